Source: an optimization exercise on an open RTL-to-GDS flow (aim: small area and a short achievable clock period). Production flows keep margins and buffers that such runs may drop. In this exercise RTL edits were held to simulation tests only and were not proved equivalent to the original. The runs stand in the order in which they began. Some may have run side by side, so a run need not build on the results above it, and the first need not be the original design. The series may have gaps, and a smaller design here may also do less where the tests do not look.

**flow/design.v**
```verilog
module axis_cordic #
(
  parameter FREQ_WIDTH = 32, 
  parameter IN_WIDTH   = 18,  
  parameter EXTRA_BITS = 5   
)
(
  input wire aresetn,
  input wire aclk,
  input signed [FREQ_WIDTH-1:0] frequency,
  input signed [IN_WIDTH-1:0] in_data,
  output wire [47:0] m_axis_tdata,
  output wire m_axis_tvalid 
);
localparam WR =  IN_WIDTH + EXTRA_BITS + 1;  
localparam OUT_WIDTH = WR;                   
localparam WZ =  IN_WIDTH + EXTRA_BITS - 1;  
localparam STG = IN_WIDTH + EXTRA_BITS - 2;  
localparam WO = OUT_WIDTH;
localparam WF = 32;  
localparam WP = WF;  
localparam WT = 32;
wire signed [WT-1:0] atan_table [1:WT-1];
assign atan_table[01] = 32'b00100101110010000000101000111011;  
assign atan_table[02] = 32'b00010011111101100111000010110111;  
assign atan_table[03] = 32'b00001010001000100010001110101000;  
assign atan_table[04] = 32'b00000101000101100001101010000110;  
assign atan_table[05] = 32'b00000010100010111010111111000011;  
assign atan_table[06] = 32'b00000001010001011110110000111101;  
assign atan_table[07] = 32'b00000000101000101111100010101010;  
assign atan_table[08] = 32'b00000000010100010111110010100111;  
assign atan_table[09] = 32'b00000000001010001011111001011101;  
assign atan_table[10] = 32'b00000000000101000101111100110000;  
assign atan_table[11] = 32'b00000000000010100010111110011000;  
assign atan_table[12] = 32'b00000000000001010001011111001100;  
assign atan_table[13] = 32'b00000000000000101000101111100110;  
assign atan_table[14] = 32'b00000000000000010100010111110011;  
assign atan_table[15] = 32'b00000000000000001010001011111010;  
assign atan_table[16] = 32'b00000000000000000101000101111101;  
assign atan_table[17] = 32'b00000000000000000010100010111110;  
assign atan_table[18] = 32'b00000000000000000001010001011111;  
assign atan_table[19] = 32'b00000000000000000000101000110000;  
assign atan_table[20] = 32'b00000000000000000000010100011000;  
assign atan_table[21] = 32'b00000000000000000000001010001100;  
assign atan_table[22] = 32'b00000000000000000000000101000110;  
assign atan_table[23] = 32'b00000000000000000000000010100011;  
assign atan_table[24] = 32'b00000000000000000000000001010001;  
assign atan_table[25] = 32'b00000000000000000000000000101001;  
assign atan_table[26] = 32'b00000000000000000000000000010100;  
assign atan_table[27] = 32'b00000000000000000000000000001010;  
assign atan_table[28] = 32'b00000000000000000000000000000101;  
assign atan_table[29] = 32'b00000000000000000000000000000011;  
assign atan_table[30] = 32'b00000000000000000000000000000001;  
assign atan_table[31] = 32'b00000000000000000000000000000001;  
reg [WP-1:0] phase;
reg signed [WR-1:0] X [0:STG-1];
reg signed [WR-1:0] Y [0:STG-1];
reg signed [WZ-1:0] Z [0:STG-1];
wire signed [WR-1:0] in_data_ext = {in_data[IN_WIDTH-1], in_data, {EXTRA_BITS{1'b0}}};
wire [1:0] quadrant = phase[WP-1:WP-2];
always @(posedge aclk)
begin
  if (!aresetn) begin 
		X[0] <= 0;
		Y[0] <= 0; 
		Z[0] <= 0;
		end 
  else 
  begin
	  case (quadrant)
		 0: begin X[0] <=  in_data_ext;   Y[0] <=  in_data_ext; end
		 1: begin X[0] <= -in_data_ext;   Y[0] <=  in_data_ext; end
		 2: begin X[0] <= -in_data_ext;   Y[0] <= -in_data_ext; end
		 3: begin X[0] <=  in_data_ext;   Y[0] <= -in_data_ext; end
	  endcase
	  Z[0] <= {~phase[WP-3], ~phase[WP-3], phase[WP-4:WP-WZ-1]};
  end 
  if 
	(!aresetn) phase <= 0;
  else
	phase <= phase + frequency;
end
genvar n;
generate
  for (n=0; n<=(STG-2); n=n+1)
    begin : stages
    wire signed [WR-1:0] X_shr = {{(n+1){X[n][WR-1]}}, X[n][WR-1:n+1]};
    wire signed [WR-1:0] Y_shr = {{(n+1){Y[n][WR-1]}}, Y[n][WR-1:n+1]};
    wire [WZ-2-n:0] atan = atan_table[n+1][WT-2-n:WT-WZ] + atan_table[n+1][WT-WZ-1];
    wire Z_sign = Z[n][WZ-1-n];
	 always @(posedge aclk)
	 begin
      X[n+1] <= !aresetn ? 0 : (Z_sign ? X[n] + Y_shr + Y[n][n] : X[n] - Y_shr - Y[n][n]);
      Y[n+1] <= !aresetn ? 0 : (Z_sign ? Y[n] - X_shr - X[n][n] : Y[n] + X_shr + X[n][n]);
      if (n < STG-2)
        begin : angles
        Z[n+1][WZ-2-n:0] <= !aresetn ? 0 : (Z_sign ? Z[n][WZ-2-n:0] + atan : Z[n][WZ-2-n:0] - atan);
        end
      end
    end
endgenerate
generate
  if (OUT_WIDTH == WR)
    begin
    assign m_axis_tdata[23:0] = X[STG-1];
    assign m_axis_tdata[47:24] = Y[STG-1];
    end
  else
    begin
    reg signed [WO-1:0] rounded_I;
    reg signed [WO-1:0] rounded_Q;
    always @(posedge aclk)
	 if (!aresetn)
		 begin 
			rounded_I <= 0;
			rounded_Q <= 0;
		 end 
	 else 
      begin
      rounded_I <= X[STG-1][WR-1 : WR-WO] + X[STG-1][WR-1-WO];
      rounded_Q <= Y[STG-1][WR-1 : WR-WO] + Y[STG-1][WR-1-WO];
      end
    assign m_axis_tdata[23:0] = rounded_I;
    assign m_axis_tdata[47:24] = rounded_Q;
    end
endgenerate
assign m_axis_tvalid = 1;                        
endmodule
```
**flow/run.sh**
```bash
#!/bin/bash
# synth_recipe.tcl (not shown) runs the flow's synth.tcl, then flattens the netlist and writes it again
# the make line also repeats each setting of config.mk as NAME=value (left out here)
make -C /OpenROAD-flow-scripts/flow DESIGN_CONFIG=/design/flow/config.mk WORK_HOME=/design/flow/orfs CLKGATE_MAP_FILE= SYNTH_SCRIPT=/design/flow/synth_recipe.tcl finish
```
**flow/config.mk**
```make
export PLATFORM = sky130hd
export DESIGN_NAME = axis_cordic
export DESIGN_NICKNAME = axis_cordic
export VERILOG_FILES = /design/flow/design.v
export SDC_FILE = /design/flow/constraint.sdc
export NUM_CORES = 4
export LEC_CHECK = 0
export CAP_MARGIN = 20
export CORE_MARGIN = 2
export CORE_UTILIZATION = 40
export SLEW_MARGIN = 20
```
**flow/constraint.sdc**
```tcl
create_clock -name core_clock -period 5.0 [get_ports {aclk}]
set_input_delay 1.0000 -clock core_clock [delete_from_list [all_inputs] [get_ports {aclk}]]
set_output_delay 1.0000 -clock core_clock [all_outputs]
set_load 0.01 [all_outputs]
```
==> flow_metrics.tcl, run 1 <==
set metrics [dict create \
    crit_start "X[13][23]$_SDFF_PN0_" \
    cts_tree "yes" \
    maxSlewViolCount 0 \
    remaining_drc_errors 0 \
    gp_congestion 0.910 \
    fin_crit_sh_pct 84.4 \
    post-route-min-period_ns 4.22 \
    drt_iter0_drc 7740 \
    startpoint_type "register" \
    worst_pin_slew_ns 1.11 \
    arrival_ns 5.10 \
    ff2ff_path_depth 12 \
    crit_chain "ha_1 -> inv_1 -> ha_1 -> and2_1 -> nand3_1 -> a2111oi_0 -> nor4bb_1 -> nor3_1 -> nor3_1 -> o211a_1 -> a211oi_1 -> mux2i_1" \
    outcome "no timing/DRC/antenna violations" \
    finalHoldViolCount 0 \
    nNetsFinal 22200 \
    fp.dieW_um 611 \
    rsz0062_at_grt "no" \
    ys_top_cells_by_area "ha_1 24%, dfxtp_1 17%, inv_1 7.5%" \
    first_pass_iters 8 \
    crit_fanout 13 \
    synth_cells 19100 \
    antenna_found_initial 17 \
    path_delay_family "compound AO/OA/AOI/OAI gates" \
    post_cts_resized 0 \
    syn2layout_area_growth_pct 8.47 \
    setup_violations 0 \
    grt_usage_pct 21.1 \
    async_flop_share_pct 0 \
    yosys.cell_types.count 109 \
    clock_path_buffers 4 \
    slew_headroom_pct 25.3 \
    critPathKind "reg2reg" \
    cap_violations 0 \
    cts_sinks 1262 \
    first_global_vias 122000 \
    routed_wl_um 409000 \
    initial_core_util_pct 40.3 \
    yosysTopAreaCellShare_pct 23.6 \
    die_h_um 611 \
    routed-via-count 129000 \
    clk_latency_ns 0.95 \
    wire_per_inst_um 17.0 \
    vias_per_cell 5.34 \
    grt_pass1_wl_um 649000 \
    path_buf_inv 1 \
    crit_slowest_cell "a2111oi_0" \
    io_pins 101 \
    cts_buffers 168 \
    cts.clk_slew.worst_paths_ns 0.06 \
    cts_setup_buffers 0 \
    synth_area_per_cell_um2 7.70 \
    yosysTopAreaCell "ha_1" \
    overflow 0 \
    timing.rr.start "X[13][23]$_SDFF_PN0_" \
    end_kind "register" \
    row_count 222 \
    worst_slack_ns 0.778 \
    hp-class "reg2reg" \
    dp_worst_setup_slack_ns 0.773 \
    postCtsHoldBufs 0 \
    postRouteAntennaNets 0 \
    max_freq_ghz 0.237 \
    max_stage_delay_ns 0.88 \
    yosysSeqAreaShare_pct 17.1 \
    dieArea_um2 374000 \
    htree_levels 4 \
    hpwl_um 329000 \
    synth_warnings 4 \
    finalClockSkew_ns 0.0976 \
    cts_root_buf "clkbuf_16" \
    ys_ff_latch 1262 \
    synth_nets 22100 \
    synth_edf_count 0 \
    port-buffer-count 99 \
    hp-start "phase[29]$_SDFF_PN0_" \
    fin_tns_setup_ns 0 \
    worstPathRequired_ns 5.88 \
    synth_area_um2 147000 \
    hold_depth 1 \
    grt_max_degree 106 \
    synthFlopType "dfxtp_1" \
    path_depth 12 \
    core_area_um2 366000 \
    drive_gt1_share_pct 3.26 \
]
-- through the flow --
stage | hold WS, ns | instances | utilization (%) | cell area [µm²]
global placement | 0.413 | 23800 | 42.1 | 154000
detailed placement | 0.414 | 23800 | 42.1 | 154000
finish | 0.429 | 24100 | 43.7 | 160000
global route | 0.430 | 24100 | 43.7 | 160000
floorplan | 0.397 | 19100 | - | 147000
CTS | 0.426 | 24100 | 43.7 | 160000
-- final timing paths --
check,endpoint,slack [ns]
worst max-delay path,Y[14][23]$_SDFF_PN0_,0.78
worst min-delay path,Z[0][20]$_SDFF_PN0_,0.43
worst max register to register,Y[14][23]$_SDFF_PN0_,0.78
worst min register to register,Z[0][20]$_SDFF_PN0_,0.43
-- layout make-up --
class / instances / area [µm²]
clock buffer: 202 / 4550
multi-input combinational: 14600 / 110000
tap: 4816 / 6030
inverter: 2966 / 11100
fill: 37100 / 206000
clock inverter: 99 / 1280
sequential: 1262 / 25300
timing repair buffer: 210 / 1970
antenna: 2 / 5.00
-- layer usage --
metal | GRT usage [%] | routed length (µm)
met2 | 37.0 | 193000
met5 | 0 | 0
met3 | 1.74 | 15100
met4 | 5.43 | 10400
met1 | 27.7 | 190000
-- cells by family (layout without fill, tap and decap cells) --
logic type,after synthesis,in the layout,synth area share (%)
AO/OA/AOI/OAI,5040,5040,22.3
XOR/XNOR,1606,1606,9.54
adder cells (fa/ha/maj),2958,2958,25.9
buffers and inverters,3333,3477,8.49
flip-flops,1262,1262,17.1
multiplexers,156,156,1.07
other,1,3,0.00254
AND/OR/NAND/NOR,4792,4792,15.6
-- layout by cell type, fill, tap and decap left out, drive strengths merged, types with 216 or more instances in the layout --
cell    instances
xnor2        1223
dfxtp        1262
nand2         745
or3           216
o21bai        293
a21o          359
o21ai         839
inv          2978
nand3         297
xor2          383
nor2         1856
ha           2781
a21oi        1576
nand2b        295
a211oi        494
nor3          455
-- worst register-to-register path: stages, from the launching register on --
cell and delay (ns):
dfxtp_1 0.76, ha_1 0.33, inv_1 0.10, ha_1 0.36, and2_1 0.24, nand3_1 0.16, a2111oi_0 0.88, nor4bb_1 0.20
nor3_1 0.32, nor3_1 0.12, o211a_1 0.23, a211oi_1 0.27, mux2i_1 0.21
-- synthesized netlist by cell type, types with 46 or more instances --
cell type	number
inv_1	2956
ha_1	2781
nor2_1	1855
a21oi_1	1576
dfxtp_1	1262
xnor2_1	1223
o21ai_0	822
nand2_1	745
a211oi_1	490
nor3_1	454
xor2_1	383
a21o_1	359
clkbuf_1	299
nand3_1	297
nand2b_1	295
o21bai_1	292
or3_1	216
o21a_1	204
nor2b_1	203
a31oi_1	159
fa_1	159
mux2i_1	137
o31ai_1	128
and3_1	123
and2_1	119
o211ai_1	106
nand4_1	87
or2_2	86
nor4_1	80
o22ai_1	75
nor3b_1	65
buf_1	64
a311oi_1	63
a21boi_0	62
a211o_1	54
o211a_1	50
o2111ai_1	48
a221oi_1	46
-- flip-flops by register name, indices dropped and copies added (netlist names) --
name and flops:
X 491, Y 492, Z 247, phase 32
Power of run 1 is left out: the tool's default activity adds up to more than one toggle a clock period on the data nets, which glitch-free logic cannot reach.
==> run 2: changes to the inputs <==
==> flow/design.v (replaced) <==
module axis_cordic #
(
  parameter FREQ_WIDTH = 32,
  parameter IN_WIDTH   = 18,  
  parameter EXTRA_BITS = 5   
)
(
  input wire aresetn,
  input wire aclk,
  input signed [FREQ_WIDTH-1:0] frequency,
  input signed [IN_WIDTH-1:0] in_data,
  output wire [47:0] m_axis_tdata,
  output wire m_axis_tvalid
);
localparam WR =  IN_WIDTH + EXTRA_BITS + 1;  
localparam WZ =  IN_WIDTH + EXTRA_BITS - 1;  
localparam STG = IN_WIDTH + EXTRA_BITS - 2;  
localparam WP = 32;                          
localparam WT = 32;
wire signed [WT-1:0] atan_table [1:WT-1];
assign atan_table[01] = 32'b00100101110010000000101000111011;  
assign atan_table[02] = 32'b00010011111101100111000010110111;  
assign atan_table[03] = 32'b00001010001000100010001110101000;  
assign atan_table[04] = 32'b00000101000101100001101010000110;  
assign atan_table[05] = 32'b00000010100010111010111111000011;  
assign atan_table[06] = 32'b00000001010001011110110000111101;  
assign atan_table[07] = 32'b00000000101000101111100010101010;  
assign atan_table[08] = 32'b00000000010100010111110010100111;  
assign atan_table[09] = 32'b00000000001010001011111001011101;  
assign atan_table[10] = 32'b00000000000101000101111100110000;  
assign atan_table[11] = 32'b00000000000010100010111110011000;  
assign atan_table[12] = 32'b00000000000001010001011111001100;  
assign atan_table[13] = 32'b00000000000000101000101111100110;  
assign atan_table[14] = 32'b00000000000000010100010111110011;  
assign atan_table[15] = 32'b00000000000000001010001011111010;  
assign atan_table[16] = 32'b00000000000000000101000101111101;  
assign atan_table[17] = 32'b00000000000000000010100010111110;  
assign atan_table[18] = 32'b00000000000000000001010001011111;  
assign atan_table[19] = 32'b00000000000000000000101000110000;  
assign atan_table[20] = 32'b00000000000000000000010100011000;  
assign atan_table[21] = 32'b00000000000000000000001010001100;  
assign atan_table[22] = 32'b00000000000000000000000101000110;  
assign atan_table[23] = 32'b00000000000000000000000010100011;  
assign atan_table[24] = 32'b00000000000000000000000001010001;  
assign atan_table[25] = 32'b00000000000000000000000000101001;  
assign atan_table[26] = 32'b00000000000000000000000000010100;  
assign atan_table[27] = 32'b00000000000000000000000000001010;  
assign atan_table[28] = 32'b00000000000000000000000000000101;  
assign atan_table[29] = 32'b00000000000000000000000000000011;  
assign atan_table[30] = 32'b00000000000000000000000000000001;  
assign atan_table[31] = 32'b00000000000000000000000000000001;  
reg [WP-1:0] freq_r;         
reg [WP-1:0] phase;          
reg          rst_d;          
reg [IN_WIDTH-1:0] d_r;      
reg [4:0]    cnt;            
wire         live = (cnt == STG);
always @(posedge aclk)
begin
  freq_r <= frequency;
  rst_d  <= !aresetn;
  d_r    <= in_data;
  phase  <= rst_d ? {WP{1'b0}} : phase + freq_r;
  cnt    <= !aresetn ? 5'd0 : (live ? cnt : cnt + 5'd1);
end
reg signed [WR-1:0] X [1:STG-1];
reg signed [WR-1:0] Y [1:STG-1];
reg        [WZ-1:0] Z [1:STG-2];
wire ax_neg = phase[WP-1] ^ phase[WP-2];
wire ay_neg = phase[WP-1];
wire sg_neg = phase[WP-3];            
wire big_x  = ~(ax_neg ^ ay_neg ^ sg_neg);
wire big_y  = ~big_x;
wire [19:0] d_ext = {{2{d_r[IN_WIDTH-1]}}, d_r};
wire [19:0] d4    = {d_r, 2'b00};
wire [19:0] x1a = big_x ? (d4 ^ {20{ax_neg}}) : 20'd0;
wire [19:0] x1b = d_ext ^ {20{big_x ^ ax_neg}};
wire        x1c = big_x | ax_neg;
wire [19:0] y1a = big_y ? (d4 ^ {20{ay_neg}}) : 20'd0;
wire [19:0] y1b = d_ext ^ {20{big_y ^ ay_neg}};
wire        y1c = big_y | ay_neg;
wire [20:0] x1s = {x1a, 1'b1} + {x1b, x1c};
wire [20:0] y1s = {y1a, 1'b1} + {y1b, y1c};
wire        zs0  = ~phase[WP-3];
wire [WZ-2:0] z0 = {~phase[WP-3], phase[WP-4:WP-WZ-1]};
wire [WZ-2:0] at0 = atan_table[1][WT-2:WT-WZ] + atan_table[1][WT-WZ-1];
wire [WZ-1:0] z1s = {z0, 1'b1} + {at0 ^ {(WZ-1){~zs0}}, ~zs0};
always @(posedge aclk)
begin
  X[1] <= {x1s[20:1], 4'b0000};
  Y[1] <= {y1s[20:1], 4'b0000};
  Z[1][WZ-2:0] <= z1s[WZ-1:1];
end
genvar n;
generate
  for (n=1; n<=(STG-2); n=n+1)
    begin : stages
    wire signed [WR-1:0] X_shr = {{(n+1){X[n][WR-1]}}, X[n][WR-1:n+1]};
    wire signed [WR-1:0] Y_shr = {{(n+1){Y[n][WR-1]}}, Y[n][WR-1:n+1]};
    wire Z_sign = Z[n][WZ-1-n];
    wire m = ~Z_sign;
    wire [WR:0] xs = {X[n], 1'b1} + {Y_shr ^ {WR{m}}, Y[n][n] ^ m};
    wire [WR:0] ys = {Y[n], 1'b1} + {X_shr ^ {WR{Z_sign}}, X[n][n] ^ Z_sign};
    always @(posedge aclk)
    begin
      X[n+1] <= xs[WR:1];
      Y[n+1] <= ys[WR:1];
    end
    if (n < STG-2)
      begin : angles
      wire [WZ-2-n:0] atan = atan_table[n+1][WT-2-n:WT-WZ] + atan_table[n+1][WT-WZ-1];
      wire [WZ-1-n:0] zs = {Z[n][WZ-2-n:0], 1'b1} + {atan ^ {(WZ-1-n){m}}, m};
      always @(posedge aclk)
        Z[n+1][WZ-2-n:0] <= zs[WZ-1-n:1];
      end
    end
endgenerate
assign m_axis_tdata[23:0]  = X[STG-1] & {WR{live}};
assign m_axis_tdata[47:24] = Y[STG-1] & {WR{live}};
assign m_axis_tvalid = 1;                        
endmodule
==> run 2 against run 1 <==
Against the previous run:
- die area is 41% lower
- sequential cell count did not move
- critical path depth unchanged
- hold slack better by 0.083 ns
- utilization rose by 1.0 points
- first-iteration DRC count shrank 47%
- non-clock buffer count decreased by 48
- cell count shrank 47%
- global-route usage fell by 2.6 points
- worst setup slack gained 0.23 ns
- design area is 40% lower
- still clean
==> flow_metrics.tcl, run 2 <==
set metrics [dict create \
    outcome "no timing/DRC/antenna violations" \
    routed-via-count 69200 \
    arrival_ns 4.66 \
    synth_cells 9764 \
    die_h_um 469 \
    startpoint_type "register" \
    io_pins 101 \
    fin_tns_setup_ns 0 \
    gp_congestion 0.882 \
    postRouteAntennaNets 0 \
    yosys.cell_types.count 104 \
    synth_compound_area_share_pct 20.8 \
    drt_iter0_drc 4105 \
    routed_wl_um 209000 \
    synth_area_um2 86500 \
    row_count 170 \
    ys_ff_latch 1262 \
    hp-class "reg2reg" \
    final_common_cell "dfxtp_1" \
    cts_root_buf "clkbuf_16" \
    finalClockSkew_ns 0.0246 \
    setup_violations 0 \
    synth_area_per_cell_um2 8.86 \
    grt_usage_pct 18.5 \
    htree_levels 4 \
    cts_tree "yes" \
    first_pass_iters 8 \
    grt_pass1_wl_um 337000 \
    synth_nets 11000 \
    critPathKind "reg2reg" \
    hpwl_um 167000 \
    post_cts_resized 0 \
    synth-simple-area-share_pct 13.2 \
    cts_buffers 145 \
    worstPathRequired_ns 5.66 \
    synth_edf_count 0 \
    synth.top_cells.by_count "1,262 x dfxtp_1, 1,167 x ha_1, 1,018 x xnor2_1" \
    yosysTopAreaCell "dfxtp_1" \
    nNetsFinal 11200 \
    cts_sinks 1262 \
    fp.dieW_um 469 \
    grtUsageMet3_pct 2.25 \
    worst_pin_slew_ns 0.944 \
    rsz0062_at_grt "no" \
    reg_top3 "X x474, Y x474, Z x226" \
    postCtsHoldBufs 0 \
    fin_crit_sh_pct 79.9 \
    cap_violations 0 \
    core_area_um2 215000 \
    synth_xor_area_share_pct 16.1 \
    overflow 0 \
    use_met2_pct 29.9 \
    top_usage_layer "met2" \
    async_flop_share_pct 0 \
    synthFlopType "dfxtp_1" \
    cts.clk_slew.worst_paths_ns 0.06 \
    yosysTopAreaCellShare_pct 29.2 \
    r2r_slack_ns 1.00 \
    dieArea_um2 220000 \
    first_global_vias 66000 \
    clk_latency_ns 0.79 \
    port-buffer-count 99 \
    synth_fa_ha_area_share_pct 17.9 \
    wire_per_inst_um 16.2 \
    post-route-min-period_ns 4.00 \
    ys_top_cells_by_area "dfxtp_1 29%, ha_1 17%, xnor2_1 10%" \
    remaining_drc_errors 0 \
    grt_max_degree 58 \
    vias_per_cell 5.37 \
    grt.met1_usage_pct 26.1 \
    slew_headroom_pct 36.6 \
    yosysSeqAreaShare_pct 29.2 \
    clock_path_buffers 3 \
    end_kind "register" \
    antenna_cells 0 \
    antenna_found_initial 3 \
    finalHoldViolCount 0 \
    drive_gt1_share_pct 4.30 \
    synth_warnings 4 \
    synth.most_common_cell "dfxtp_1" \
    yosys-mux-area-fraction_pct 0.165 \
    layout_common_cells "1,249 x dfxtp_1, 1,167 x ha_1, 1,016 x xnor2_1, 902 x a21oi_1, 681 x nor2_1" \
    syn2layout_area_growth_pct 11.0 \
    synth_top_family_by_area "compound AO/OA/AOI/OAI gates" \
    initial_core_util_pct 40.3 \
    maxSlewViolCount 0 \
    crit_fanout 17 \
    max_freq_ghz 0.250 \
    cts_setup_buffers 0 \
]
[run 2: path summary, 6_finish.rpt]
check                       from                  end  cells past startpoint
max             Z[13][8]$_DFF_P_    X[14][22]$_DFF_P_                     12
min          cnt[4]$_SDFFE_PN0P_  cnt[4]$_SDFFE_PN0P_                      2
max reg2reg     Z[13][8]$_DFF_P_    X[14][22]$_DFF_P_                     12
min reg2reg  cnt[4]$_SDFFE_PN0P_  cnt[4]$_SDFFE_PN0P_                      2
[run 2: final cells by class]
cell class | count | area (µm²)
fillers | 20800 | 119000
repair buffers | 162 | 1490
clock buffers | 199 | 4140
clock inverters | 67 | 871
multi-input cells | 7937 | 59100
inverters | 422 | 1580
flip-flops and latches | 1262 | 25300
well taps | 2838 | 3550
[run 2: kinds of logic after synthesis]
group / Yosys count
other: 1
multiplexers: 14
AO/OA/AOI/OAI: 2780
XOR/XNOR: 1583
buffers and inverters: 565
adder cells (fa/ha/maj): 1213
AND/OR/NAND/NOR: 2346
flip-flops: 1262
[run 2: per-layer routing]
metal,share of wire [%],vias up
met2,44,1212
met4,1.9,0
met5,0,-
li1,-,35400
met3,3.9,262
met1,50,32400
[run 2: stage by stage]
stage                     util (%)  std cells  hold WS (ns)  instance area (µm²)  worst slack [ns]
after CTS                     44.7      12900         0.518                96000              1.00
after global placement        42.3      12600         0.490                90900              1.05
after global routing          44.7      12900         0.551                96000             0.600
after floorplan                  -       9764         0.414                86500             0.818
final                         44.7      12900         0.512                96000              1.00
after detailed placement      42.3      12600         0.503                90900              1.01
[run 2: critical path, stage by stage (launching register included)]
cell	delay, ns
dfxtp_1	0.86
buf_4	0.39
xnor2_1	0.16
ha_1	0.30
and2_1	0.21
and3_1	0.20
a32oi_1	0.17
a31oi_1	0.17
a21oi_1	0.40
a21oi_1	0.16
a21boi_0	0.49
o31ai_1	0.17
xor2_1	0.17
Power of run 2 is left out for the same reason.
==> run 3: changes to the inputs <==
==> flow/design.v (replaced) <==
module axis_cordic #
(
  parameter FREQ_WIDTH = 32,
  parameter IN_WIDTH   = 18,  
  parameter EXTRA_BITS = 5   
)
(
  input wire aresetn,
  input wire aclk,
  input signed [FREQ_WIDTH-1:0] frequency,
  input signed [IN_WIDTH-1:0] in_data,
  output wire [47:0] m_axis_tdata,
  output wire m_axis_tvalid
);
reg [31:0] freq_r;           
reg [31:0] phase;            
reg        rst_d;            
reg [17:0] d_r;              
reg [4:0]  cnt;              
wire       live = (cnt == 5'd21);
wire [31:0] phase_sum;
cordic_add #(.W(32), .ARCH(0)) acc (.a(phase), .b(freq_r), .ci(1'b0), .s(phase_sum), .co());
always @(posedge aclk)
begin
  freq_r <= frequency;
  rst_d  <= !aresetn;
  d_r    <= in_data;
  phase  <= rst_d ? 32'd0 : phase_sum;
  cnt    <= !aresetn ? 5'd0 : (live ? cnt : cnt + 5'd1);
end
wire [2:0] q_nx = rst_d ? 3'd0 : phase_sum[31:29];
reg ax_neg, ay_neg, big_x;
always @(posedge aclk)
begin
  ax_neg <= q_nx[2] ^ q_nx[1];        
  ay_neg <= q_nx[2];                  
  big_x  <= ~(q_nx[1] ^ q_nx[0]);     
end
wire big_y = ~big_x;
wire [19:0] d_ext = {{2{d_r[17]}}, d_r};
wire [19:0] d4    = {d_r, 2'b00};
wire [19:0] x1s, y1s;
cordic_add #(.W(20), .ARCH(0)) x1add (.a(big_x ? (d4 ^ {20{ax_neg}}) : 20'd0),
  .b(d_ext ^ {20{big_x ^ ax_neg}}), .ci(big_x | ax_neg), .s(x1s), .co());
cordic_add #(.W(20), .ARCH(0)) y1add (.a(big_y ? (d4 ^ {20{ay_neg}}) : 20'd0),
  .b(d_ext ^ {20{big_y ^ ay_neg}}), .ci(big_y | ay_neg), .s(y1s), .co());
reg [19:0] X1, Y1;           
always @(posedge aclk)
begin
  X1 <= x1s;
  Y1 <= y1s;
end
wire [0:0] zs0 = ~phase[29];    
wire [20:0] zn1;
cordic_sxadd #(.W(21), .LO(20), .ARCH(0)) zadd1 (.a({~phase[29], phase[28:9]}), .b(20'd619011 ^ {20{~zs0}}), .bs(~zs0), .ci(~zs0), .s(zn1));
reg [20:0] Z1;
always @(posedge aclk) Z1 <= zn1;
wire [0:0] zs1 = Z1[20];    
wire [19:0] zn2;
cordic_sxadd #(.W(20), .LO(19), .ARCH(0)) zadd2 (.a(Z1[19:0]), .b(19'd327068 ^ {19{~zs1}}), .bs(~zs1), .ci(~zs1), .s(zn2));
reg [19:0] Z2;
always @(posedge aclk) Z2 <= zn2;
wire [0:0] zs2 = Z2[19];    
wire [18:0] zn3;
cordic_sxadd #(.W(19), .LO(18), .ARCH(0)) zadd3 (.a(Z2[18:0]), .b(18'd166025 ^ {18{~zs2}}), .bs(~zs2), .ci(~zs2), .s(zn3));
reg [18:0] Z3;
always @(posedge aclk) Z3 <= zn3;
wire [0:0] zs3 = Z3[18];    
wire [17:0] zn4;
cordic_sxadd #(.W(18), .LO(17), .ARCH(0)) zadd4 (.a(Z3[17:0]), .b(17'd83335 ^ {17{~zs3}}), .bs(~zs3), .ci(~zs3), .s(zn4));
reg [17:0] Z4;
always @(posedge aclk) Z4 <= zn4;
wire [0:0] zs4 = Z4[17];    
wire [16:0] zn5;
cordic_sxadd #(.W(17), .LO(16), .ARCH(0)) zadd5 (.a(Z4[16:0]), .b(16'd41708 ^ {16{~zs4}}), .bs(~zs4), .ci(~zs4), .s(zn5));
reg [16:0] Z5;
always @(posedge aclk) Z5 <= zn5;
wire [0:0] zs5 = Z5[16];    
wire [15:0] zn6;
cordic_sxadd #(.W(16), .LO(15), .ARCH(0)) zadd6 (.a(Z5[15:0]), .b(15'd20859 ^ {15{~zs5}}), .bs(~zs5), .ci(~zs5), .s(zn6));
reg [15:0] Z6;
always @(posedge aclk) Z6 <= zn6;
wire [0:0] zs6 = Z6[15];    
wire [14:0] zn7;
cordic_sxadd #(.W(15), .LO(14), .ARCH(0)) zadd7 (.a(Z6[14:0]), .b(14'd10430 ^ {14{~zs6}}), .bs(~zs6), .ci(~zs6), .s(zn7));
reg [14:0] Z7;
always @(posedge aclk) Z7 <= zn7;
wire [0:0] zs7 = Z7[14];    
wire [13:0] zn8;
cordic_sxadd #(.W(14), .LO(13), .ARCH(0)) zadd8 (.a(Z7[13:0]), .b(13'd5215 ^ {13{~zs7}}), .bs(~zs7), .ci(~zs7), .s(zn8));
reg [13:0] Z8;
always @(posedge aclk) Z8 <= zn8;
wire [0:0] zs8 = Z8[13];    
wire [12:0] zn9;
cordic_sxadd #(.W(13), .LO(12), .ARCH(0)) zadd9 (.a(Z8[12:0]), .b(12'd2608 ^ {12{~zs8}}), .bs(~zs8), .ci(~zs8), .s(zn9));
reg [12:0] Z9;
always @(posedge aclk) Z9 <= zn9;
wire [0:0] zs9 = Z9[12];    
wire [11:0] zn10;
cordic_sxadd #(.W(12), .LO(11), .ARCH(0)) zadd10 (.a(Z9[11:0]), .b(11'd1304 ^ {11{~zs9}}), .bs(~zs9), .ci(~zs9), .s(zn10));
reg [11:0] Z10;
always @(posedge aclk) Z10 <= zn10;
wire [0:0] zs10 = Z10[11];    
wire [10:0] zn11;
cordic_sxadd #(.W(11), .LO(10), .ARCH(0)) zadd11 (.a(Z10[10:0]), .b(10'd652 ^ {10{~zs10}}), .bs(~zs10), .ci(~zs10), .s(zn11));
reg [10:0] Z11;
always @(posedge aclk) Z11 <= zn11;
wire [0:0] zs11 = Z11[10];    
wire [9:0] zn12;
cordic_sxadd #(.W(10), .LO(9), .ARCH(0)) zadd12 (.a(Z11[9:0]), .b(9'd326 ^ {9{~zs11}}), .bs(~zs11), .ci(~zs11), .s(zn12));
reg [9:0] Z12;
always @(posedge aclk) Z12 <= zn12;
wire [0:0] zs12 = Z12[9];    
wire [8:0] zn13;
cordic_sxadd #(.W(9), .LO(8), .ARCH(0)) zadd13 (.a(Z12[8:0]), .b(8'd163 ^ {8{~zs12}}), .bs(~zs12), .ci(~zs12), .s(zn13));
reg [8:0] Z13;
always @(posedge aclk) Z13 <= zn13;
wire [0:0] zs13 = Z13[8];    
wire [7:0] zn14;
cordic_sxadd #(.W(8), .LO(7), .ARCH(0)) zadd14 (.a(Z13[7:0]), .b(7'd81 ^ {7{~zs13}}), .bs(~zs13), .ci(~zs13), .s(zn14));
reg [7:0] Z14;
always @(posedge aclk) Z14 <= zn14;
wire [0:0] zs14 = Z14[7];    
wire [6:0] zn15;
cordic_sxadd #(.W(7), .LO(6), .ARCH(0)) zadd15 (.a(Z14[6:0]), .b(6'd41 ^ {6{~zs14}}), .bs(~zs14), .ci(~zs14), .s(zn15));
reg [6:0] Z15;
always @(posedge aclk) Z15 <= zn15;
wire [0:0] zs15 = Z15[6];    
wire [5:0] zn16;
cordic_sxadd #(.W(6), .LO(5), .ARCH(0)) zadd16 (.a(Z15[5:0]), .b(5'd20 ^ {5{~zs15}}), .bs(~zs15), .ci(~zs15), .s(zn16));
reg [5:0] Z16;
always @(posedge aclk) Z16 <= zn16;
wire [0:0] zs16 = Z16[5];    
wire [4:0] zn17;
cordic_sxadd #(.W(5), .LO(4), .ARCH(0)) zadd17 (.a(Z16[4:0]), .b(4'd10 ^ {4{~zs16}}), .bs(~zs16), .ci(~zs16), .s(zn17));
reg [4:0] Z17;
always @(posedge aclk) Z17 <= zn17;
wire [0:0] zs17 = Z17[4];    
wire [3:0] zn18;
cordic_sxadd #(.W(4), .LO(3), .ARCH(0)) zadd18 (.a(Z17[3:0]), .b(3'd5 ^ {3{~zs17}}), .bs(~zs17), .ci(~zs17), .s(zn18));
reg [3:0] Z18;
always @(posedge aclk) Z18 <= zn18;
wire [0:0] zs18 = Z18[3];    
wire [2:0] zn19;
cordic_sxadd #(.W(3), .LO(2), .ARCH(0)) zadd19 (.a(Z18[2:0]), .b(2'd3 ^ {2{~zs18}}), .bs(~zs18), .ci(~zs18), .s(zn19));
reg [2:0] Z19;
always @(posedge aclk) Z19 <= zn19;
wire [23:0] Xf1 = {X1, 4'b0000};
wire [23:0] Yf1 = {Y1, 4'b0000};
wire m1 = ~Z1[20];
wire [21:0] xs2, ys2;
cordic_sxadd #(.W(22), .LO(20), .ARCH(0)) xadd2 (.a({X1, 2'b00}), .b(Y1 ^ {20{m1}}), .bs(Y1[19] ^ m1), .ci(m1), .s(xs2));
cordic_sxadd #(.W(22), .LO(20), .ARCH(0)) yadd2 (.a({Y1, 2'b00}), .b(X1 ^ {20{~m1}}), .bs(X1[19] ^ ~m1), .ci(~m1), .s(ys2));
reg [21:0] X2, Y2;
always @(posedge aclk) begin X2 <= xs2; Y2 <= ys2; end
wire [23:0] Xf2 = {X2, 2'b00};
wire [23:0] Yf2 = {Y2, 2'b00};
wire m2 = ~Z2[19];
wire [23:0] xs3, ys3;
cordic_sxadd #(.W(24), .LO(20), .ARCH(0)) xadd3 (.a(Xf2), .b(Yf2[22:3] ^ {20{m2}}), .bs(Yf2[23] ^ m2), .ci(Yf2[2] ^ m2), .s(xs3));
cordic_sxadd #(.W(24), .LO(20), .ARCH(0)) yadd3 (.a(Yf2), .b(Xf2[22:3] ^ {20{~m2}}), .bs(Xf2[23] ^ ~m2), .ci(Xf2[2] ^ ~m2), .s(ys3));
reg [23:0] X3, Y3;
always @(posedge aclk) begin X3 <= xs3; Y3 <= ys3; end
wire [23:0] Xf3 = X3;
wire [23:0] Yf3 = Y3;
wire m3 = ~Z3[18];
wire [23:0] xs4, ys4;
cordic_sxadd #(.W(24), .LO(19), .ARCH(0)) xadd4 (.a(Xf3), .b(Yf3[22:4] ^ {19{m3}}), .bs(Yf3[23] ^ m3), .ci(Yf3[3] ^ m3), .s(xs4));
cordic_sxadd #(.W(24), .LO(19), .ARCH(0)) yadd4 (.a(Yf3), .b(Xf3[22:4] ^ {19{~m3}}), .bs(Xf3[23] ^ ~m3), .ci(Xf3[3] ^ ~m3), .s(ys4));
reg [23:0] X4, Y4;
always @(posedge aclk) begin X4 <= xs4; Y4 <= ys4; end
wire [23:0] Xf4 = X4;
wire [23:0] Yf4 = Y4;
wire m4 = ~Z4[17];
wire [23:0] xs5, ys5;
cordic_sxadd #(.W(24), .LO(18), .ARCH(0)) xadd5 (.a(Xf4), .b(Yf4[22:5] ^ {18{m4}}), .bs(Yf4[23] ^ m4), .ci(Yf4[4] ^ m4), .s(xs5));
cordic_sxadd #(.W(24), .LO(18), .ARCH(0)) yadd5 (.a(Yf4), .b(Xf4[22:5] ^ {18{~m4}}), .bs(Xf4[23] ^ ~m4), .ci(Xf4[4] ^ ~m4), .s(ys5));
reg [23:0] X5, Y5;
always @(posedge aclk) begin X5 <= xs5; Y5 <= ys5; end
wire [23:0] Xf5 = X5;
wire [23:0] Yf5 = Y5;
wire m5 = ~Z5[16];
wire [23:0] xs6, ys6;
cordic_sxadd #(.W(24), .LO(17), .ARCH(0)) xadd6 (.a(Xf5), .b(Yf5[22:6] ^ {17{m5}}), .bs(Yf5[23] ^ m5), .ci(Yf5[5] ^ m5), .s(xs6));
cordic_sxadd #(.W(24), .LO(17), .ARCH(0)) yadd6 (.a(Yf5), .b(Xf5[22:6] ^ {17{~m5}}), .bs(Xf5[23] ^ ~m5), .ci(Xf5[5] ^ ~m5), .s(ys6));
reg [23:0] X6, Y6;
always @(posedge aclk) begin X6 <= xs6; Y6 <= ys6; end
wire [23:0] Xf6 = X6;
wire [23:0] Yf6 = Y6;
wire m6 = ~Z6[15];
wire [23:0] xs7, ys7;
cordic_sxadd #(.W(24), .LO(16), .ARCH(0)) xadd7 (.a(Xf6), .b(Yf6[22:7] ^ {16{m6}}), .bs(Yf6[23] ^ m6), .ci(Yf6[6] ^ m6), .s(xs7));
cordic_sxadd #(.W(24), .LO(16), .ARCH(0)) yadd7 (.a(Yf6), .b(Xf6[22:7] ^ {16{~m6}}), .bs(Xf6[23] ^ ~m6), .ci(Xf6[6] ^ ~m6), .s(ys7));
reg [23:0] X7, Y7;
always @(posedge aclk) begin X7 <= xs7; Y7 <= ys7; end
wire [23:0] Xf7 = X7;
wire [23:0] Yf7 = Y7;
wire m7 = ~Z7[14];
wire [23:0] xs8, ys8;
cordic_sxadd #(.W(24), .LO(15), .ARCH(0)) xadd8 (.a(Xf7), .b(Yf7[22:8] ^ {15{m7}}), .bs(Yf7[23] ^ m7), .ci(Yf7[7] ^ m7), .s(xs8));
cordic_sxadd #(.W(24), .LO(15), .ARCH(0)) yadd8 (.a(Yf7), .b(Xf7[22:8] ^ {15{~m7}}), .bs(Xf7[23] ^ ~m7), .ci(Xf7[7] ^ ~m7), .s(ys8));
reg [23:0] X8, Y8;
always @(posedge aclk) begin X8 <= xs8; Y8 <= ys8; end
wire [23:0] Xf8 = X8;
wire [23:0] Yf8 = Y8;
wire m8 = ~Z8[13];
wire [23:0] xs9, ys9;
cordic_sxadd #(.W(24), .LO(14), .ARCH(0)) xadd9 (.a(Xf8), .b(Yf8[22:9] ^ {14{m8}}), .bs(Yf8[23] ^ m8), .ci(Yf8[8] ^ m8), .s(xs9));
cordic_sxadd #(.W(24), .LO(14), .ARCH(0)) yadd9 (.a(Yf8), .b(Xf8[22:9] ^ {14{~m8}}), .bs(Xf8[23] ^ ~m8), .ci(Xf8[8] ^ ~m8), .s(ys9));
reg [23:0] X9, Y9;
always @(posedge aclk) begin X9 <= xs9; Y9 <= ys9; end
wire [23:0] Xf9 = X9;
wire [23:0] Yf9 = Y9;
wire m9 = ~Z9[12];
wire [23:0] xs10, ys10;
cordic_sxadd #(.W(24), .LO(13), .ARCH(0)) xadd10 (.a(Xf9), .b(Yf9[22:10] ^ {13{m9}}), .bs(Yf9[23] ^ m9), .ci(Yf9[9] ^ m9), .s(xs10));
cordic_sxadd #(.W(24), .LO(13), .ARCH(0)) yadd10 (.a(Yf9), .b(Xf9[22:10] ^ {13{~m9}}), .bs(Xf9[23] ^ ~m9), .ci(Xf9[9] ^ ~m9), .s(ys10));
reg [23:0] X10, Y10;
always @(posedge aclk) begin X10 <= xs10; Y10 <= ys10; end
wire [23:0] Xf10 = X10;
wire [23:0] Yf10 = Y10;
wire m10 = ~Z10[11];
wire [23:0] xs11, ys11;
cordic_sxadd #(.W(24), .LO(12), .ARCH(0)) xadd11 (.a(Xf10), .b(Yf10[22:11] ^ {12{m10}}), .bs(Yf10[23] ^ m10), .ci(Yf10[10] ^ m10), .s(xs11));
cordic_sxadd #(.W(24), .LO(12), .ARCH(0)) yadd11 (.a(Yf10), .b(Xf10[22:11] ^ {12{~m10}}), .bs(Xf10[23] ^ ~m10), .ci(Xf10[10] ^ ~m10), .s(ys11));
reg [23:0] X11, Y11;
always @(posedge aclk) begin X11 <= xs11; Y11 <= ys11; end
wire [23:0] Xf11 = X11;
wire [23:0] Yf11 = Y11;
wire m11 = ~Z11[10];
wire [23:0] xs12, ys12;
cordic_sxadd #(.W(24), .LO(11), .ARCH(0)) xadd12 (.a(Xf11), .b(Yf11[22:12] ^ {11{m11}}), .bs(Yf11[23] ^ m11), .ci(Yf11[11] ^ m11), .s(xs12));
cordic_sxadd #(.W(24), .LO(11), .ARCH(0)) yadd12 (.a(Yf11), .b(Xf11[22:12] ^ {11{~m11}}), .bs(Xf11[23] ^ ~m11), .ci(Xf11[11] ^ ~m11), .s(ys12));
reg [23:0] X12, Y12;
always @(posedge aclk) begin X12 <= xs12; Y12 <= ys12; end
wire [23:0] Xf12 = X12;
wire [23:0] Yf12 = Y12;
wire m12 = ~Z12[9];
wire [23:0] xs13, ys13;
cordic_sxadd #(.W(24), .LO(10), .ARCH(0)) xadd13 (.a(Xf12), .b(Yf12[22:13] ^ {10{m12}}), .bs(Yf12[23] ^ m12), .ci(Yf12[12] ^ m12), .s(xs13));
cordic_sxadd #(.W(24), .LO(10), .ARCH(0)) yadd13 (.a(Yf12), .b(Xf12[22:13] ^ {10{~m12}}), .bs(Xf12[23] ^ ~m12), .ci(Xf12[12] ^ ~m12), .s(ys13));
reg [23:0] X13, Y13;
always @(posedge aclk) begin X13 <= xs13; Y13 <= ys13; end
wire [23:0] Xf13 = X13;
wire [23:0] Yf13 = Y13;
wire m13 = ~Z13[8];
wire [23:0] xs14, ys14;
cordic_sxadd #(.W(24), .LO(9), .ARCH(0)) xadd14 (.a(Xf13), .b(Yf13[22:14] ^ {9{m13}}), .bs(Yf13[23] ^ m13), .ci(Yf13[13] ^ m13), .s(xs14));
cordic_sxadd #(.W(24), .LO(9), .ARCH(0)) yadd14 (.a(Yf13), .b(Xf13[22:14] ^ {9{~m13}}), .bs(Xf13[23] ^ ~m13), .ci(Xf13[13] ^ ~m13), .s(ys14));
reg [23:0] X14, Y14;
always @(posedge aclk) begin X14 <= xs14; Y14 <= ys14; end
wire [23:0] Xf14 = X14;
wire [23:0] Yf14 = Y14;
wire m14 = ~Z14[7];
wire [23:0] xs15, ys15;
cordic_sxadd #(.W(24), .LO(8), .ARCH(0)) xadd15 (.a(Xf14), .b(Yf14[22:15] ^ {8{m14}}), .bs(Yf14[23] ^ m14), .ci(Yf14[14] ^ m14), .s(xs15));
cordic_sxadd #(.W(24), .LO(8), .ARCH(0)) yadd15 (.a(Yf14), .b(Xf14[22:15] ^ {8{~m14}}), .bs(Xf14[23] ^ ~m14), .ci(Xf14[14] ^ ~m14), .s(ys15));
reg [23:0] X15, Y15;
always @(posedge aclk) begin X15 <= xs15; Y15 <= ys15; end
wire [23:0] Xf15 = X15;
wire [23:0] Yf15 = Y15;
wire m15 = ~Z15[6];
wire [23:0] xs16, ys16;
cordic_sxadd #(.W(24), .LO(7), .ARCH(0)) xadd16 (.a(Xf15), .b(Yf15[22:16] ^ {7{m15}}), .bs(Yf15[23] ^ m15), .ci(Yf15[15] ^ m15), .s(xs16));
cordic_sxadd #(.W(24), .LO(7), .ARCH(0)) yadd16 (.a(Yf15), .b(Xf15[22:16] ^ {7{~m15}}), .bs(Xf15[23] ^ ~m15), .ci(Xf15[15] ^ ~m15), .s(ys16));
reg [23:0] X16, Y16;
always @(posedge aclk) begin X16 <= xs16; Y16 <= ys16; end
wire [23:0] Xf16 = X16;
wire [23:0] Yf16 = Y16;
wire m16 = ~Z16[5];
wire [23:0] xs17, ys17;
cordic_sxadd #(.W(24), .LO(6), .ARCH(0)) xadd17 (.a(Xf16), .b(Yf16[22:17] ^ {6{m16}}), .bs(Yf16[23] ^ m16), .ci(Yf16[16] ^ m16), .s(xs17));
cordic_sxadd #(.W(24), .LO(6), .ARCH(0)) yadd17 (.a(Yf16), .b(Xf16[22:17] ^ {6{~m16}}), .bs(Xf16[23] ^ ~m16), .ci(Xf16[16] ^ ~m16), .s(ys17));
reg [23:0] X17, Y17;
always @(posedge aclk) begin X17 <= xs17; Y17 <= ys17; end
wire [23:0] Xf17 = X17;
wire [23:0] Yf17 = Y17;
wire m17 = ~Z17[4];
wire [23:0] xs18, ys18;
cordic_sxadd #(.W(24), .LO(5), .ARCH(0)) xadd18 (.a(Xf17), .b(Yf17[22:18] ^ {5{m17}}), .bs(Yf17[23] ^ m17), .ci(Yf17[17] ^ m17), .s(xs18));
cordic_sxadd #(.W(24), .LO(5), .ARCH(0)) yadd18 (.a(Yf17), .b(Xf17[22:18] ^ {5{~m17}}), .bs(Xf17[23] ^ ~m17), .ci(Xf17[17] ^ ~m17), .s(ys18));
reg [23:0] X18, Y18;
always @(posedge aclk) begin X18 <= xs18; Y18 <= ys18; end
wire [23:0] Xf18 = X18;
wire [23:0] Yf18 = Y18;
wire m18 = ~Z18[3];
wire [23:0] xs19, ys19;
cordic_sxadd #(.W(24), .LO(4), .ARCH(0)) xadd19 (.a(Xf18), .b(Yf18[22:19] ^ {4{m18}}), .bs(Yf18[23] ^ m18), .ci(Yf18[18] ^ m18), .s(xs19));
cordic_sxadd #(.W(24), .LO(4), .ARCH(0)) yadd19 (.a(Yf18), .b(Xf18[22:19] ^ {4{~m18}}), .bs(Xf18[23] ^ ~m18), .ci(Xf18[18] ^ ~m18), .s(ys19));
reg [23:0] X19, Y19;
always @(posedge aclk) begin X19 <= xs19; Y19 <= ys19; end
wire [23:0] Xf19 = X19;
wire [23:0] Yf19 = Y19;
wire m19 = ~Z19[2];
wire [23:0] xs20, ys20;
cordic_sxadd #(.W(24), .LO(3), .ARCH(0)) xadd20 (.a(Xf19), .b(Yf19[22:20] ^ {3{m19}}), .bs(Yf19[23] ^ m19), .ci(Yf19[19] ^ m19), .s(xs20));
cordic_sxadd #(.W(24), .LO(3), .ARCH(0)) yadd20 (.a(Yf19), .b(Xf19[22:20] ^ {3{~m19}}), .bs(Xf19[23] ^ ~m19), .ci(Xf19[19] ^ ~m19), .s(ys20));
reg [23:0] X20, Y20;
always @(posedge aclk) begin X20 <= xs20; Y20 <= ys20; end
wire [23:0] Xf20 = X20;
wire [23:0] Yf20 = Y20;
assign m_axis_tdata[23:0]  = X20 & {24{live}};
assign m_axis_tdata[47:24] = Y20 & {24{live}};
assign m_axis_tvalid = 1;                        
endmodule
module cordic_add #
(
  parameter W    = 8,
  parameter ARCH = 0
)
(
  input  wire [W-1:0] a,
  input  wire [W-1:0] b,
  input  wire         ci,
  output wire [W-1:0] s,
  output wire         co
);
function [W-1:0] carries;
  input [W-1:0] gi;
  input [W-1:0] pi;
  input         cin;
  reg   [W-1:0] g, p;
  integer l, i;
  begin
    g = gi;
    p = pi;
    g[0] = g[0] | (p[0] & cin);
    for (l = 0; (1 << l) < W; l = l + 1)
      for (i = W - 1; i >= 0; i = i - 1)
        if (ARCH == 0 && ((i >> l) & 1)) begin
          g[i] = g[i] | (p[i] & g[((i >> l) << l) - 1]);
          p[i] = p[i] & p[((i >> l) << l) - 1];
        end
        else if (ARCH == 1 && i >= (1 << l)) begin
          g[i] = g[i] | (p[i] & g[i - (1 << l)]);
          p[i] = p[i] & p[i - (1 << l)];
        end
    carries = g;
  end
endfunction
generate
  if (ARCH == 2) begin : plain
    wire [W:0] t = {1'b0, a} + {1'b0, b} + {{W{1'b0}}, ci};
    assign s  = t[W-1:0];
    assign co = t[W];
  end
  else begin : prefix
    wire [W-1:0] h = a ^ b;
    wire [W-1:0] g = carries(a & b, h, ci);
    assign s  = h ^ {g[W-2:0], ci};
    assign co = g[W-1];
  end
endgenerate
endmodule
module cordic_pand #
(
  parameter W = 8
)
(
  input  wire [W-1:0] x,
  output wire [W:0]   y
);
function [W-1:0] pand;
  input [W-1:0] x;
  reg   [W-1:0] q;
  integer l, i;
  begin
    q = x;
    for (l = 0; (1 << l) < W; l = l + 1)
      for (i = W - 1; i >= 0; i = i - 1)
        if ((i >> l) & 1)
          q[i] = q[i] & q[((i >> l) << l) - 1];
    pand = q;
  end
endfunction
assign y = {pand(x), 1'b1};
endmodule
module cordic_sxadd #
(
  parameter W    = 24,
  parameter LO   = 8,
  parameter ARCH = 0
)
(
  input  wire [W-1:0]  a,
  input  wire [LO-1:0] b,
  input  wire          bs,
  input  wire          ci,
  output wire [W-1:0]  s
);
localparam H = W - LO;
wire cl;
wire [H:0] ones, zeros;
wire [H-1:0] ah = a[W-1:LO];
cordic_add #(.W(LO), .ARCH(ARCH)) low (.a(a[LO-1:0]), .b(b), .ci(ci), .s(s[LO-1:0]), .co(cl));
cordic_pand #(.W(H)) po (.x(ah), .y(ones));
cordic_pand #(.W(H)) pz (.x(~ah), .y(zeros));
wire [H-1:0] a1 = bs ? ah : ah ^ ones[H-1:0];
wire [H-1:0] a0 = bs ? ah ^ zeros[H-1:0] : ah;
assign s[W-1:LO] = cl ? a1 : a0;
endmodule
==> flow/flow/run.sh (new file) <==
#!/bin/bash
# Own layout flow: the standard layout (standard.sh), with the synthesis step
# run by flow/synth.tcl (see there). Each tool's output goes to a log file here.
set -euo pipefail
here=$(pwd)
export FLOW_ABC_SCRIPT=$here/flow/abc.script
# standard.sh with the synthesis script swapped
sed "s#SYNTH_SCRIPT=[^ ]*#SYNTH_SCRIPT=$here/flow/synth.tcl#" standard.sh > own_standard.sh
grep -q "SYNTH_SCRIPT=$here/flow/synth.tcl" own_standard.sh
bash own_standard.sh finish > flow_make.log 2>&1
test -s out/final.def
==> flow/flow/abc.script (new file) <==
strash
dch
map
topo
buffer -c
upsize -c
dnsize -c
==> flow/flow/synth.tcl (new file) <==
proc synth {args} { yosys synth -nofsm -noshare {*}$args }
# The standard synthesis (synth_recipe.tcl) with two changes to the combinational
# mapping only: no full/half-adder extraction, and flow/abc.script as the ABC
# script. Registers, their names and cell types are the standard synthesis's.
set ::env(ADDER_MAP_FILE) ""
trace add variable ::abc_args write {apply {{n1 n2 op} {
  set i [lsearch $::abc_args -script]
  if {$i >= 0} { lset ::abc_args [expr {$i + 1}] $::env(FLOW_ABC_SCRIPT) }
}}}
source $::env(SCRIPTS_DIR)/synth.tcl
# left out here: clear keep_hierarchy, flatten, clean up, hide names made inside functions, write 1_2_yosys.v
==> flow/standard.sh (new file) <==
#!/bin/bash
# synth_recipe.tcl (not shown) runs the flow's synth.tcl, then flattens the netlist and writes it again
# the make line also repeats each setting of config.mk as NAME=value (left out here)
make -C /OpenROAD-flow-scripts/flow DESIGN_CONFIG=/design/flow/config.mk WORK_HOME=/design/flow/orfs CLKGATE_MAP_FILE= SYNTH_SCRIPT=/design/flow/synth_recipe.tcl "${@:-finish}"
removed: flow/run.sh
==> run 3 against run 2 <==
Against the previous run:
- still clean
- synthesized cell count is 35% higher
- register-to-register slack better by 0.60 ns
- sequential share of layout area is 0.28 points higher
- sequential cell count is 3 higher
- hold slack worse by 0.19 ns
- non-clock buffer count is 3 lower
- maximum frequency is 15% higher
- global-route usage is 1.3 points higher
- clock skew is 0.034 ns higher
==> flow_metrics.tcl, run 3 <==
set metrics [dict create \
    startpoint_type "register" \
    initial_core_util_pct 40.2 \
    cts_tree "yes" \
    grt_usage_pct 19.7 \
    fp.dieW_um 471 \
    fin_crit_sh_pct 69.3 \
    cts_sinks 1265 \
    yosysTopAreaCellShare_pct 29.0 \
    end_kind "primary output" \
    gp_congestion 0.872 \
    synth_edf_count 0 \
    grt_max_degree 52 \
    path_delay_family "buffers and inverters" \
    worst_pin_slew_ns 1.06 \
    core_area_um2 217000 \
    routed_wl_um 225000 \
    row_count 171 \
    critPathKind "reg2out" \
    drive_gt1_share_pct 5.30 \
    crit_slowest_cell "clkdlybuf4s50_1" \
    cts_root_buf "clkbuf_16" \
    nNetsFinal 13100 \
    clk_latency_ns 0.80 \
    synth.top_cells.by_count "2,572 x nand2_1, 1,862 x nor2_1, 1,468 x inv_1" \
    cts.clk_slew.worst_paths_ns 0.06 \
    max_freq_ghz 0.288 \
    die_h_um 471 \
    yosysTopAreaCell "dfxtp_1" \
    ys_ff_latch 1265 \
    arrival_ns 2.47 \
    postRouteAntennaNets 0 \
    routed-via-count 80800 \
    hp-class "reg2reg" \
    synth_area_um2 87400 \
    cts_setup_buffers 0 \
    place_area_um2 90000 \
    io_pins 101 \
    cap_violations 0 \
    setup_violations 0 \
    finalClockSkew_ns 0.0586 \
    ys_top_cells_by_area "dfxtp_1 29%, nand2_1 11%, xor2_1 8.7%" \
    crit_chain "inv_1 -> nand3_1 -> nor2_1 -> inv_1 -> buf_4 -> nor2_1 -> clkdlybuf4s50_1" \
    remaining_drc_errors 0 \
    cts_buffers 151 \
    fin_tns_setup_ns 0 \
    post-route-min-period_ns 3.47 \
    vias_per_cell 5.03 \
    reg_top3 "freq_r x32, phase x32" \
    postCtsHoldBufs 0 \
    path_buf_inv 4 \
    yosysSeqAreaShare_pct 29.0 \
    dp_worst_setup_slack_ns 1.67 \
    synth_area_per_cell_um2 6.63 \
    maxSlewViolCount 0 \
    worst_slack_ns 1.53 \
    overflow 0 \
    hpwl_um 174000 \
    rsz0062_at_grt "no" \
    final_common_cell "nand2_1" \
    grt_pass1_wl_um 369000 \
    postLayoutCellArea_um2 95200 \
    synth_cells 13200 \
    antenna_found_initial 2 \
    crit_fanout 49 \
    outcome "no timing/DRC/antenna violations" \
    synth.most_common_cell "nand2_1" \
    max_stage_delay_ns 0.58 \
    layout_common_cells "2,572 x nand2_1, 1,857 x nor2_1, 1,468 x inv_1, 1,252 x dfxtp_1, 941 x o21ai_0" \
    dieArea_um2 222000 \
    syn2layout_area_growth_pct 8.97 \
    slew_headroom_pct 29.0 \
    first_global_vias 73700 \
    drt_iter0_drc 5110 \
    finalHoldViolCount 0 \
    synth_nets 13200 \
    wire_per_inst_um 14.0 \
    post_cts_resized 0 \
    htree_levels 4 \
    yosys.cell_types.count 101 \
    async_flop_share_pct 0 \
    worstPathRequired_ns 4.00 \
    first_pass_iters 8 \
    port-buffer-count 99 \
    synthFlopType "dfxtp_1" \
    synth_warnings 41 \
    clock_path_buffers 3 \
]
## run 3: per-stage QoR
stage	std cells	hold WS (ns)	util, %
final	16100	0.322	43.8
after CTS	16100	0.325	43.8
after floorplan	13200	0.371	-
after global placement	15800	0.310	41.4
after global routing	16100	0.322	43.8
after detailed placement	15800	0.313	41.4
## run 3: final timing paths
check	from	end	slack, ns	depth (start not counted)
worst min-delay path	Z10[1]$_DFF_P_	Z11[1]$_DFF_P_	0.32	0
worst max register to register	Z14[7]$_DFF_P_	X15[14]$_DFF_P_	1.60	10
worst max-delay path	cnt[3]$_SDFFE_PN0P_	m_axis_tdata[46]	1.53	7
worst min register to register	Z10[1]$_DFF_P_	Z11[1]$_DFF_P_	0.32	0
## run 3: cell families after synthesis
family / share of synthesized area, %
buf+inv: 9.22
flops: 29.0
fa+ha+maj: 0.228
simple gates: 28.5
other cells: 0.00429
xor+xnor: 14.5
compound gates: 18.6
## run 3: area by class of cell
type                       count  area, µm²
fill                       22700     122000
multi-input combinational  10000      54000
sequential                  1265      25300
inverter                    1503       5640
clock buffer                 201       4270
tap                         2854       3570
timing repair buffer         159       1460
clock inverter                72        901
antenna                        1       2.50
## run 3: layer usage
layer / track usage [%] / vias to the layer above / part of all wire, %
met2: 34.0 / 1353 / 47
met3: 2.23 / 270 / 3.7
li1: - / 42800 / -
met1: 26.2 / 36300 / 48
met4: 4.64 / 0 / 2.1
met5: 0 / - / 0
Power of run 3 is left out for the same reason.
==> run 4: changes to the inputs <==
==> flow/design.v (replaced) <==
module axis_cordic #
(
  parameter FREQ_WIDTH = 32,
  parameter IN_WIDTH   = 18,  
  parameter EXTRA_BITS = 5   
)
(
  input wire aresetn,
  input wire aclk,
  input signed [FREQ_WIDTH-1:0] frequency,
  input signed [IN_WIDTH-1:0] in_data,
  output wire [47:0] m_axis_tdata,
  output wire m_axis_tvalid
);
reg [31:0] freq_r;           
reg [31:0] phase;            
reg        rst_d;            
reg [17:0] d_r;              
reg [4:0]  cnt;              
reg        live;             
wire       keep = aresetn & live;    
wire [31:0] phase_sum;
cordic_add #(.W(32), .ARCH(0)) acc (.a(phase), .b(freq_r), .ci(1'b0), .s(phase_sum), .co());
always @(posedge aclk)
begin
  freq_r <= frequency;
  rst_d  <= !aresetn;
  d_r    <= in_data;
  phase  <= rst_d ? 32'd0 : phase_sum;
  cnt    <= !aresetn ? 5'd0 : (cnt == 5'd21 ? cnt : cnt + 5'd1);
  live   <= aresetn & (cnt >= 5'd19);
end
wire [2:0] q_nx = rst_d ? 3'd0 : phase_sum[31:29];
reg ax_neg, ay_neg, big_x;
always @(posedge aclk)
begin
  ax_neg <= q_nx[2] ^ q_nx[1];        
  ay_neg <= q_nx[2];                  
  big_x  <= ~(q_nx[1] ^ q_nx[0]);     
end
wire big_y = ~big_x;
wire [19:0] d_ext = {{2{d_r[17]}}, d_r};
wire [19:0] d4    = {d_r, 2'b00};
wire [19:0] x1s, y1s;
cordic_add #(.W(20), .ARCH(0)) x1add (.a(big_x ? (d4 ^ {20{ax_neg}}) : 20'd0),
  .b(d_ext ^ {20{big_x ^ ax_neg}}), .ci(big_x | ax_neg), .s(x1s), .co());
cordic_add #(.W(20), .ARCH(0)) y1add (.a(big_y ? (d4 ^ {20{ay_neg}}) : 20'd0),
  .b(d_ext ^ {20{big_y ^ ay_neg}}), .ci(big_y | ay_neg), .s(y1s), .co());
reg [19:0] X1, Y1;           
always @(posedge aclk)
begin
  X1 <= x1s;
  Y1 <= y1s;
end
wire [0:0] zs0 = ~phase[29];    
wire [20:0] zn1;
cordic_sxadd #(.W(21), .LO(20), .ARCH(0)) zadd1 (.a({~phase[29], phase[28:9]}), .b(20'd619011 ^ {20{~zs0}}), .bs(~zs0), .ci(~zs0), .s(zn1));
reg [20:0] Z1;
reg xm1;    
always @(posedge aclk) begin Z1 <= zn1; xm1 <= ~zn1[20]; end
wire [0:0] zs1 = Z1[20];    
wire [19:0] zn2;
cordic_sxadd #(.W(20), .LO(19), .ARCH(0)) zadd2 (.a(Z1[19:0]), .b(19'd327068 ^ {19{~zs1}}), .bs(~zs1), .ci(~zs1), .s(zn2));
reg [19:0] Z2;
reg xm2;    
always @(posedge aclk) begin Z2 <= zn2; xm2 <= ~zn2[19]; end
wire [0:0] zs2 = Z2[19];    
wire [18:0] zn3;
cordic_sxadd #(.W(19), .LO(18), .ARCH(0)) zadd3 (.a(Z2[18:0]), .b(18'd166025 ^ {18{~zs2}}), .bs(~zs2), .ci(~zs2), .s(zn3));
reg [18:0] Z3;
reg xm3;    
always @(posedge aclk) begin Z3 <= zn3; xm3 <= ~zn3[18]; end
wire [0:0] zs3 = Z3[18];    
wire [17:0] zn4;
cordic_sxadd #(.W(18), .LO(17), .ARCH(0)) zadd4 (.a(Z3[17:0]), .b(17'd83335 ^ {17{~zs3}}), .bs(~zs3), .ci(~zs3), .s(zn4));
reg [17:0] Z4;
reg xm4;    
always @(posedge aclk) begin Z4 <= zn4; xm4 <= ~zn4[17]; end
wire [0:0] zs4 = Z4[17];    
wire [16:0] zn5;
cordic_sxadd #(.W(17), .LO(16), .ARCH(0)) zadd5 (.a(Z4[16:0]), .b(16'd41708 ^ {16{~zs4}}), .bs(~zs4), .ci(~zs4), .s(zn5));
reg [16:0] Z5;
reg xm5;    
always @(posedge aclk) begin Z5 <= zn5; xm5 <= ~zn5[16]; end
wire [0:0] zs5 = Z5[16];    
wire [15:0] zn6;
cordic_sxadd #(.W(16), .LO(15), .ARCH(0)) zadd6 (.a(Z5[15:0]), .b(15'd20859 ^ {15{~zs5}}), .bs(~zs5), .ci(~zs5), .s(zn6));
reg [15:0] Z6;
reg xm6;    
always @(posedge aclk) begin Z6 <= zn6; xm6 <= ~zn6[15]; end
wire [0:0] zs6 = Z6[15];    
wire [14:0] zn7;
cordic_sxadd #(.W(15), .LO(14), .ARCH(0)) zadd7 (.a(Z6[14:0]), .b(14'd10430 ^ {14{~zs6}}), .bs(~zs6), .ci(~zs6), .s(zn7));
reg [14:0] Z7;
reg xm7;    
always @(posedge aclk) begin Z7 <= zn7; xm7 <= ~zn7[14]; end
wire [0:0] zs7 = Z7[14];    
wire [13:0] zn8;
cordic_sxadd #(.W(14), .LO(13), .ARCH(0)) zadd8 (.a(Z7[13:0]), .b(13'd5215 ^ {13{~zs7}}), .bs(~zs7), .ci(~zs7), .s(zn8));
reg [13:0] Z8;
reg xm8;    
always @(posedge aclk) begin Z8 <= zn8; xm8 <= ~zn8[13]; end
wire [0:0] zs8 = Z8[13];    
wire [12:0] zn9;
cordic_sxadd #(.W(13), .LO(12), .ARCH(0)) zadd9 (.a(Z8[12:0]), .b(12'd2608 ^ {12{~zs8}}), .bs(~zs8), .ci(~zs8), .s(zn9));
reg [12:0] Z9;
reg xm9;    
always @(posedge aclk) begin Z9 <= zn9; xm9 <= ~zn9[12]; end
wire [0:0] zs9 = Z9[12];    
wire [11:0] zn10;
cordic_sxadd #(.W(12), .LO(11), .ARCH(0)) zadd10 (.a(Z9[11:0]), .b(11'd1304 ^ {11{~zs9}}), .bs(~zs9), .ci(~zs9), .s(zn10));
reg [11:0] Z10;
reg xm10;    
always @(posedge aclk) begin Z10 <= zn10; xm10 <= ~zn10[11]; end
wire [0:0] zs10 = Z10[11];    
wire [10:0] zn11;
cordic_sxadd #(.W(11), .LO(10), .ARCH(0)) zadd11 (.a(Z10[10:0]), .b(10'd652 ^ {10{~zs10}}), .bs(~zs10), .ci(~zs10), .s(zn11));
reg [10:0] Z11;
reg xm11;    
always @(posedge aclk) begin Z11 <= zn11; xm11 <= ~zn11[10]; end
wire [0:0] zs11 = Z11[10];    
wire [9:0] zn12;
cordic_sxadd #(.W(10), .LO(9), .ARCH(0)) zadd12 (.a(Z11[9:0]), .b(9'd326 ^ {9{~zs11}}), .bs(~zs11), .ci(~zs11), .s(zn12));
reg [9:0] Z12;
reg xm12;    
always @(posedge aclk) begin Z12 <= zn12; xm12 <= ~zn12[9]; end
wire [0:0] zs12 = Z12[9];    
wire [8:0] zn13;
cordic_sxadd #(.W(9), .LO(8), .ARCH(0)) zadd13 (.a(Z12[8:0]), .b(8'd163 ^ {8{~zs12}}), .bs(~zs12), .ci(~zs12), .s(zn13));
reg [8:0] Z13;
reg xm13;    
always @(posedge aclk) begin Z13 <= zn13; xm13 <= ~zn13[8]; end
wire [0:0] zs13 = Z13[8];    
wire [7:0] zn14;
cordic_sxadd #(.W(8), .LO(7), .ARCH(0)) zadd14 (.a(Z13[7:0]), .b(7'd81 ^ {7{~zs13}}), .bs(~zs13), .ci(~zs13), .s(zn14));
reg [7:0] Z14;
reg xm14;    
always @(posedge aclk) begin Z14 <= zn14; xm14 <= ~zn14[7]; end
wire [0:0] zs14 = Z14[7];    
wire [6:0] zn15;
cordic_sxadd #(.W(7), .LO(6), .ARCH(0)) zadd15 (.a(Z14[6:0]), .b(6'd41 ^ {6{~zs14}}), .bs(~zs14), .ci(~zs14), .s(zn15));
reg [6:0] Z15;
reg xm15;    
always @(posedge aclk) begin Z15 <= zn15; xm15 <= ~zn15[6]; end
wire [0:0] zs15 = Z15[6];    
wire [5:0] zn16;
cordic_sxadd #(.W(6), .LO(5), .ARCH(0)) zadd16 (.a(Z15[5:0]), .b(5'd20 ^ {5{~zs15}}), .bs(~zs15), .ci(~zs15), .s(zn16));
reg [5:0] Z16;
reg xm16;    
always @(posedge aclk) begin Z16 <= zn16; xm16 <= ~zn16[5]; end
wire [0:0] zs16 = Z16[5];    
wire [4:0] zn17;
cordic_sxadd #(.W(5), .LO(4), .ARCH(0)) zadd17 (.a(Z16[4:0]), .b(4'd10 ^ {4{~zs16}}), .bs(~zs16), .ci(~zs16), .s(zn17));
reg [4:0] Z17;
reg xm17;    
always @(posedge aclk) begin Z17 <= zn17; xm17 <= ~zn17[4]; end
wire [0:0] zs17 = Z17[4];    
wire [3:0] zn18;
cordic_sxadd #(.W(4), .LO(3), .ARCH(0)) zadd18 (.a(Z17[3:0]), .b(3'd5 ^ {3{~zs17}}), .bs(~zs17), .ci(~zs17), .s(zn18));
reg [3:0] Z18;
reg xm18;    
always @(posedge aclk) begin Z18 <= zn18; xm18 <= ~zn18[3]; end
wire [0:0] zs18 = Z18[3];    
wire [2:0] zn19;
cordic_sxadd #(.W(3), .LO(2), .ARCH(0)) zadd19 (.a(Z18[2:0]), .b(2'd3 ^ {2{~zs18}}), .bs(~zs18), .ci(~zs18), .s(zn19));
reg [2:0] Z19;
reg xm19;    
always @(posedge aclk) begin Z19 <= zn19; xm19 <= ~zn19[2]; end
wire [23:0] Xf1 = {X1, 4'b0000};
wire [23:0] Yf1 = {Y1, 4'b0000};
wire m1 = xm1;
wire [21:0] xs2, ys2;
cordic_sxadd #(.W(22), .LO(20), .ARCH(0)) xadd2 (.a({X1, 2'b00}), .b(Y1 ^ {20{m1}}), .bs(Y1[19] ^ m1), .ci(m1), .s(xs2));
cordic_sxadd #(.W(22), .LO(20), .ARCH(0)) yadd2 (.a({Y1, 2'b00}), .b(X1 ^ {20{Z1[20]}}), .bs(X1[19] ^ Z1[20]), .ci(Z1[20]), .s(ys2));
reg [21:0] X2, Y2;
always @(posedge aclk) begin X2 <= xs2; Y2 <= ys2; end
wire [23:0] Xf2 = {X2, 2'b00};
wire [23:0] Yf2 = {Y2, 2'b00};
wire m2 = xm2;
wire [23:0] xs3, ys3;
cordic_sxadd #(.W(24), .LO(20), .ARCH(0)) xadd3 (.a(Xf2), .b(Yf2[22:3] ^ {20{m2}}), .bs(Yf2[23] ^ m2), .ci(Yf2[2] ^ m2), .s(xs3));
cordic_sxadd #(.W(24), .LO(20), .ARCH(0)) yadd3 (.a(Yf2), .b(Xf2[22:3] ^ {20{Z2[19]}}), .bs(Xf2[23] ^ Z2[19]), .ci(Xf2[2] ^ Z2[19]), .s(ys3));
reg [23:0] X3, Y3;
always @(posedge aclk) begin X3 <= xs3; Y3 <= ys3; end
wire [23:0] Xf3 = X3;
wire [23:0] Yf3 = Y3;
wire m3 = xm3;
wire [23:0] xs4, ys4;
cordic_sxadd #(.W(24), .LO(19), .ARCH(0)) xadd4 (.a(Xf3), .b(Yf3[22:4] ^ {19{m3}}), .bs(Yf3[23] ^ m3), .ci(Yf3[3] ^ m3), .s(xs4));
cordic_sxadd #(.W(24), .LO(19), .ARCH(0)) yadd4 (.a(Yf3), .b(Xf3[22:4] ^ {19{Z3[18]}}), .bs(Xf3[23] ^ Z3[18]), .ci(Xf3[3] ^ Z3[18]), .s(ys4));
reg [23:0] X4, Y4;
always @(posedge aclk) begin X4 <= xs4; Y4 <= ys4; end
wire [23:0] Xf4 = X4;
wire [23:0] Yf4 = Y4;
wire m4 = xm4;
wire [23:0] xs5, ys5;
cordic_sxadd #(.W(24), .LO(18), .ARCH(0)) xadd5 (.a(Xf4), .b(Yf4[22:5] ^ {18{m4}}), .bs(Yf4[23] ^ m4), .ci(Yf4[4] ^ m4), .s(xs5));
cordic_sxadd #(.W(24), .LO(18), .ARCH(0)) yadd5 (.a(Yf4), .b(Xf4[22:5] ^ {18{Z4[17]}}), .bs(Xf4[23] ^ Z4[17]), .ci(Xf4[4] ^ Z4[17]), .s(ys5));
reg [23:0] X5, Y5;
always @(posedge aclk) begin X5 <= xs5; Y5 <= ys5; end
wire [23:0] Xf5 = X5;
wire [23:0] Yf5 = Y5;
wire m5 = xm5;
wire [23:0] xs6, ys6;
cordic_sxadd #(.W(24), .LO(17), .ARCH(0)) xadd6 (.a(Xf5), .b(Yf5[22:6] ^ {17{m5}}), .bs(Yf5[23] ^ m5), .ci(Yf5[5] ^ m5), .s(xs6));
cordic_sxadd #(.W(24), .LO(17), .ARCH(0)) yadd6 (.a(Yf5), .b(Xf5[22:6] ^ {17{Z5[16]}}), .bs(Xf5[23] ^ Z5[16]), .ci(Xf5[5] ^ Z5[16]), .s(ys6));
reg [23:0] X6, Y6;
always @(posedge aclk) begin X6 <= xs6; Y6 <= ys6; end
wire [23:0] Xf6 = X6;
wire [23:0] Yf6 = Y6;
wire m6 = xm6;
wire [23:0] xs7, ys7;
cordic_sxadd #(.W(24), .LO(16), .ARCH(0)) xadd7 (.a(Xf6), .b(Yf6[22:7] ^ {16{m6}}), .bs(Yf6[23] ^ m6), .ci(Yf6[6] ^ m6), .s(xs7));
cordic_sxadd #(.W(24), .LO(16), .ARCH(0)) yadd7 (.a(Yf6), .b(Xf6[22:7] ^ {16{Z6[15]}}), .bs(Xf6[23] ^ Z6[15]), .ci(Xf6[6] ^ Z6[15]), .s(ys7));
reg [23:0] X7, Y7;
always @(posedge aclk) begin X7 <= xs7; Y7 <= ys7; end
wire [23:0] Xf7 = X7;
wire [23:0] Yf7 = Y7;
wire m7 = xm7;
wire [23:0] xs8, ys8;
cordic_sxadd #(.W(24), .LO(15), .ARCH(0)) xadd8 (.a(Xf7), .b(Yf7[22:8] ^ {15{m7}}), .bs(Yf7[23] ^ m7), .ci(Yf7[7] ^ m7), .s(xs8));
cordic_sxadd #(.W(24), .LO(15), .ARCH(0)) yadd8 (.a(Yf7), .b(Xf7[22:8] ^ {15{Z7[14]}}), .bs(Xf7[23] ^ Z7[14]), .ci(Xf7[7] ^ Z7[14]), .s(ys8));
reg [23:0] X8, Y8;
always @(posedge aclk) begin X8 <= xs8; Y8 <= ys8; end
wire [23:0] Xf8 = X8;
wire [23:0] Yf8 = Y8;
wire m8 = xm8;
wire [23:0] xs9, ys9;
cordic_sxadd #(.W(24), .LO(14), .ARCH(0)) xadd9 (.a(Xf8), .b(Yf8[22:9] ^ {14{m8}}), .bs(Yf8[23] ^ m8), .ci(Yf8[8] ^ m8), .s(xs9));
cordic_sxadd #(.W(24), .LO(14), .ARCH(0)) yadd9 (.a(Yf8), .b(Xf8[22:9] ^ {14{Z8[13]}}), .bs(Xf8[23] ^ Z8[13]), .ci(Xf8[8] ^ Z8[13]), .s(ys9));
reg [23:0] X9, Y9;
always @(posedge aclk) begin X9 <= xs9; Y9 <= ys9; end
wire [23:0] Xf9 = X9;
wire [23:0] Yf9 = Y9;
wire m9 = xm9;
wire [23:0] xs10, ys10;
cordic_sxadd #(.W(24), .LO(13), .ARCH(0)) xadd10 (.a(Xf9), .b(Yf9[22:10] ^ {13{m9}}), .bs(Yf9[23] ^ m9), .ci(Yf9[9] ^ m9), .s(xs10));
cordic_sxadd #(.W(24), .LO(13), .ARCH(0)) yadd10 (.a(Yf9), .b(Xf9[22:10] ^ {13{Z9[12]}}), .bs(Xf9[23] ^ Z9[12]), .ci(Xf9[9] ^ Z9[12]), .s(ys10));
reg [23:0] X10, Y10;
always @(posedge aclk) begin X10 <= xs10; Y10 <= ys10; end
wire [23:0] Xf10 = X10;
wire [23:0] Yf10 = Y10;
wire m10 = xm10;
wire [23:0] xs11, ys11;
cordic_sxadd #(.W(24), .LO(12), .ARCH(0)) xadd11 (.a(Xf10), .b(Yf10[22:11] ^ {12{m10}}), .bs(Yf10[23] ^ m10), .ci(Yf10[10] ^ m10), .s(xs11));
cordic_sxadd #(.W(24), .LO(12), .ARCH(0)) yadd11 (.a(Yf10), .b(Xf10[22:11] ^ {12{Z10[11]}}), .bs(Xf10[23] ^ Z10[11]), .ci(Xf10[10] ^ Z10[11]), .s(ys11));
reg [23:0] X11, Y11;
always @(posedge aclk) begin X11 <= xs11; Y11 <= ys11; end
wire [23:0] Xf11 = X11;
wire [23:0] Yf11 = Y11;
wire m11 = xm11;
wire [23:0] xs12, ys12;
cordic_sxadd #(.W(24), .LO(11), .ARCH(0)) xadd12 (.a(Xf11), .b(Yf11[22:12] ^ {11{m11}}), .bs(Yf11[23] ^ m11), .ci(Yf11[11] ^ m11), .s(xs12));
cordic_sxadd #(.W(24), .LO(11), .ARCH(0)) yadd12 (.a(Yf11), .b(Xf11[22:12] ^ {11{Z11[10]}}), .bs(Xf11[23] ^ Z11[10]), .ci(Xf11[11] ^ Z11[10]), .s(ys12));
reg [23:0] X12, Y12;
always @(posedge aclk) begin X12 <= xs12; Y12 <= ys12; end
wire [23:0] Xf12 = X12;
wire [23:0] Yf12 = Y12;
wire m12 = xm12;
wire [23:0] xs13, ys13;
cordic_sxadd #(.W(24), .LO(10), .ARCH(0)) xadd13 (.a(Xf12), .b(Yf12[22:13] ^ {10{m12}}), .bs(Yf12[23] ^ m12), .ci(Yf12[12] ^ m12), .s(xs13));
cordic_sxadd #(.W(24), .LO(10), .ARCH(0)) yadd13 (.a(Yf12), .b(Xf12[22:13] ^ {10{Z12[9]}}), .bs(Xf12[23] ^ Z12[9]), .ci(Xf12[12] ^ Z12[9]), .s(ys13));
reg [23:0] X13, Y13;
always @(posedge aclk) begin X13 <= xs13; Y13 <= ys13; end
wire [23:0] Xf13 = X13;
wire [23:0] Yf13 = Y13;
wire m13 = xm13;
wire [23:0] xs14, ys14;
cordic_sxadd #(.W(24), .LO(9), .ARCH(0)) xadd14 (.a(Xf13), .b(Yf13[22:14] ^ {9{m13}}), .bs(Yf13[23] ^ m13), .ci(Yf13[13] ^ m13), .s(xs14));
cordic_sxadd #(.W(24), .LO(9), .ARCH(0)) yadd14 (.a(Yf13), .b(Xf13[22:14] ^ {9{Z13[8]}}), .bs(Xf13[23] ^ Z13[8]), .ci(Xf13[13] ^ Z13[8]), .s(ys14));
reg [23:0] X14, Y14;
always @(posedge aclk) begin X14 <= xs14; Y14 <= ys14; end
wire [23:0] Xf14 = X14;
wire [23:0] Yf14 = Y14;
wire m14 = xm14;
wire [23:0] xs15, ys15;
cordic_sxadd #(.W(24), .LO(8), .ARCH(0)) xadd15 (.a(Xf14), .b(Yf14[22:15] ^ {8{m14}}), .bs(Yf14[23] ^ m14), .ci(Yf14[14] ^ m14), .s(xs15));
cordic_sxadd #(.W(24), .LO(8), .ARCH(0)) yadd15 (.a(Yf14), .b(Xf14[22:15] ^ {8{Z14[7]}}), .bs(Xf14[23] ^ Z14[7]), .ci(Xf14[14] ^ Z14[7]), .s(ys15));
reg [23:0] X15, Y15;
always @(posedge aclk) begin X15 <= xs15; Y15 <= ys15; end
wire [23:0] Xf15 = X15;
wire [23:0] Yf15 = Y15;
wire m15 = xm15;
wire [23:0] xs16, ys16;
cordic_sxadd #(.W(24), .LO(7), .ARCH(0)) xadd16 (.a(Xf15), .b(Yf15[22:16] ^ {7{m15}}), .bs(Yf15[23] ^ m15), .ci(Yf15[15] ^ m15), .s(xs16));
cordic_sxadd #(.W(24), .LO(7), .ARCH(0)) yadd16 (.a(Yf15), .b(Xf15[22:16] ^ {7{Z15[6]}}), .bs(Xf15[23] ^ Z15[6]), .ci(Xf15[15] ^ Z15[6]), .s(ys16));
reg [23:0] X16, Y16;
always @(posedge aclk) begin X16 <= xs16; Y16 <= ys16; end
wire [23:0] Xf16 = X16;
wire [23:0] Yf16 = Y16;
wire m16 = xm16;
wire [23:0] xs17, ys17;
cordic_sxadd #(.W(24), .LO(6), .ARCH(0)) xadd17 (.a(Xf16), .b(Yf16[22:17] ^ {6{m16}}), .bs(Yf16[23] ^ m16), .ci(Yf16[16] ^ m16), .s(xs17));
cordic_sxadd #(.W(24), .LO(6), .ARCH(0)) yadd17 (.a(Yf16), .b(Xf16[22:17] ^ {6{Z16[5]}}), .bs(Xf16[23] ^ Z16[5]), .ci(Xf16[16] ^ Z16[5]), .s(ys17));
reg [23:0] X17, Y17;
always @(posedge aclk) begin X17 <= xs17; Y17 <= ys17; end
wire [23:0] Xf17 = X17;
wire [23:0] Yf17 = Y17;
wire m17 = xm17;
wire [23:0] xs18, ys18;
cordic_sxadd #(.W(24), .LO(5), .ARCH(0)) xadd18 (.a(Xf17), .b(Yf17[22:18] ^ {5{m17}}), .bs(Yf17[23] ^ m17), .ci(Yf17[17] ^ m17), .s(xs18));
cordic_sxadd #(.W(24), .LO(5), .ARCH(0)) yadd18 (.a(Yf17), .b(Xf17[22:18] ^ {5{Z17[4]}}), .bs(Xf17[23] ^ Z17[4]), .ci(Xf17[17] ^ Z17[4]), .s(ys18));
reg [23:0] X18, Y18;
always @(posedge aclk) begin X18 <= xs18; Y18 <= ys18; end
wire [23:0] Xf18 = X18;
wire [23:0] Yf18 = Y18;
wire m18 = xm18;
wire [23:0] xs19, ys19;
cordic_sxadd #(.W(24), .LO(4), .ARCH(0)) xadd19 (.a(Xf18), .b(Yf18[22:19] ^ {4{m18}}), .bs(Yf18[23] ^ m18), .ci(Yf18[18] ^ m18), .s(xs19));
cordic_sxadd #(.W(24), .LO(4), .ARCH(0)) yadd19 (.a(Yf18), .b(Xf18[22:19] ^ {4{Z18[3]}}), .bs(Xf18[23] ^ Z18[3]), .ci(Xf18[18] ^ Z18[3]), .s(ys19));
reg [23:0] X19, Y19;
always @(posedge aclk) begin X19 <= xs19; Y19 <= ys19; end
wire [23:0] Xf19 = X19;
wire [23:0] Yf19 = Y19;
wire m19 = xm19;
wire [23:0] xs20, ys20;
cordic_sxadd #(.W(24), .LO(3), .ARCH(0)) xadd20 (.a(Xf19), .b(Yf19[22:20] ^ {3{m19}}), .bs(Yf19[23] ^ m19), .ci(Yf19[19] ^ m19), .s(xs20));
cordic_sxadd #(.W(24), .LO(3), .ARCH(0)) yadd20 (.a(Yf19), .b(Xf19[22:20] ^ {3{Z19[2]}}), .bs(Xf19[23] ^ Z19[2]), .ci(Xf19[19] ^ Z19[2]), .s(ys20));
reg [23:0] X20, Y20;
always @(posedge aclk) begin X20 <= xs20 & {24{keep}}; Y20 <= ys20 & {24{keep}}; end
wire [23:0] Xf20 = X20;
wire [23:0] Yf20 = Y20;
assign m_axis_tdata[23:0]  = X20;
assign m_axis_tdata[47:24] = Y20;
assign m_axis_tvalid = 1;                        
endmodule
module cordic_add #
(
  parameter W    = 8,
  parameter ARCH = 0
)
(
  input  wire [W-1:0] a,
  input  wire [W-1:0] b,
  input  wire         ci,
  output wire [W-1:0] s,
  output wire         co
);
function [W-1:0] carries;
  input [W-1:0] gi;
  input [W-1:0] pi;
  input         cin;
  reg   [W-1:0] g, p;
  integer l, i;
  begin
    g = gi;
    p = pi;
    g[0] = g[0] | (p[0] & cin);
    for (l = 0; (1 << l) < W; l = l + 1)
      for (i = W - 1; i >= 0; i = i - 1)
        if (ARCH == 0 && ((i >> l) & 1)) begin
          g[i] = g[i] | (p[i] & g[((i >> l) << l) - 1]);
          p[i] = p[i] & p[((i >> l) << l) - 1];
        end
        else if (ARCH == 1 && i >= (1 << l)) begin
          g[i] = g[i] | (p[i] & g[i - (1 << l)]);
          p[i] = p[i] & p[i - (1 << l)];
        end
    carries = g;
  end
endfunction
generate
  if (ARCH == 2) begin : plain
    wire [W:0] t = {1'b0, a} + {1'b0, b} + {{W{1'b0}}, ci};
    assign s  = t[W-1:0];
    assign co = t[W];
  end
  else begin : prefix
    wire [W-1:0] h = a ^ b;
    wire [W-1:0] g = carries(a & b, h, ci);
    assign s  = h ^ {g[W-2:0], ci};
    assign co = g[W-1];
  end
endgenerate
endmodule
module cordic_pand #
(
  parameter W = 8
)
(
  input  wire [W-1:0] x,
  output wire [W:0]   y
);
function [W-1:0] pand;
  input [W-1:0] x;
  reg   [W-1:0] q;
  integer l, i;
  begin
    q = x;
    for (l = 0; (1 << l) < W; l = l + 1)
      for (i = W - 1; i >= 0; i = i - 1)
        if ((i >> l) & 1)
          q[i] = q[i] & q[((i >> l) << l) - 1];
    pand = q;
  end
endfunction
assign y = {pand(x), 1'b1};
endmodule
module cordic_sxadd #
(
  parameter W    = 24,
  parameter LO   = 8,
  parameter ARCH = 0
)
(
  input  wire [W-1:0]  a,
  input  wire [LO-1:0] b,
  input  wire          bs,
  input  wire          ci,
  output wire [W-1:0]  s
);
localparam H = W - LO;
wire cl;
wire [H:0] ones, zeros;
wire [H-1:0] ah = a[W-1:LO];
cordic_add #(.W(LO), .ARCH(ARCH)) low (.a(a[LO-1:0]), .b(b), .ci(ci), .s(s[LO-1:0]), .co(cl));
cordic_pand #(.W(H)) po (.x(ah), .y(ones));
cordic_pand #(.W(H)) pz (.x(~ah), .y(zeros));
wire [H-1:0] a1 = bs ? ah : ah ^ ones[H-1:0];
wire [H-1:0] a0 = bs ? ah ^ zeros[H-1:0] : ah;
assign s[W-1:LO] = cl ? a1 : a0;
endmodule
--- a/flow/config.mk
+++ b/flow/config.mk
@@ -9,3 +9,4 @@
 export CORE_MARGIN = 2
 export CORE_UTILIZATION = 40
+export SETUP_SLACK_MARGIN = 2.5
 export SLEW_MARGIN = 20
==> run 4 against run 3 <==
Against the previous run:
- cell count grew 2.5%
- via count grew 2.4%
- routed wire length grew 2.4%
- worst setup slack gained 1.0 ns
- design area grew 4.5%
- register-to-register slack gained 0.93 ns
- sequential share of layout area shrank 0.65 points
- largest cell class unchanged
- count of clock-buffer cells in the layout grew 3
==> flow_metrics.tcl, run 4 <==
set metrics [dict create \
    die_h_um 473 \
    rsz0062_at_grt "yes" \
    startpoint_type "register" \
    max_freq_ghz 0.405 \
    initial_core_util_pct 40.2 \
    grt_pass1_wl_um 371000 \
    fill_cells 22500 \
    reg_top3 "freq_r x32, phase x32" \
    synth_warnings 41 \
    synth_top_family_by_area "simple AND/OR/NAND/NOR gates" \
    slew_headroom_pct 40.0 \
    synth_area_per_cell_um2 6.58 \
    drt_iter0_drc 5670 \
    core_area_um2 219000 \
    routed-via-count 82700 \
    final_common_cell "nand2_1" \
    row_count 172 \
    drive_gt1_share_pct 8.02 \
    end_kind "register" \
    synth_nets 13400 \
    hpwl_um 173000 \
    antenna_found_initial 3 \
    yosys.cell_types.count 90 \
    critPathKind "reg2reg" \
    port-buffer-count 99 \
    cts_sinks 1285 \
    final_util_pct 45.4 \
    remaining_drc_errors 0 \
    hp-class "reg2reg" \
    htree_levels 4 \
    yosysTopAreaCellShare_pct 29.2 \
    layout_common_cells "2,821 x nand2_1, 1,748 x nor2_1, 1,437 x inv_1, 1,236 x dfxtp_1, 1,050 x o21ai_0" \
    fp.dieW_um 473 \
    gp_congestion 0.889 \
    routed_wl_um 230000 \
    synth_area_um2 88000 \
    worst_pin_slew_ns 0.899 \
    arrival_ns 3.19 \
    grt_max_degree 62 \
    finalHoldViolCount 0 \
    synth_xor_area_share_pct 13.0 \
    synth_cells 13400 \
    synth.top_cells.by_count "2,831 x nand2_1, 1,780 x nor2_1, 1,449 x inv_1" \
    synthFlopType "dfxtp_1" \
    synth_fa_ha_area_share_pct 0.114 \
    synth_edf_count 0 \
    synth-simple-area-share_pct 29.7 \
    syn2layout_area_growth_pct 13.1 \
    yosysSeqAreaShare_pct 29.2 \
    ys_ff_latch 1285 \
    yosys-mux-area-fraction_pct 0 \
    cts_tree "yes" \
    post-route-min-period_ns 2.47 \
    cts.clk_slew.worst_paths_ns 0.06 \
    dieArea_um2 224000 \
    postRouteAntennaNets 0 \
    worstPathRequired_ns 5.72 \
    setup_violations 0 \
    multi_input_area_um2 55600 \
    first_pass_iters 7 \
    finalClockSkew_ns 0.0369 \
    cap_violations 0 \
    regArea_um2 25900 \
    synth.most_common_cell "nand2_1" \
    cts_buffers 155 \
    cts_root_buf "clkbuf_16" \
    yosysTopAreaCell "dfxtp_1" \
    first_global_vias 73500 \
    fin_tns_setup_ns 0 \
    overflow 0 \
    ys_top_cells_by_area "dfxtp_1 29%, nand2_1 12%, xor2_1 7.9%" \
    clock_path_buffers 3 \
    fin_crit_sh_pct 49.4 \
    clk_latency_ns 0.80 \
    wire_per_inst_um 14.0 \
    io_pins 101 \
    outcome "no timing/DRC/antenna violations" \
    maxSlewViolCount 0 \
    nNetsFinal 13500 \
    grt_usage_pct 19.7 \
    crit_fanout 6 \
    vias_per_cell 5.02 \
    synth_compound_area_share_pct 18.9 \
    async_flop_share_pct 0 \
]
-- run 4: kinds of logic after synthesis --
family,after synthesis
xor+xnor,1281
other cells,1
flops,1285
buf+inv,1904
fa+ha+maj,10
simple gates,6134
compound gates,2758
-- run 4: metal layers --
metal,GRT usage (%),vias up,routed length [µm],part of all wire [%]
met2,33.0,1683,104000,45
li1,-,43900,-,-
met4,4.58,2,4760,2.1
met5,0,-,234,0.10
met1,27.0,36900,111000,48
met3,2.38,269,10100,4.4
-- run 4: what timing repair did --
item | in CTS | in global routing
gates resized for setup | 179 | 257
cloned | 13 | 9
pin swaps | 23 | 57
endpoints found under the setup margin | 679 | 552
setup buffers | 35 | 131
hold buffers | 0 | 0
-- run 4: final cells by class --
cell class | instances | area share (%)
diodes | 1 | 0.00252
well taps | 2871 | 3.61
flip-flops and latches | 1285 | 26.0
clock inverters | 83 | 1.20
inverters | 1488 | 5.70
repair inverters | 2 | 0.0151
repair buffers | 325 | 3.21
multi-input cells | 10200 | 55.9
clock buffers | 204 | 4.41
-- run 4: worst paths after layout --
kind / from / end / slack, ns / depth (start not counted)
setup / recovery: X7[7]$_DFF_P_ / Y8[9]$_DFF_P_ / 2.53 / 9
hold / removal: Z9[1]$_DFF_P_ / Z10[1]$_DFF_P_ / 0.32 / 0
hold reg to reg: Z9[1]$_DFF_P_ / Z10[1]$_DFF_P_ / 0.32 / 0
setup reg to reg: X7[7]$_DFF_P_ / Y8[9]$_DFF_P_ / 2.53 / 9
-- run 4: through the flow --
stage	setup WS, ns	instance area (µm²)	hold WS (ns)	instances
5_1_grt	2.36	99500	0.327	16500
3_5_place_dp	1.83	90600	0.312	16000
2_1_floorplan	3.00	88000	0.378	13400
6_report	2.53	99500	0.322	16500
4_1_cts	2.50	97100	0.312	16300
3_3_place_gp	1.84	90600	0.311	16000
-- run 4: worst max-delay path, stage by stage, from the launching register on --
cell	delay [ns]
dfxtp_1	0.53
xor2_1	0.27
a21oi_1	0.14
o21ai_1	0.36
a31oi_4	0.21
o21bai_4	0.31
clkbuf_4	0.26
nand2_1	0.08
o2bb2ai_1	0.13
nand2_1	0.10
Power of run 4 is left out for the same reason.
==> run 5: changes to the inputs <==
--- a/flow/config.mk
+++ b/flow/config.mk
@@ -9,4 +9,7 @@
 export CORE_MARGIN = 2
 export CORE_UTILIZATION = 40
+export CTS_BUF_LIST = sky130_fd_sc_hd__clkbuf_8
+export CTS_CLUSTER_DIAMETER = 100
+export CTS_CLUSTER_SIZE = 12
 export SETUP_SLACK_MARGIN = 2.5
 export SLEW_MARGIN = 20
==> run 5 against run 4 <==
Against the previous run:
- first-iteration DRC count grew 2.9%
- non-clock buffer count shrank 5
- synthesized area is the same
- maximum frequency grew 2.4%
- still clean
- count of clock-buffer cells in the layout shrank 81
- critical path type unchanged
- sequential cell count is the same
- global-route usage is essentially flat
- routed wire length grew 0.10%
==> flow_metrics.tcl, run 5 <==
set metrics [dict create \
    cts_buffers 121 \
    routed.top_layer "met4" \
    fin_tns_setup_ns 0 \
    critPathKind "reg2reg" \
    cp_common_cell "nand2_1" \
    grt_usage_pct 19.7 \
    max_freq_ghz 0.414 \
    dieArea_um2 224000 \
    antenna_found_initial 3 \
    drt_iter0_drc 5836 \
    synth_area_um2 88000 \
    route.met3.wl_um 9580 \
    crit_slowest_cell "dfxtp_2" \
    worstPathRequired_ns 5.80 \
    die_h_um 473 \
    fp.dieW_um 473 \
    synth_warnings 41 \
    cts_root_buf "clkbuf_8" \
    clk_latency_ns 0.95 \
    first_pass_iters 6 \
    worst_pin_slew_ns 0.882 \
    nNetsFinal 13500 \
    cap_violations 0 \
    cts.clk_slew.worst_paths_ns 0.09 \
    yosysSeqAreaShare_pct 29.2 \
    met1_length_um 111000 \
    max_stage_delay_ns 0.43 \
    yosysTopAreaCellShare_pct 29.2 \
    vias_per_cell 5.04 \
    setup_violations 0 \
    yosys.cell_types.count 90 \
    synth.top_cells.by_count "2,831 x nand2_1, 1,780 x nor2_1, 1,449 x inv_1" \
    htree_levels 3 \
    postRouteAntennaNets 0 \
    dr_wl_met2_um 105000 \
    startpoint_type "register" \
    syn2layout_area_growth_pct 9.09 \
    row_count 172 \
    wire_per_inst_um 14.1 \
    synth.most_common_cell "nand2_1" \
    post-route-min-period_ns 2.41 \
    slew_headroom_pct 41.1 \
    synth_edf_count 0 \
    drive_gt1_share_pct 7.72 \
    first_global_vias 73200 \
    cts_sinks 1285 \
    reg_top3 "freq_r x32, phase x32" \
    initial_core_util_pct 40.2 \
    end_kind "register" \
    cts_tree "yes" \
    synth_cells 13400 \
    rsz0062_at_grt "yes" \
    hpwl_um 173000 \
    routed_wl_um 230000 \
    postCtsHoldBufs 0 \
    grt_pass1_wl_um 370000 \
    hp-class "reg2reg" \
    ys_ff_latch 1285 \
    port-buffer-count 99 \
    gp_congestion 0.889 \
    synth_area_per_cell_um2 6.58 \
    overflow 0 \
    io_pins 101 \
    core_area_um2 219000 \
    layout_common_cells "2,820 x nand2_1, 1,751 x nor2_1, 1,440 x inv_1, 1,206 x dfxtp_1, 1,049 x o21ai_0" \
    final_common_cell "nand2_1" \
    ys_top_cells_by_area "dfxtp_1 29%, nand2_1 12%, xor2_1 7.9%" \
    arrival_ns 3.21 \
    grt_max_degree 62 \
    synthFlopType "dfxtp_1" \
    yosysTopAreaCell "dfxtp_1" \
    outcome "no timing/DRC/antenna violations" \
    routed-via-count 82200 \
    crit_fanout 7 \
    async_flop_share_pct 0 \
    crit_chain "clkinvlp_4 -> buf_4 -> nand2_1 -> a21oi_2 -> nor2_1 -> nand2_1 -> nor3_4 -> a21boi_4 -> o21ai_0" \
    finalClockSkew_ns 0.0632 \
    fill_cells 22800 \
    finalHoldViolCount 0 \
    clock_path_buffers 3 \
    synth_nets 13400 \
    maxSlewViolCount 0 \
    fin_crit_sh_pct 48.3 \
    remaining_drc_errors 0 \
]
## run 5: cell counts after synthesis
No cell type changed its count.
## run 5: kinds of logic (layout without fill, tap and decap cells)
group           Yosys count  count (layout)  share of synthesized area, %
flops                  1285            1285                          29.2
buf+inv                1904            1953                          9.13
fa+ha+maj                10              10                         0.114
xor+xnor               1281            1281                          13.0
simple gates           6134            6140                          29.7
other cells               1               5                       0.00426
compound gates         2758            2772                          18.9
## run 5: metal layers
metal | up-vias | global-route usage [%]
met5 | - | 0
met4 | 0 | 4.51
met3 | 240 | 1.82
met2 | 1554 | 33.2
met1 | 36700 | 27.0
li1 | 43700 | -
## run 5: layout make-up
cell class | count | area (µm²) | share of cell area, %
clock inverter | 20 | 219 | 0.228
inverter | 1488 | 5670 | 5.91
multi-input combinational | 10200 | 55700 | 58.0
timing repair inverter | 2 | 15.0 | 0.0156
timing repair buffer | 320 | 3200 | 3.34
tap | 2871 | 3590 | 3.74
antenna | 4 | 10.0 | 0.0104
sequential | 1285 | 25900 | 27.0
clock buffer | 123 | 1690 | 1.76
## run 5: what timing repair did
| action | in CTS | in global routing |
|---|---|---|
| cloned | 13 | 14 |
| setup endpoints to repair | 690 | 544 |
| pin swaps | 21 | 62 |
| buffers inserted | 37 | 123 |
| resized for setup | 385 | 265 |
## run 5: metrics by stage
step           hold slack (ns)  worst slack [ns]  instances  area (µm²)  util [%]
6_report                 0.321              2.59      16300       96000      43.8
2_1_floorplan            0.378              3.00      13400       88000         -
3_3_place_gp             0.311              1.84      16000       90600      41.4
4_1_cts                  0.318              2.47      16200       93500      42.7
3_5_place_dp             0.312              1.83      16000       90600      41.4
5_1_grt                  0.322              2.37      16300       96000      43.8
## run 5: path summary, 6_finish.rpt
path,from,end,slack [ns],cells past startpoint
max,Z6[15]$_DFF_P_,Y7[23]$_DFF_P_,2.59,9
min,Z4[1]$_DFF_P_,Z5[1]$_DFF_P_,0.32,0
max reg2reg,Z6[15]$_DFF_P_,Y7[23]$_DFF_P_,2.59,9
min reg2reg,Z4[1]$_DFF_P_,Z5[1]$_DFF_P_,0.32,0
## run 5: critical path: cells and delay by family, from the launching register on
| family | cells | cell delay, ns |
|---|---|---|
| DFF | 1 | 0.43 |
| and+or+nand+nor | 4 | 0.91 |
| buffers and inverters | 2 | 0.44 |
| AOI/OAI and AO/OA | 3 | 0.51 |
Power of run 5 is left out for the same reason.
==> run 6: changes to the inputs <==
--- a/flow/config.mk
+++ b/flow/config.mk
@@ -8,8 +8,9 @@
 export CAP_MARGIN = 20
 export CORE_MARGIN = 2
-export CORE_UTILIZATION = 40
+export CORE_UTILIZATION = 60
 export CTS_BUF_LIST = sky130_fd_sc_hd__clkbuf_8
 export CTS_CLUSTER_DIAMETER = 100
 export CTS_CLUSTER_SIZE = 12
+export PLACE_DENSITY = 0.75
 export SETUP_SLACK_MARGIN = 2.5
 export SLEW_MARGIN = 20
==> run 6 against run 5 <==
Against the previous run:
- still clean
- first-iteration DRC count up 26%
- count of clock-buffer cells in the layout down 5
- sequential share of layout area up 0.36 points
- synthesized area unchanged
- hold slack better by 0.0040 ns
- die area down 33%
- register-to-register slack worse by 0.08 ns
- worst setup slack worse by 0.081 ns
- maximum frequency down 3.2%
- cell count down 5.8%
- global-route usage up 12 points
==> flow_metrics.tcl, run 6 <==
set metrics [dict create \
    outcome "no timing/DRC/antenna violations" \
    synth_area_per_cell_um2 6.58 \
    overflow 0 \
    fin_crit_sh_pct 49.9 \
    antenna_found_initial 9 \
    io_pins 101 \
    dieArea_um2 150000 \
    arrival_ns 3.31 \
    setup_violations 0 \
    cap_violations 0 \
    finalHoldViolCount 0 \
    synthFlopType "dfxtp_1" \
    rsz0062_at_grt "yes" \
    synth.top_cells.by_count "2,831 x nand2_1, 1,780 x nor2_1, 1,449 x inv_1" \
    core_area_um2 146000 \
    ys_top_cells_by_area "dfxtp_1 29%, nand2_1 12%, xor2_1 7.9%" \
    fp.dieW_um 387 \
    cp_common_cell "nand2_1" \
    synth_warnings 41 \
    cts_root_buf "clkbuf_8" \
    cts.clk_slew.worst_paths_ns 0.09 \
    finalClockSkew_ns 0.0475 \
    reg_top3 "freq_r x32, phase x32" \
    grt_usage_pct 31.3 \
    row_count 140 \
    drt_iter0_drc 7347 \
    routed_wl_um 250000 \
    clock_path_buffers 3 \
    max_stage_delay_ns 0.50 \
    worst_pin_slew_ns 0.929 \
    hold_depth 0 \
    syn2layout_area_growth_pct 7.64 \
    ys_ff_latch 1285 \
    layout_common_cells "2,818 x nand2_1, 1,737 x nor2_1, 1,438 x inv_1, 1,218 x dfxtp_1, 1,041 x o21ai_0" \
    crit_slowest_cell "dfxtp_4" \
    die_h_um 387 \
    first_global_vias 79200 \
    grt_max_degree 63 \
    slew_headroom_pct 37.5 \
    worstPathRequired_ns 5.82 \
    first_pass_iters 7 \
    hold_ws_ns 0.325 \
    fill_cells 13300 \
    synth_nets 13400 \
    max_freq_ghz 0.401 \
    maxSlewViolCount 0 \
    drive_gt1_share_pct 7.57 \
    yosys.cell_types.count 90 \
    crit_chain "buf_4 -> nand2_1 -> nand3_1 -> nand4_1 -> nor3_1 -> and2_1 -> nand2_2 -> a21oi_4 -> o22ai_1 -> nand2_1" \
    postRouteAntennaNets 0 \
    htree_levels 3 \
    startpoint_type "register" \
    cts_sinks 1285 \
    yosysTopAreaCellShare_pct 29.2 \
    critPathKind "reg2reg" \
    vias_per_cell 5.69 \
    routed-via-count 87400 \
    nNetsFinal 13500 \
    path_delay_family "simple AND/OR/NAND/NOR gates" \
    synth_edf_count 0 \
    remaining_drc_errors 0 \
    timing.rr.start "xm5$_DFF_P_" \
    async_flop_share_pct 0 \
    grt_pass1_wl_um 392000 \
    post-route-min-period_ns 2.49 \
    synth.most_common_cell "nand2_1" \
    crit_fanout 17 \
    cts_buffers 117 \
    hp-class "reg2reg" \
    fin_tns_setup_ns 0 \
    whs_endpoint "Z5[1]$_DFF_P_" \
    synth_area_um2 88000 \
    port-buffer-count 99 \
    cts_tree "yes" \
    synth_cells 13400 \
    path_buf_inv 1 \
    r2r_end "X6[19]$_DFF_P_" \
    gp_congestion 0.954 \
    initial_core_util_pct 60.4 \
    r2r_slack_ns 2.51 \
    wire_per_inst_um 16.3 \
    final_common_cell "nand2_1" \
    yosysSeqAreaShare_pct 29.2 \
    yosysTopAreaCell "dfxtp_1" \
    end_kind "register" \
    clk_latency_ns 0.90 \
    hpwl_um 187000 \
    ff2ff_path_depth 10 \
    hp-start "Z4[1]$_DFF_P_" \
]
run 6: worst reg2reg max path, delay by kind of cell, from the launching register on:
kind | cells | cell delay (ns)
buffers and inverters | 1 | 0.27
AO/OA/AOI/OAI | 2 | 0.40
flip-flops | 1 | 0.50
AND/OR/NAND/NOR | 7 | 1.29
run 6: per-stage QoR:
stage | setup WS (ns) | instances | area, µm² | util (%)
after detailed placement | 1.65 | 15000 | 89400 | 61.4
after floorplan | 3.00 | 13400 | 88000 | -
after global routing | 2.33 | 15400 | 94700 | 65.1
after CTS | 2.49 | 15200 | 92100 | 63.3
final | 2.51 | 15400 | 94700 | 65.1
after global placement | 1.69 | 15000 | 89300 | 61.4
run 6: logic make-up (layout without fill, tap and decap cells):
group / after synthesis / after routing / synth area share [%]
adder cells (fa/ha/maj): 10 / 10 / 0.114
other: 1 / 7 / 0.00426
AND/OR/NAND/NOR: 6134 / 6139 / 29.7
buffers and inverters: 1904 / 1949 / 9.13
AO/OA/AOI/OAI: 2758 / 2775 / 18.9
flip-flops: 1285 / 1285 / 29.2
XOR/XNOR: 1281 / 1281 / 13.0
run 6: what timing repair did:
action / in CTS / in global routing
setup endpoints to repair: 724 / 525
gates cloned: 13 / 15
buffers inserted: 45 / 136
hold buffers: 0 / 0
resized for setup: 279 / 288
pin swaps: 27 / 53
run 6: worst max path at each step:
| stage | startpoint | endpoint | slack (ns) | depth (start not counted) |
|---|---|---|---|---|
| 2_1_floorplan | Z10[11]$_DFF_P_ | Y11[14]$_DFF_P_ | 3.00 | 10 |
| 3_3_place_gp | Z11[10]$_DFF_P_ | Y12[12]$_DFF_P_ | 1.69 | 10 |
| 3_5_place_dp | Z11[10]$_DFF_P_ | Y12[18]$_DFF_P_ | 1.65 | 10 |
| 4_1_cts | Z3[18]$_DFF_P_ | Z4[15]$_DFF_P_ | 2.49 | 12 |
| 5_1_grt | xm5$_DFF_P_ | X6[21]$_DFF_P_ | 2.33 | 10 |
| 6_report | xm5$_DFF_P_ | X6[19]$_DFF_P_ | 2.51 | 10 |
run 6: metal layers:
layer / global-route usage, % / wire length (µm) / vias to the layer above
met5: 0 / 28 / -
met4: 11.1 / 8810 / 4
met3: 3.92 / 17400 / 511
met2: 52.0 / 114000 / 2957
met1: 41.7 / 110000 / 40200
li1: - / - / 43700
run 6: cell type report:
| class | count | area (µm²) | area share [%] |
|---|---|---|---|
| Clock inverter | 7 | 53.8 | 0.0568 |
| Inverter | 1488 | 5670 | 5.98 |
| Sequential cell | 1285 | 25900 | 27.3 |
| Antenna cell | 6 | 15.0 | 0.0159 |
| Multi-Input combinational cell | 10200 | 55900 | 59.0 |
| Timing Repair Buffer | 333 | 3180 | 3.36 |
| Tap cell | 1917 | 2400 | 2.53 |
| Timing Repair inverter | 3 | 21.3 | 0.0225 |
| Clock buffer | 118 | 1620 | 1.71 |
Power of run 6 is left out for the same reason.

what the ideal ports hide:
Ports are ideal in the flow. The routed layouts listed here were re-timed in OpenROAD.
Step 1 (the two cells are an assumption about what drives the block):
set clk [get_ports {aclk}]
set_driving_cell -lib_cell sky130_fd_sc_hd__clkbuf_16 $clk
set_driving_cell -lib_cell sky130_fd_sc_hd__buf_2 [delete_from_list [all_inputs] $clk]
Step 2 times the ports against the registers' clock, not the clock port: input delays grow and output delays shrink by t, the midpoint of the rising clock arrivals with the driver on.
a / b / c = ideal ports / drivers / drivers and shift; a / b = the first two.
run	t, ns	slack for setup (ns)	worst data-port slew with drivers (ns)
run 1	0.998	0.778 / 0.778 / 0.770	0.20
run 2	0.867	1.005 / 1.005 / 1.005	0.07
run 3	0.863	1.533 / 1.443 / 1.598	0.06
run 4	0.865	2.528 / 2.520 / 2.198	0.05
run 5	1.004	2.587 / 2.515 / 2.196	0.06
run 6	0.946	2.506 / 2.492 / 2.051	0.15
After both steps setup and hold are still met in every run listed. The setup slack of run 6, which loses most, moves by -0.014 ns with the drivers and by -0.455 ns with both steps.
